Background: an optimization exercise with open tools, aiming at small area, a short achievable clock period and few clock cycles. Do not read the settings as production practice. RTL that was checked went through simulation tests only; none was proved equivalent to the original. The runs stand in the order in which they began. Some may have run side by side, so a run need not build on the results above it, and the first need not be the original design. Not every run is shown, and edits may drop behaviour that the tests do not exercise. No functional check of the RTL was part of runs 3 and 4.

## flow/config.mk

```make
export PLATFORM = sky130hd
export DESIGN_NAME = HT_TOP
export DESIGN_NICKNAME = HT_TOP
export VERILOG_FILES = /design/flow/design.v
export SDC_FILE = /design/flow/constraint.sdc
export NUM_CORES = 4
export LEC_CHECK = 0
export CAP_MARGIN = 20
export CORE_MARGIN = 2
export CORE_UTILIZATION = 40
export SLEW_MARGIN = 20
```

## flow/constraint.sdc

```tcl
create_clock -name core_clock -period 15.0 [get_ports {clk}]
set_input_delay 3.0000 -clock core_clock [delete_from_list [all_inputs] [get_ports {clk}]]
set_output_delay 3.0000 -clock core_clock [all_outputs]
set_load 0.01 [all_outputs]
```

## flow/design.v

```verilog
module SORT_IP #(
  parameter IP_WIDTH = 8   
) (
  IN_character,   
  IN_weight,   
  OUT_character
);
  input [IP_WIDTH*4-1:0] IN_character;   
  input [IP_WIDTH*5-1:0] IN_weight;   
  output reg [IP_WIDTH*4-1:0] OUT_character;
  integer i, j, toBeInsert;
  generate
    case (IP_WIDTH)   
      2: begin : _7_9
        reg [3:0] ary0[0:1];
        reg [4:0] w0[0:1];
        always @(*) begin
          for (i = 0; i < 2; i = i + 1) begin
            ary0[i] = IN_character[4*(1-i)+:4];
            w0[i]   = IN_weight[5*(1-i)+:5];
          end
          if (w0[0] < w0[1]) OUT_character = {ary0[1], ary0[0]};
          else OUT_character = {ary0[0], ary0[1]};
        end
      end
    endcase
  endgenerate
endmodule
module HT_TOP (
  input clk,
  input rst_n,
  input in_valid,
  input [2:0] in_weight,   
  input out_mode,
  output reg out_valid,
  output reg out_code
);
  parameter IDLE = 0, EAT = 1, CALC = 2, OUTPUT = 3;
  integer i;
  reg [1:0] state;
  reg [2:0] char;   
  reg [3:0] cnt;   
  reg [3:0] node_reg[0:7];   
  wire [3:0] node_wire[0:7];
  reg [4:0] _weight[0:7];   
  reg [4:0] weight[0:8];   
  reg mode;
  reg [6:0] encode[0:7];
  reg [2:0] set[0:7], ptr[0:7];
  reg flag;
  reg zero[0:7];
  TWO_MIN_IP FIND (
    .IN_character({
      node_reg[0],
      node_reg[1],
      node_reg[2],
      node_reg[3],
      node_reg[4],
      node_reg[5],
      node_reg[6],
      node_reg[7]
    }),
    .IN_weight({
      weight[node_reg[0]],
      weight[node_reg[1]],
      weight[node_reg[2]],
      weight[node_reg[3]],
      weight[node_reg[4]],
      weight[node_reg[5]],
      weight[node_reg[6]],
      weight[node_reg[7]]
    }),
    .OUT_character({
      node_wire[0],
      node_wire[1],
      node_wire[2],
      node_wire[3],
      node_wire[4],
      node_wire[5],
      node_wire[6],
      node_wire[7]
    })
  );
  localparam A = 0;
  localparam B = 1;
  localparam C = 2;
  localparam E = 3;
  localparam I = 4;
  localparam L = 5;
  localparam O = 6;
  localparam V = 7;
  always @(posedge clk) begin
    if (state == IDLE) if (in_valid) mode <= out_mode;
  end
  always @(posedge clk) begin
    if (cnt[3] == 0)   
      _weight[cnt] <= {2'b0, in_weight};
    else begin   
      case (cnt)
        8, 9, 10, 11, 12, 13:
        _weight[node_wire[7]] <= _weight[node_wire[6]] + _weight[node_wire[7]];
      endcase
    end
  end
  always @(posedge clk) begin
    if (state == IDLE && !in_valid) begin
      cnt <= 0;
    end else cnt <= cnt + 1;
  end
  always @(*) begin
    for (i = 0; i < 8; i = i + 1) zero[i] = ptr[i] == 0;
  end
  always @(posedge clk) begin
    if (state == IDLE) for (i = 0; i < 8; i = i + 1) node_reg[i] <= i;   
    else if (state == CALC) begin   
      {node_reg[0], node_reg[1], node_reg[2], node_reg[3], 
      node_reg[4], node_reg[5], node_reg[6], node_reg[7]} <= 
    {
        4'd8,   
        node_wire[0],
        node_wire[1],
        node_wire[2],
        node_wire[3],
        node_wire[4],
        node_wire[5],
        node_wire[7]   
      };
    end
  end
  always @(*) begin
    for (i = 0; i < 8; i = i + 1) weight[i] = _weight[i];
    weight[8] = 31;   
  end
  always @(posedge clk) begin
    if (state == IDLE) char <= I;
    else if (char == E && zero[E] || char == B && zero[B]) char <= I;
    else if (state == OUTPUT) begin
      case (1)
        char == I: if (zero[I]) char <= mode == 0 ? L : C;
        char == A: if (zero[A]) char <= B;
        char == C: if (zero[C]) char <= L;
        char == L: if (zero[L]) char <= mode == 0 ? O : A;
        char == O: if (zero[O]) char <= V;
        char == V: if (zero[V]) char <= E;
        default:   char <= char;
      endcase
    end
  end
  always @(posedge clk, negedge rst_n) begin
    if (!rst_n) state <= IDLE;
    else begin
      case (1)
        state == OUTPUT: begin
          if (char == E && zero[E] || char == B && zero[B]) state <= IDLE;
        end
        state == CALC: begin
          if (cnt == 14) state <= OUTPUT;
        end
        state == EAT: if (cnt == 7) state <= CALC;
        in_valid: state <= EAT;
      endcase
    end
  end
  always @(posedge clk) begin
    if (state == IDLE) begin
      for (i = 0; i < 8; i = i + 1) begin
        encode[i] <= 8'b0;
        ptr[i] <= 3'd0;
      end
    end else if (state == CALC) begin
      for (i = 0; i < 8; i = i + 1) begin
        if (set[i] == set[node_wire[6]]) begin   
          if (cnt != 14) ptr[i] <= ptr[i] + 1;
        end else if (set[i] == set[node_wire[7]]) begin   
          encode[i][ptr[i]] <= 1'b1;
          if (cnt != 14) ptr[i] <= ptr[i] + 1;
        end else begin   
          if (cnt == 14) begin
            ptr[i] <= ptr[i] - 1;   
          end
        end
      end
    end else if (state == OUTPUT) begin
      if (!zero[char]) ptr[char] <= ptr[char] - 1;
    end
  end
  always @(posedge clk) begin
    if (state == IDLE) begin
      for (i = 0; i < 8; i = i + 1) begin
        set[i] <= i;
      end
    end else begin
      case (cnt)
        8, 9, 10, 11, 12, 13: begin
          for (i = 0; i < 8; i = i + 1) begin   
            if (set[i] == set[node_wire[6]]) begin   
              set[i] <= set[node_wire[7]];   
            end
          end
        end
      endcase
    end
  end
  always @(posedge clk, negedge rst_n) begin
    if (!rst_n) out_valid <= 0;
    else if (state == CALC) begin
      if (cnt == 14) out_valid <= 1;
    end else if (char == E && zero[E] || char == B && zero[B]) out_valid <= 0;
  end
  always @(*) begin
    if (state != OUTPUT) out_code = 0;
    else out_code = encode[char][ptr[char]];
  end
endmodule
module TWO_MIN_IP (
  input [31:0] IN_character,   
  input [39:0] IN_weight,   
  output reg [31:0] OUT_character
);
  integer i, toBeInsert;
  wire [3:0] prearr0[0:1];
  reg [3:0] arr0[0:7], arr1[0:7];
  reg [4:0] w0[0:7], w1[0:7];
  integer
    r_gold_candidate13,
    r_gold_loser13,
    r_gold_candidate57,
    r_gold_loser57,
    r_gold,
    r_subgold,
    r_best_silver,
    r_silver,
    l_gold_candidate02,
    l_gold_candidate46,
    l_gold,
    silver,
    gold,
    idx[0:7];
  SORT_IP #(   
    .IP_WIDTH(2)
  ) SORT (
    .IN_character(IN_character[31:24]),
    .IN_weight(IN_weight[39:30]),
    .OUT_character({prearr0[0], prearr0[1]})
  );
  always @(*) begin
    {arr0[0], arr0[1]} = {prearr0[0], prearr0[1]};
    for (i = 2; i < 8; i = i + 1) arr0[i] = IN_character[4*(7-i)+:4];
    for (i = 0; i < 8; i = i + 1) w0[i] = IN_weight[5*(7-i)+:5];
    if (w0[0] < w0[1]) begin   
      {w0[0], w0[1]} = {w0[1], w0[0]};
    end
    if (w0[2] < w0[3]) begin   
      {arr0[2], arr0[3]} = {arr0[3], arr0[2]};
      {w0[2], w0[3]} = {w0[3], w0[2]};
    end
    if (w0[4] < w0[5]) begin   
      {arr0[4], arr0[5]} = {arr0[5], arr0[4]};
      {w0[4], w0[5]} = {w0[5], w0[4]};
    end
    if (w0[6] < w0[7]) begin   
      {arr0[6], arr0[7]} = {arr0[7], arr0[6]};
      {w0[6], w0[7]} = {w0[7], w0[6]};
    end
    {idx[0], idx[1], idx[2], idx[3], idx[4], idx[5], idx[6], idx[7]} = {
      0, 1, 2, 3, 4, 5, 6, 7
    };
    r_gold_candidate13 = idx[3];
    r_gold_loser13 = idx[1];
    r_gold_candidate57 = idx[7];
    r_gold_loser57 = idx[5];
    if (w0[idx[1]] < w0[idx[3]]) begin   
      r_gold_candidate13 = idx[1];
      r_gold_loser13 = idx[3];
      {idx[1], idx[3]} = {idx[3], idx[1]};
    end
    if (w0[idx[5]] < w0[idx[7]]) begin   
      r_gold_candidate57 = idx[5];
      r_gold_loser57 = idx[7];
      {idx[5], idx[7]} = {idx[7], idx[5]};
    end
    gold = r_gold_candidate57;
    r_subgold = r_gold_candidate13;
    r_best_silver = r_gold_loser57;
    if (w0[idx[3]] < w0[idx[7]]) begin
      gold = r_gold_candidate13;
      r_subgold = r_gold_candidate57;
      r_best_silver = r_gold_loser13;
    end
    case (1)
      w0[r_subgold] > w0[r_best_silver]: r_silver = r_best_silver;
      w0[r_subgold] == w0[r_best_silver]:
      r_silver = r_subgold < r_best_silver ? r_best_silver : r_subgold;
      w0[r_subgold] < w0[r_best_silver]: r_silver = r_subgold;
      default: r_silver = 0;
    endcase
    if (w0[idx[0]] < w0[idx[2]]) begin
      l_gold_candidate02 = idx[0];
    end else l_gold_candidate02 = idx[2];
    if (w0[idx[4]] < w0[idx[6]]) begin
      l_gold_candidate46 = idx[4];
    end else l_gold_candidate46 = idx[6];
    if (w0[l_gold_candidate02] < w0[l_gold_candidate46]) begin
      l_gold = l_gold_candidate02;
    end else l_gold = l_gold_candidate46;
    case (1)
      w0[r_silver] > w0[l_gold]: silver = l_gold;
      w0[r_silver] == w0[l_gold]:
      silver = r_silver < l_gold ? l_gold : r_silver;
      w0[r_silver] < w0[l_gold]: silver = r_silver;
      default: silver = 0;
    endcase
    case ({
      silver, gold
    })
      {
        32'd0, 32'd1
      }, {
        32'd1, 32'd0
      } : begin
        {arr1[0], arr1[1], arr1[2], arr1[3], arr1[4], arr1[5]} = {
          arr0[2], arr0[3], arr0[4], arr0[5], arr0[6], arr0[7]
        };
      end
      {
        32'd0, 32'd2
      }, {
        32'd2, 32'd0
      } : begin
        {arr1[0], arr1[1], arr1[2], arr1[3], arr1[4], arr1[5]} = {
          arr0[1], arr0[3], arr0[4], arr0[5], arr0[6], arr0[7]
        };
      end
      {
        32'd0, 32'd3
      }, {
        32'd3, 32'd0
      } : begin
        {arr1[0], arr1[1], arr1[2], arr1[3], arr1[4], arr1[5]} = {
          arr0[1], arr0[2], arr0[4], arr0[5], arr0[6], arr0[7]
        };
      end
      {
        32'd0, 32'd4
      }, {
        32'd4, 32'd0
      } : begin
        {arr1[0], arr1[1], arr1[2], arr1[3], arr1[4], arr1[5]} = {
          arr0[1], arr0[2], arr0[3], arr0[5], arr0[6], arr0[7]
        };
      end
      {
        32'd0, 32'd5
      }, {
        32'd5, 32'd0
      } : begin
        {arr1[0], arr1[1], arr1[2], arr1[3], arr1[4], arr1[5]} = {
          arr0[1], arr0[2], arr0[3], arr0[4], arr0[6], arr0[7]
        };
      end
      {
        32'd0, 32'd6
      }, {
        32'd6, 32'd0
      } : begin
        {arr1[0], arr1[1], arr1[2], arr1[3], arr1[4], arr1[5]} = {
          arr0[1], arr0[2], arr0[3], arr0[4], arr0[5], arr0[7]
        };
      end
      {
        32'd0, 32'd7
      }, {
        32'd7, 32'd0
      } : begin
        {arr1[0], arr1[1], arr1[2], arr1[3], arr1[4], arr1[5]} = {
          arr0[1], arr0[2], arr0[3], arr0[4], arr0[5], arr0[6]
        };
      end
      {
        32'd1, 32'd2
      }, {
        32'd2, 32'd1
      } : begin
        {arr1[0], arr1[1], arr1[2], arr1[3], arr1[4], arr1[5]} = {
          arr0[0], arr0[3], arr0[4], arr0[5], arr0[6], arr0[7]
        };
      end
      {
        32'd1, 32'd3
      }, {
        32'd3, 32'd1
      } : begin
        {arr1[0], arr1[1], arr1[2], arr1[3], arr1[4], arr1[5]} = {
          arr0[0], arr0[2], arr0[4], arr0[5], arr0[6], arr0[7]
        };
      end
      {
        32'd1, 32'd4
      }, {
        32'd4, 32'd1
      } : begin
        {arr1[0], arr1[1], arr1[2], arr1[3], arr1[4], arr1[5]} = {
          arr0[0], arr0[2], arr0[3], arr0[5], arr0[6], arr0[7]
        };
      end
      {
        32'd1, 32'd5
      }, {
        32'd5, 32'd1
      } : begin
        {arr1[0], arr1[1], arr1[2], arr1[3], arr1[4], arr1[5]} = {
          arr0[0], arr0[2], arr0[3], arr0[4], arr0[6], arr0[7]
        };
      end
      {
        32'd1, 32'd6
      }, {
        32'd6, 32'd1
      } : begin
        {arr1[0], arr1[1], arr1[2], arr1[3], arr1[4], arr1[5]} = {
          arr0[0], arr0[2], arr0[3], arr0[4], arr0[5], arr0[7]
        };
      end
      {
        32'd1, 32'd7
      }, {
        32'd7, 32'd1
      } : begin
        {arr1[0], arr1[1], arr1[2], arr1[3], arr1[4], arr1[5]} = {
          arr0[0], arr0[2], arr0[3], arr0[4], arr0[5], arr0[6]
        };
      end
      {
        32'd2, 32'd3
      }, {
        32'd3, 32'd2
      } : begin
        {arr1[0], arr1[1], arr1[2], arr1[3], arr1[4], arr1[5]} = {
          arr0[0], arr0[1], arr0[4], arr0[5], arr0[6], arr0[7]
        };
      end
      {
        32'd2, 32'd4
      }, {
        32'd4, 32'd2
      } : begin
        {arr1[0], arr1[1], arr1[2], arr1[3], arr1[4], arr1[5]} = {
          arr0[0], arr0[1], arr0[3], arr0[5], arr0[6], arr0[7]
        };
      end
      {
        32'd2, 32'd5
      }, {
        32'd5, 32'd2
      } : begin
        {arr1[0], arr1[1], arr1[2], arr1[3], arr1[4], arr1[5]} = {
          arr0[0], arr0[1], arr0[3], arr0[4], arr0[6], arr0[7]
        };
      end
      {
        32'd2, 32'd6
      }, {
        32'd6, 32'd2
      } : begin
        {arr1[0], arr1[1], arr1[2], arr1[3], arr1[4], arr1[5]} = {
          arr0[0], arr0[1], arr0[3], arr0[4], arr0[5], arr0[7]
        };
      end
      {
        32'd2, 32'd7
      }, {
        32'd7, 32'd2
      } : begin
        {arr1[0], arr1[1], arr1[2], arr1[3], arr1[4], arr1[5]} = {
          arr0[0], arr0[1], arr0[3], arr0[4], arr0[5], arr0[6]
        };
      end
      {
        32'd3, 32'd4
      }, {
        32'd4, 32'd3
      } : begin
        {arr1[0], arr1[1], arr1[2], arr1[3], arr1[4], arr1[5]} = {
          arr0[0], arr0[1], arr0[2], arr0[5], arr0[6], arr0[7]
        };
      end
      {
        32'd3, 32'd5
      }, {
        32'd5, 32'd3
      } : begin
        {arr1[0], arr1[1], arr1[2], arr1[3], arr1[4], arr1[5]} = {
          arr0[0], arr0[1], arr0[2], arr0[4], arr0[6], arr0[7]
        };
      end
      {
        32'd3, 32'd6
      }, {
        32'd6, 32'd3
      } : begin
        {arr1[0], arr1[1], arr1[2], arr1[3], arr1[4], arr1[5]} = {
          arr0[0], arr0[1], arr0[2], arr0[4], arr0[5], arr0[7]
        };
      end
      {
        32'd3, 32'd7
      }, {
        32'd7, 32'd3
      } : begin
        {arr1[0], arr1[1], arr1[2], arr1[3], arr1[4], arr1[5]} = {
          arr0[0], arr0[1], arr0[2], arr0[4], arr0[5], arr0[6]
        };
      end
      {
        32'd4, 32'd5
      }, {
        32'd5, 32'd4
      } : begin
        {arr1[0], arr1[1], arr1[2], arr1[3], arr1[4], arr1[5]} = {
          arr0[0], arr0[1], arr0[2], arr0[3], arr0[6], arr0[7]
        };
      end
      {
        32'd4, 32'd6
      }, {
        32'd6, 32'd4
      } : begin
        {arr1[0], arr1[1], arr1[2], arr1[3], arr1[4], arr1[5]} = {
          arr0[0], arr0[1], arr0[2], arr0[3], arr0[5], arr0[7]
        };
      end
      {
        32'd4, 32'd7
      }, {
        32'd7, 32'd4
      } : begin
        {arr1[0], arr1[1], arr1[2], arr1[3], arr1[4], arr1[5]} = {
          arr0[0], arr0[1], arr0[2], arr0[3], arr0[5], arr0[6]
        };
      end
      {
        32'd5, 32'd6
      }, {
        32'd6, 32'd5
      } : begin
        {arr1[0], arr1[1], arr1[2], arr1[3], arr1[4], arr1[5]} = {
          arr0[0], arr0[1], arr0[2], arr0[3], arr0[4], arr0[7]
        };
      end
      {
        32'd5, 32'd7
      }, {
        32'd7, 32'd5
      } : begin
        {arr1[0], arr1[1], arr1[2], arr1[3], arr1[4], arr1[5]} = {
          arr0[0], arr0[1], arr0[2], arr0[3], arr0[4], arr0[6]
        };
      end
      {
        32'd6, 32'd7
      }, {
        32'd7, 32'd6
      } : begin
        {arr1[0], arr1[1], arr1[2], arr1[3], arr1[4], arr1[5]} = {
          arr0[0], arr0[1], arr0[2], arr0[3], arr0[4], arr0[5]
        };
      end
      default: begin
        {arr1[0], arr1[1], arr1[2], arr1[3], arr1[4], arr1[5]} = 24'b0;
      end
    endcase
    arr1[6] = arr0[silver];
    arr1[7] = arr0[gold];
    OUT_character = {
      arr1[0], arr1[1], arr1[2], arr1[3], arr1[4], arr1[5], arr1[6], arr1[7]
    };
  end
endmodule
```

## flow/run.sh

```bash
#!/bin/bash
# synth_recipe.tcl (not shown) runs the flow's synth.tcl, then flattens the netlist and writes it again
# the make line also repeats each setting of config.mk as NAME=value (left out here)
make -C /OpenROAD-flow-scripts/flow DESIGN_CONFIG=/design/flow/config.mk WORK_HOME=/design/flow/orfs CLKGATE_MAP_FILE= SYNTH_SCRIPT=/design/flow/synth_recipe.tcl finish
```

==> impl_metrics.toml, run 1 <==
[status]
status = "timing/DRC/antenna clean"

[global_route]
grt_first_pass_wirelength_um = 114000
grt_max_degree = 51
grtUsageTotal_pct = 30.0
first_global_vias = 18176
overflow = 0
grt_antenna_before_repair = 0

[synth]
synth-seq-cells = 184
synth_top_family_by_area = "compound AO/OA/AOI/OAI gates"
syn-num-nets = 2625
synthXorXnorAreaFrac_pct = 2.58
syn_avg_cell_area_um2 = 7.57
syn_inst = 2514
synth.area.mux_share_pct = 11.6
yosysWarningCount = 15
synth-compound-area-share_pct = 30.4
yosysUniqueCellTypes = 102
synth_area_um2 = 19000
synthSimpleGateAreaFrac_pct = 20.7
ys_seq_area_share_pct = 21.6
synth_top_flop_cell = "dfxtp_1"
async_reset_ff_share_pct = 1.63
synth_edf_count = 41
yosys.area_share.adder_pct = 6.87

[floorplanning]
start_util_pct = 40.7
core_area_um2 = 46800
core.rowCount = 79
die_width_um = 222
design.die.area_um2 = 49400
fp.dieH_um = 222
io_pins = 9

[cells_and_area]
finalNetCount = 2550
antenna_cells = 0
stdcell_count = 3059
layout_commonest_cell = "nor2_1"
area_delta_synth_final_pct = 8.49
num-fill-cells = 4733
mostFrequentLayoutCells = "nor2_1 (260), nand2_1 (256), a21oi_1 (195)"
largest_reg_flops = 56
drive_gt1_share_pct = 11.9

[timing]
relSlewSlack_pct = 24.9
fin_ws_ns = 0.598
fmax_mhz = 69.4
clock-skew-final_ns = 0.0172
setup_violations = 0
worstMarginPinSlew_ns = 1.12
slew_viol_final = 0
hold_viol_final = 0
period_minus_slack_ns = 14.40
period_share_pct = 96.0

[routing]
first_iter_violations = 2772
wirelength_um = 77200
wl_met3_um = 8620
top_layer_used = "met4"
drc = 0
wl_per_cell_um = 25.2
avgViaCountPerCell = 6.69
dr_wl_met2_um = 31900
antenna_left = 0
met1_length_um = 34300
via_count = 20453
first_pass_iters = 8

[critical_path]
path_class = "reg -> reg"
arrival_ns = 14.76
cp.required_ns = 15.36
cpMaxStageDelayCell = "a211oi_1"
cp_max_fo = 16
start_kind = "register"
cp-end-kind = "register"
slowest_delay_ns = 0.56

[place]
port_buffers = 8
dp_slack_ns = -0.0363
gp_congestion = 0.993
dp_cells = 3017
post-dp-hpwl_um = 56800

[clock_tree]
clockBufferDepth = 2
cts-buffers-inserted = 17
cts_root_buf = "clkbuf_16"
path_clk_slew_ns = 0.08
clk_latency_ns = 0.48
htreeDepth = 4
cts_tree = "done"
clock-sinks = 184

[min_path]
hold_class = "reg -> reg"

[run]
drv_cap = 0
synth_stat cells, types with 14 or more instances:
cell,count,area [um^2]
a211o_1,15,131
a211oi_1,53,398
a21o_1,24,180
a21oi_1,202,1010
a221oi_1,30,263
a22oi_1,22,165
a31oi_1,43,269
and2_1,20,125
and3_1,24,150
buf_1,28,105
buf_2,24,120
clkbuf_1,138,518
dfxtp_1,140,2800
edfxtp_1,41,1230
ha_1,103,1290
inv_1,106,398
mux2_2,37,417
mux2i_1,122,1220
mux4_2,24,541
nand2_1,256,961
nand2b_1,26,163
nand3_1,49,245
nor2_1,262,983
nor2b_1,30,188
nor3_1,64,320
o211ai_1,38,285
o21ai_0,148,741
o221ai_1,17,149
o22ai_1,36,225
or2_2,14,87.6
or3_1,18,113
xnor2_1,49,429
routing by layer:
| layer | GRT usage [%] | vias to the layer above |
|---|---|---|
| met3 | 6.31 | 148 |
| met4 | 9.81 | 0 |
| met5 | 0 | - |
| met1 | 44.0 | 9813 |
| met2 | 43.4 | 1251 |
| li1 | - | 9241 |
layout make-up:
type	count	area (um^2)	area share [%]
repair buffers	101	778	3.77
clock inverters	15	169	0.818
inverters	109	413	2.00
multi-input cells	2026	14000	67.7
flip-flops and latches	184	4130	20.0
well taps	607	759	3.68
clock buffers	17	425	2.06
worst paths after layout:
kind	from	depth (start not counted)	slack [ns]	to
min in group asynchronous	rst_n	1	2.72	out_valid
worst min-delay path	encode[6][0]	2	0.46	encode[6][0]
worst max-delay path	node_reg[6][0]	63	0.60	ptr[2][0]
worst max register to register	node_reg[6][0]	63	0.60	ptr[2][0]
worst min register to register	encode[6][0]	2	0.46	encode[6][0]
max in group asynchronous	rst_n	1	12.10	state[0]
cells by family (layout without fill, tap and decap cells):
| group | after synthesis | count (layout) |
|---|---|---|
| compound gates | 836 | 837 |
| xor+xnor | 56 | 56 |
| fa+ha+maj | 104 | 104 |
| buf+inv | 305 | 242 |
| flops | 184 | 184 |
| mux | 186 | 186 |
| simple gates | 843 | 843 |
critical path: cells and delay by family (launching register included):
kind | cells | cell delay, ns
AO/OA/AOI/OAI | 30 | 7.09
flip-flops | 1 | 0.44
buffers and inverters | 7 | 1.46
AND/OR/NAND/NOR | 19 | 3.17
adder cells (fa/ha/maj) | 5 | 1.52
multiplexers | 2 | 0.52
repair_timing:
action,4_1_cts,5_1_grt
buffers inserted,0,9
pin swaps,0,7
endpoints found under the setup margin,4,149
resized for setup,1,50
hold buffers,0,0
cloned,0,1
hold endpoints to repair,0,0
through the flow:
stage	TNS [ns]	hold slack, ns	area (um^2)	util, %
after global placement	0	0.445	19700	42.2
after CTS	0	0.466	20400	43.5
final	0	0.463	20700	44.2
after global routing	-1.04	0.479	20700	44.2
after floorplan	0	0.426	19000	-
after detailed placement	-0.0875	0.450	19700	42.2
Testbench counts, summed over its fixed seeds: cycles 32,151.
Power of run 1 is left out: the tool's default activity adds up to more than one toggle a clock period on the data nets, which glitch-free logic cannot reach.
==> run 2: changes to the inputs <==
==> flow/design.v (replaced) <==
module SORT_IP (
  input  [79:0] li,    
  input  [9:0]  xi,    
  input         xv,    
  output [79:0] lo,
  output [9:0]  xo,    
  output [4:0]  gm,    
  output [4:0]  sm     
);
  wire [9:0] e[0:9];
  genvar j;
  generate
    for (j = 0; j < 8; j = j + 1) begin : g_e
      assign e[j] = li[10*j+:10];
    end
  endgenerate
  assign e[8] = {5'd31, 5'd0};
  assign e[9] = {5'd31, 5'd0};
  wire [4:0] xw = xi[9:5], xm = xi[4:0];
  wire [4:0] e0w = e[0][9:5], e0m = e[0][4:0];
  wire [4:0] e1w = e[1][9:5], e1m = e[1][4:0];
  wire cC = !xv || (xw > e1w);
  wire cA = !cC && (xw <= e0w);
  assign gm = cA ? xm : e0m;
  assign sm = cA ? e0m : (cC ? e1m : xm);
  wire [4:0] ow = cC ? e1w : xw;
  wire [4:0] om = cC ? e1m : xm;
  assign xo = {e0w + ow, e0m | om};
  wire [7:0] c;
  generate
    for (j = 0; j < 8; j = j + 1) begin : g_c
      assign c[j] = xv && (xw <= e[j+2][9:5]);
    end
    for (j = 0; j < 8; j = j + 1) begin : g_lo
      if (j == 0)
        assign lo[10*j+:10] = !cC ? e[j+1] : (c[j] ? xi : e[j+2]);
      else
        assign lo[10*j+:10] = !cC ? e[j+1] : (c[j] ? (c[j-1] ? e[j+1] : xi) : e[j+2]);
    end
  endgenerate
endmodule
module HT_TOP (
  input clk,
  input rst_n,
  input in_valid,
  input [2:0] in_weight,
  input out_mode,
  output reg out_valid,
  output reg out_code
);
  localparam MPC = 2;           
  localparam NMC = 6 / MPC;     
  localparam IDLE = 2'd0, INPUT = 2'd1, MERGE = 2'd2, OUTPUT = 2'd3;
  reg [1:0] state;
  reg [2:0] cnt;
  reg mode;
  reg [9:0] L[0:7];    
  reg [9:0] x;         
  reg [7:0] cr[0:4];   
  integer i, k;
  wire md = (state == IDLE) ? out_mode : mode;
  reg [4:0] lm;   
  always @(*) begin
    case (cnt)
      3'd0: lm = md ? 5'b01000 : 5'b00000;   
      3'd1: lm = md ? 5'b10000 : 5'b00000;   
      3'd2: lm = md ? 5'b00010 : 5'b00000;   
      3'd3: lm = md ? 5'b00000 : 5'b10000;   
      3'd4: lm = 5'b00001;                   
      3'd5: lm = md ? 5'b00100 : 5'b00010;   
      3'd6: lm = md ? 5'b00000 : 5'b00100;   
      default: lm = md ? 5'b00000 : 5'b01000;   
    endcase
  end
  wire [9:0] xin = {2'b00, in_weight, lm};
  reg [8:0] B;   
  always @(*) begin
    for (i = 0; i < 8; i = i + 1) B[i] = (i < 8 - cnt) || (L[i][7:5] < in_weight);
    B[8] = 1'b0;
  end
  reg [9:0] Lin[0:7];
  always @(*) begin
    for (i = 0; i < 8; i = i + 1)
      if (i < 7 && B[i+1]) Lin[i] = L[i+1];
      else if (B[i]) Lin[i] = xin;
      else Lin[i] = L[i];
  end
  wire [79:0] lv[0:MPC];
  wire [9:0] xs[0:MPC];
  wire [4:0] gm[1:MPC], sm[1:MPC];
  genvar g;
  generate
    for (g = 0; g < 8; g = g + 1) begin : g_lv
      assign lv[0][10*g+:10] = L[g];
    end
    assign xs[0] = x;
    for (g = 0; g < MPC; g = g + 1) begin : g_st
      SORT_IP st (
        .li(lv[g]), .xi(xs[g]), .xv(g != 0 || cnt != 0),
        .lo(lv[g+1]), .xo(xs[g+1]), .gm(gm[g+1]), .sm(sm[g+1])
      );
    end
  endgenerate
  wire [9:0] xl = xs[MPC];
  wire [9:0] el = lv[MPC][9:0];
  wire xg = xl[9:5] <= el[9:5];             
  wire [4:0] b7 = xg ? xl[4:0] : ~xl[4:0];  
  wire last = (cnt == NMC - 1);
  reg [7:0] crm[0:4];
  always @(*) begin
    for (i = 0; i < 5; i = i + 1) begin
      crm[i] = cr[i];
      for (k = 1; k <= MPC; k = k + 1)
        if (gm[k][i]) crm[i] = {crm[i][6:0], 1'b1};
        else if (sm[k][i]) crm[i] = {crm[i][6:0], 1'b0};
      if (last && i != 0) crm[i] = {crm[i][6:0], b7[i]};
    end
  end
  always @(posedge clk) begin
    case (state)
      IDLE, INPUT: begin
        for (i = 0; i < 8; i = i + 1) L[i] <= Lin[i];
        for (i = 0; i < 5; i = i + 1) cr[i] <= 8'd1;
      end
      MERGE: begin
        for (i = 0; i < 8; i = i + 1) L[i] <= lv[MPC][10*i+:10];
        x <= xs[MPC];
        for (i = 0; i < 5; i = i + 1) cr[i] <= crm[i];
      end
      default: begin
        if (cr[0] == 8'd1) begin
          cr[0] <= {1'b0, cr[1][7:1]};
          cr[1] <= cr[2];
          cr[2] <= cr[3];
          cr[3] <= cr[4];
          cr[4] <= 8'd0;
        end else cr[0] <= {1'b0, cr[0][7:1]};
      end
    endcase
  end
  always @(posedge clk) begin
    if (state == IDLE) mode <= out_mode;
    if (state == IDLE && !in_valid) cnt <= 3'd0;
    else if (state == INPUT && cnt == 3'd7) cnt <= 3'd0;
    else cnt <= cnt + 3'd1;
  end
  always @(posedge clk, negedge rst_n) begin
    if (!rst_n) begin
      state <= IDLE;
      out_valid <= 1'b0;
      out_code <= 1'b0;
    end else begin
      case (state)
        IDLE: if (in_valid) state <= INPUT;
        INPUT: if (cnt == 3'd7) state <= MERGE;
        MERGE:
        if (last) begin
          state <= OUTPUT;
          out_valid <= 1'b1;
          out_code <= b7[0];
        end
        default:
        if (cr[0] != 8'd1) out_code <= cr[0][0];
        else if (cr[1] != 8'd0) out_code <= cr[1][0];
        else begin
          state <= IDLE;
          out_valid <= 1'b0;
          out_code <= 1'b0;
        end
      endcase
    end
  end
endmodule
==> run 2 against run 1 <==
Count of clock-buffer cells in the layout unchanged; clock skew down 0.0052 ns; maximum frequency up 64%; setup slack better by 5.6 ns; flip-flop and latch count down 48; critical path depth down 31; register-to-register slack better by 5.6 ns.
==> impl_metrics.toml, run 2 <==
[routing]
via_count = 13647
avgViaCountPerCell = 6.62
drc = 0
first_iter_violations = 1832
antenna_left = 0
wl_per_cell_um = 24.8
first_pass_iters = 6
wirelength_um = 51100

[run]
drv_cap = 0

[status]
status = "timing/DRC/antenna clean"

[global_route]
grt_first_pass_wirelength_um = 78400
first_global_vias = 13150
grt_max_degree = 65
grt_antenna_before_repair = 0
grtUsageTotal_pct = 28.5
overflow = 0

[synth]
yosys.area.top_type_share_pct = 26.7
syn_inst = 1643
ys_seq_area_share_pct = 29.0
syn-num-nets = 1768
synthTopCellsByArea = "edfxtp_1 (27%), ha_1 (11%), a21oi_1 (4.7%), nand2_1 (4.4%), o21ai_0 (4.0%)"
synth_edf_count = 121
synth_top_flop_cell = "edfxtp_1"
yosysUniqueCellTypes = 86
yosysMostFrequentCell = "nand2_1"
synth-seq-cells = 136
async_reset_ff_share_pct = 2.94
synthTopCellsByCount = "nand2_1 (158), nor2_1 (134), a21oi_1 (129)"
syn_avg_cell_area_um2 = 8.29
synth_area_leader_cell = "edfxtp_1"
yosysWarningCount = 10
synth_area_um2 = 13600

[critical_path]
path_class = "reg -> reg"
crit-reg2reg-launch = "cnt[0]"
cpMaxStageDelayCell = "a31oi_1"
slowest_delay_ns = 0.71
r2r-end = "cr[2][0]"
cp.required_ns = 15.16
rr_worst_depth = 32
cp-end-kind = "register"
critPathLaunch = "cnt[0]"
endpoint = "cr[2][0]"
rrSetupSlack_ns = 6.23
start_kind = "register"
path_common_cell = "ha_1"
arrival_ns = 8.94
cp_max_fo = 45

[cells_and_area]
top_register = "L"
drive_gt1_share_pct = 8.24
finalNetCount = 1729
largest_reg_flops = 78
mostFrequentLayoutCells = "nand2_1 (158), nor2_1 (133), a21oi_1 (126)"
layout_commonest_cell = "nand2_1"
antenna_cells = 0
area_delta_synth_final_pct = 8.60

[timing]
period_share_pct = 58.5
period_minus_slack_ns = 8.77
worstMarginPinSlew_ns = 1.11
relSlewSlack_pct = 25.6
slew_viol_final = 0
setup_violations = 0
hold_viol_final = 0
rsz0062_at_grt = "no"
fmax_mhz = 114
tns_ns = 0
clock-skew-final_ns = 0.0121

[floorplanning]
fp.dieH_um = 188
core_area_um2 = 33500
core.rowCount = 67
start_util_pct = 40.6
die_width_um = 188
design.die.area_um2 = 35500
io_pins = 9

[min_path]
hold_class = "reg -> reg"
min_from = "cnt[0]"

[clock_tree]
clock-sinks = 136
cts_setup_buffers = 0
cts_root_buf = "clkbuf_16"
clk_latency_ns = 0.44
cts-buffers-inserted = 17
htreeDepth = 4
cts_resized = 0
hold_buffers = 0
clockBufferDepth = 2
path_clk_slew_ns = 0.06
cts_tree = "done"

[place]
port_buffers = 8
post-dp-hpwl_um = 38000
gp_congestion = 0.980
[run 2: cell types whose count changed in the layout (fill, tap and decap cells not counted), sizes merged, moves of 29 or more]
cell and change:
edfxtp +80, xnor2 -40, mux2i -82, nor2 -128, o21a +30, buf -54, dfxtp -129, nor3 -37
nand2 -99, a21oi -73, o21ai -29
[run 2: per-layer routing]
metal	share of wire (%)	GRT usage (%)
met5	0	0
met4	5.0	14.4
met3	7.5	4.64
met2	46	46.0
met1	42	37.0
[run 2: final cells by class]
class                           instances  area, um^2
Fill cell                            3351       18700
Tap cell                              448         561
Timing Repair Buffer                   47         373
Inverter                               91         342
Multi-Input combinational cell       1311        8950
Clock inverter                         13         180
Sequential cell                       136        3950
Clock buffer                           17         425
[run 2: stage by stage]
stage	std cells	instance area [um^2]	worst slack (ns)	util, %	hold slack (ns)
5_1_grt	2063	14800	5.79	44.1	0.546
6_report	2063	14800	6.23	44.1	0.500
2_1_floorplan	1643	13600	6.37	-	0.444
4_1_cts	2063	14800	6.41	44.1	0.495
3_3_place_gp	2033	14200	6.71	42.3	0.464
3_5_place_dp	2033	14200	6.43	42.3	0.482
[run 2: worst min-delay path by stage]
stage                        end  slack, ns  depth (start not counted)
after global routing      cnt[0]       0.55                          1
after floorplan           cnt[0]       0.44                          1
final                     cnt[0]       0.50                          1
after global placement    cnt[0]       0.46                          1
after CTS                 cnt[0]       0.50                          1
after detailed placement  cnt[0]       0.48                          1
[run 2: logic make-up (layout without fill, tap and decap cells)]
| logic type | after synthesis | after routing | synth area share (%) |
|---|---|---|---|
| XOR/XNOR | 14 | 14 | 0.901 |
| AO/OA/AOI/OAI | 652 | 652 | 33.3 |
| multiplexers | 57 | 57 | 4.35 |
| buffers and inverters | 196 | 168 | 5.64 |
| flip-flops | 136 | 136 | 29.0 |
| adder cells (fa/ha/maj) | 118 | 118 | 11.0 |
| AND/OR/NAND/NOR | 470 | 470 | 15.8 |
[run 2: critical path, delay by kind of cell, from the launching register on]
family | cells | cell delay, ns
DFF | 1 | 0.41
and+or+nand+nor | 1 | 0.15
AOI/OAI and AO/OA | 12 | 2.62
buffers and inverters | 8 | 2.02
xor gates and xnor gates | 4 | 1.04
adders and majority gates | 7 | 2.18
Testbench counts for the RTL of run 2, summed over its fixed seeds: cycles 28,311.
Power of run 2 is left out for the same reason.
==> run 3: changes to the inputs <==
==> flow/design.v (replaced) <==
module SORT_IP (
  input  [4:0] a,
  input  [4:0] b,
  output       le    
);
  reg r;
  integer n;
  always @(*) begin
    r = 1'b1;
    for (n = 0; n < 5; n = n + 1) r = (~a[n] & b[n]) | ((~a[n] | b[n]) & r);
  end
  assign le = r;
endmodule
module HT_TOP (
  input clk,
  input rst_n,
  input in_valid,
  input [2:0] in_weight,
  input out_mode,
  output reg out_valid,
  output reg out_code
);
  localparam IDLE = 2'd0, INPUT = 2'd1, MERGE = 2'd2, OUTPUT = 2'd3;
  reg [1:0] state;
  reg [2:0] cnt;
  reg mode;
  reg last;            
  reg [4:0] W[0:6];    
  reg [4:0] xw;        
  reg [2:0] p[0:4];    
  reg inx[0:4];        
  reg [7:0] cr[0:4];   
  integer i, k;
  wire inmode = (state == IDLE) || (state == INPUT);
  wire [8:0] ce;
  genvar g;
  generate
    for (g = 0; g < 7; g = g + 1) begin : g_ce
      SORT_IP cmp (.a(xw), .b(W[g]), .le(ce[g]));
    end
  endgenerate
  assign ce[8:7] = 2'b11;
  wire [4:0] Wx[0:8];
  generate
    for (g = 0; g < 7; g = g + 1) begin : g_wx
      assign Wx[g] = W[g];
    end
  endgenerate
  assign Wx[7] = 5'd31;
  assign Wx[8] = 5'd31;
  reg [7:0] B;   
  reg [2:0] P;   
  always @(*) begin
    for (i = 0; i < 7; i = i + 1) B[i] = (i + cnt < 8) || !ce[i];
    B[7] = 1'b0;
    P = 3'd0;
    for (i = 1; i < 7; i = i + 1) if (B[i]) P = i;
  end
  wire md = (state == IDLE) ? out_mode : mode;
  reg [2:0] ls;
  always @(*) begin
    case (cnt)
      3'd0: ls = md ? 3'd3 : 3'd5;   
      3'd1: ls = md ? 3'd4 : 3'd5;   
      3'd2: ls = md ? 3'd1 : 3'd5;   
      3'd3: ls = md ? 3'd5 : 3'd4;   
      3'd4: ls = 3'd0;               
      3'd5: ls = md ? 3'd2 : 3'd1;   
      3'd6: ls = md ? 3'd5 : 3'd2;   
      default: ls = md ? 3'd5 : 3'd3;   
    endcase
  end
  wire cA = ce[0];
  wire cC = !ce[1];
  wire cB = !cA && !cC;
  wire [4:0] s01 = W[0] + W[1];
  wire [4:0] s0x = W[0] + xw;
  wire [4:0] sum = cC ? s01 : s0x;
  wire t01, t0x;
  SORT_IP c01 (.a(s01), .b(xw), .le(t01));
  SORT_IP c0x (.a(s0x), .b(W[1]), .le(t0x));
  wire xg = cC ? t01 : t0x;
  reg [2:0] Q;   
  always @(*) begin
    Q = 3'd6;
    for (i = 7; i >= 2; i = i - 1) if (ce[i]) Q = i - 2;
  end
  reg inG[0:4], inS[0:4];
  always @(*) begin
    for (i = 0; i < 5; i = i + 1) begin
      inG[i] = cA ? inx[i] : (!inx[i] && p[i] == 3'd0);
      inS[i] = cA ? (!inx[i] && p[i] == 3'd0) : cC ? (!inx[i] && p[i] == 3'd1) : inx[i];
    end
  end
  always @(posedge clk) begin
    if (inmode) begin
      xw <= {2'b00, in_weight};
      for (i = 0; i < 7; i = i + 1)
        if (i < 6 && B[i+1]) W[i] <= W[i+1];
        else if (B[i]) W[i] <= xw;
      for (i = 0; i < 5; i = i + 1) begin
        inx[i] <= (ls == i);
        if (inx[i]) p[i] <= P;
        else if (B[p[i]]) p[i] <= p[i] - 3'd1;
        cr[i] <= 8'd1;
      end
    end else if (state == MERGE) begin
      xw <= sum;
      for (i = 0; i < 7; i = i + 1)
        if (!cC || (ce[i+2] && ce[i+1])) W[i] <= Wx[i+1];
        else if (ce[i+2]) W[i] <= xw;
        else W[i] <= Wx[i+2];
      for (i = 0; i < 5; i = i + 1) begin
        inx[i] <= inG[i] || inS[i];
        if (inx[i] && !(inG[i] || inS[i])) p[i] <= Q;
        else if (cC && !ce[p[i]]) p[i] <= p[i] - 3'd2;
        else p[i] <= p[i] - 3'd1;
        if (last && i != 0) begin
          if (inG[i] || inS[i]) cr[i] <= {cr[i][5:0], inG[i], xg};
          else cr[i] <= {cr[i][6:0], !xg};
        end else if (inG[i] || inS[i]) cr[i] <= {cr[i][6:0], inG[i]};
      end
    end else begin
      if (cr[0] == 8'd1) begin
        cr[0] <= {1'b0, cr[1][7:1]};
        cr[1] <= cr[2];
        cr[2] <= cr[3];
        cr[3] <= cr[4];
        cr[4] <= 8'd0;
      end else cr[0] <= {1'b0, cr[0][7:1]};
    end
  end
  always @(posedge clk) begin
    if (state == IDLE) mode <= out_mode;
    last <= (state == MERGE) && (cnt == 3'd4);
    if (state == IDLE && !in_valid) cnt <= 3'd0;
    else if (state == INPUT && cnt == 3'd7) cnt <= 3'd0;
    else cnt <= cnt + 3'd1;
  end
  always @(posedge clk, negedge rst_n) begin
    if (!rst_n) begin
      state <= IDLE;
      out_valid <= 1'b0;
      out_code <= 1'b0;
    end else begin
      case (state)
        IDLE: if (in_valid) state <= INPUT;
        INPUT: if (cnt == 3'd7) state <= MERGE;
        MERGE:
        if (last) begin
          state <= OUTPUT;
          out_valid <= 1'b1;
          out_code <= (inG[0] || inS[0]) ~^ xg;
        end
        default:
        if (cr[0] != 8'd1) out_code <= cr[0][0];
        else if (cr[1] != 8'd0) out_code <= cr[1][0];
        else begin
          state <= IDLE;
          out_valid <= 1'b0;
          out_code <= 1'b0;
        end
      endcase
    end
  end
endmodule
==> run 3 against run 2 <==
Synthesized area fell by 39%; flip-flop and latch count down 27; first-iteration DRC count down 66%; critical path type is now in -> reg; synthesized cell count fell by 40%; register-to-register slack improved by 4.7 ns; critical path depth down 25; maximum frequency is 96% higher.
==> impl_metrics.toml, run 3 <==
[synth]
yosys.area.top_type_share_pct = 20.9
synth_top_flop_cell = "edfxtp_1"
synth_area_leader_cell = "edfxtp_1"
synthTopCellsByCount = "nand2_1 (94), a21oi_1 (92), nor2_1 (86)"
yosysMostFrequentCell = "nand2_1"
yosysUniqueCellTypes = 88
async_reset_ff_share_pct = 3.67
synth_area_um2 = 8340
synthTopCellsByArea = "edfxtp_1 (21%), dfxtp_1 (11%), ha_1 (6.3%), a21oi_1 (5.5%), mux2i_1 (4.6%)"
syn-num-nets = 1045
ys_seq_area_share_pct = 33.3
syn_inst = 994
syn_avg_cell_area_um2 = 8.39
synth_edf_count = 58
synth-seq-cells = 109
yosysWarningCount = 14

[routing]
via_count = 7445
wl_per_cell_um = 18.9
first_iter_violations = 631
wirelength_um = 23300
antenna_left = 0
drc = 0
first_pass_iters = 5
avgViaCountPerCell = 6.04

[clock_tree]
cts_setup_buffers = 0
cts-buffers-inserted = 9
path_clk_slew_ns = 0.08
clockBufferDepth = 2
htreeDepth = 3
cts_root_buf = "clkbuf_16"
cts_tree = "done"
clk_latency_ns = 0.37
clock-sinks = 109
cts_resized = 0
hold_buffers = 0

[critical_path]
critPathLaunch = "out_mode"
arrival_ns = 4.69
endpoint = "inx[4]"
rr_worst_depth = 8
rrSetupSlack_ns = 10.90
cp.required_ns = 15.22
cpMaxStageDelayCell = "or4_1"
r2r-end = "W[1][2]"
path_class = "in -> reg"
cp_cell_sequence = "clkdlybuf4s50_1 > mux2i_1 > inv_1 > nor3_1 > a21oi_1 > or4_1 > o21ai_0"
slowest_delay_ns = 0.48
cp-end-kind = "register"
crit-reg2reg-launch = "xw[4]"
cp_max_fo = 5
start_kind = "input pin"

[cells_and_area]
largest_reg_flops = 40
layout_commonest_cell = "nand2_1"
finalNetCount = 1008
num-fill-cells = 2026
top_register = "cr"
antenna_cells = 0
drive_gt1_share_pct = 4.89
area_delta_synth_final_pct = 5.70
mostFrequentLayoutCells = "nand2_1 (94), a21oi_1 (92), nor2_1 (85)"

[timing]
period_share_pct = 29.8
rsz0062_at_grt = "no"
clock-skew-final_ns = 0.00915
tns_ns = 0
setup_violations = 0
fmax_mhz = 223
slew_viol_final = 0
hold_viol_final = 0
period_minus_slack_ns = 4.48
relSlewSlack_pct = 27.2
worstMarginPinSlew_ns = 1.09

[status]
status = "timing/DRC/antenna clean"

[floorplanning]
fp.dieH_um = 148
io_pins = 9
die_width_um = 148
core_area_um2 = 20400
design.die.area_um2 = 22000
start_util_pct = 41.0
core.rowCount = 52

[global_route]
grt_first_pass_wirelength_um = 37200
first_global_vias = 6832
grt_max_degree = 69
overflow = 0
grt_antenna_before_repair = 0
grtUsageTotal_pct = 21.3

[min_path]
hold_class = "reg -> reg"

[run]
drv_cap = 0

[place]
gp_congestion = 0.881
port_buffers = 8
post-dp-hpwl_um = 16600
-- run 3: cell types whose count changed after synthesis, sizes merged, moves of 37 or more --
cell,change
nor2,-48
inv,-47
ha,-74
a21oi,-37
nand2,-65
clkbuf,-37
o21ai,-52
edfxtp,-63
-- run 3: layout make-up --
type / instances / area (um^2) / area share [%]
clock inverters: 7 / 76.3 / 0.865
clock buffers: 9 / 225 / 2.55
well taps: 270 / 338 / 3.83
repair buffers: 13 / 118 / 1.33
multi-input cells: 780 / 5110 / 57.9
inverters: 44 / 170 / 1.93
flip-flops and latches: 109 / 2780 / 31.6
-- run 3: cells by family after synthesis --
| group | share of synthesized area, % |
|---|---|
| AO/OA/AOI/OAI | 31.1 |
| AND/OR/NAND/NOR | 15.4 |
| flip-flops | 33.3 |
| buffers and inverters | 5.53 |
| adder cells (fa/ha/maj) | 8.26 |
| multiplexers | 4.69 |
| XOR/XNOR | 1.68 |
-- run 3: metal layers --
layer	GRT usage (%)	part of all wire [%]	vias up
met5	0	0	-
met4	6.00	1.8	0
met3	4.60	7.4	36
met2	31.4	42	260
met1	31.2	49	3477
li1	-	-	3672
-- run 3: per-stage QoR --
| step | setup WS, ns | instances | util [%] | hold slack [ns] | area (um^2) |
|---|---|---|---|---|---|
| after floorplan | 10.70 | 994 | - | 0.421 | 8340 |
| final | 10.52 | 1232 | 43.3 | 0.452 | 8820 |
| after detailed placement | 10.14 | 1216 | 41.8 | 0.434 | 8520 |
| after global placement | 10.17 | 1216 | 41.8 | 0.433 | 8520 |
| after global routing | 10.32 | 1232 | 43.3 | 0.496 | 8820 |
| after CTS | 10.53 | 1232 | 43.3 | 0.455 | 8820 |
-- run 3: how the worst min path moves through the flow --
stage / start / endpoint / slack (ns) / cells after the start
final: cr[3][7] / cr[3][7] / 0.45 / 1
after CTS: cr[3][7] / cr[3][7] / 0.46 / 1
after global routing: cr[3][7] / cr[3][7] / 0.50 / 1
after detailed placement: cr[3][7] / cr[3][7] / 0.43 / 1
after global placement: cr[3][7] / cr[3][7] / 0.43 / 1
after floorplan: cr[3][7] / cr[3][7] / 0.42 / 1
-- run 3: worst max-delay path: cells and delay by family --
kind | cells | cell delay (ns)
compound gates | 2 | 0.20
buf+inv | 2 | 0.51
mux | 1 | 0.31
simple gates | 2 | 0.67
Power of run 3 is not shown: the default activity estimate is doubtful for this run.
==> run 4: changes to the inputs <==
==> flow/flow/run.sh (new file) <==
#!/bin/bash
set -euo pipefail
bash standard.sh SETUP_SLACK_MARGIN=11 finish > standard_flow.log 2>&1
==> flow/standard.sh (new file) <==
#!/bin/bash
# synth_recipe.tcl (not shown) runs the flow's synth.tcl, then flattens the netlist and writes it again
# the make line also repeats each setting of config.mk as NAME=value (left out here)
make -C /OpenROAD-flow-scripts/flow DESIGN_CONFIG=/design/flow/config.mk WORK_HOME=/design/flow/orfs CLKGATE_MAP_FILE= SYNTH_SCRIPT=/design/flow/synth_recipe.tcl "${@:-finish}"
removed: flow/run.sh
==> run 4 against run 3 <==
Still clean; global-route usage up 0.63 points; core utilization up 0.62 points; die area unchanged; first-iteration DRC count up 29%; largest cell class unchanged; highest routed layer unchanged.
==> impl_metrics.toml, run 4 <==
[status]
status = "timing/DRC/antenna clean"

[timing]
tns_ns = 0
fmax_mhz = 252
slew_viol_final = 0
period_share_pct = 26.5
relSlewSlack_pct = 31.9
rsz0062_at_grt = "yes"
period_minus_slack_ns = 3.98
worstMarginPinSlew_ns = 1.02
hold_viol_final = 0
setup_violations = 0
clock-skew-final_ns = 0.00758

[floorplanning]
die_width_um = 148
io_pins = 9
core.rowCount = 52
fp.dieH_um = 148
start_util_pct = 41.0
core_area_um2 = 20400
design.die.area_um2 = 22000

[routing]
wl_per_cell_um = 19.1
top_layer_used = "met4"
drc = 0
dr_wl_met2_um = 10300
wl_met3_um = 1620
avgViaCountPerCell = 6.13
wirelength_um = 23700
first_iter_violations = 816
antenna_left = 0
first_pass_iters = 5
via_count = 7605
met1_length_um = 11400

[critical_path]
cp-end-kind = "register"
start_kind = "input pin"
arrival_ns = 4.19
cp_max_fo = 5
path_class = "in -> reg"
cp.required_ns = 15.22

[synth]
synth-seq-cells = 109
syn-num-nets = 1045
synth_area_um2 = 8340
ys_seq_area_share_pct = 33.3
synthTopCellsByCount = "nand2_1 (94), a21oi_1 (92), nor2_1 (86)"
synth_edf_count = 58
syn_avg_cell_area_um2 = 8.39
yosysUniqueCellTypes = 88
syn_inst = 994
synth_top_flop_cell = "edfxtp_1"
synthTopCellsByArea = "edfxtp_1 (21%), dfxtp_1 (11%), ha_1 (6.3%), a21oi_1 (5.5%), mux2i_1 (4.6%)"
yosysMostFrequentCell = "nand2_1"
yosysWarningCount = 14
synth_area_leader_cell = "edfxtp_1"
yosys.area.top_type_share_pct = 20.9
async_reset_ff_share_pct = 3.67

[global_route]
grt_antenna_before_repair = 0
grt_first_pass_wirelength_um = 38400
overflow = 0
first_global_vias = 7132
grt_max_degree = 69
grtUsageTotal_pct = 21.9

[place]
gp_congestion = 0.885
post-dp-hpwl_um = 16800
port_buffers = 8

[clock_tree]
htreeDepth = 3
clockBufferDepth = 2
cts-buffers-inserted = 9
cts_tree = "done"
cts_root_buf = "clkbuf_16"
path_clk_slew_ns = 0.08
clock-sinks = 109
clk_latency_ns = 0.36
hold_buffers = 0

[cells_and_area]
antenna_cells = 0
layout_commonest_cell = "nand2_1"
top_register = "cr"
finalNetCount = 1017
largest_reg_flops = 40
mostFrequentLayoutCells = "nand2_1 (94), a21oi_1 (90), nor2_1 (84)"
drive_gt1_share_pct = 7.72
area_delta_synth_final_pct = 7.21

[run]
drv_cap = 0

[min_path]
hold_class = "reg -> reg"
==> run 4: layer usage <==
layer,global-route usage [%],up-vias
li1,-,3682
met1,32.6,3609
met2,32.7,277
met3,3.53,37
met4,6.10,0
met5,0,-
==> run 4: cells by family after synthesis <==
group,after synthesis,share of synthesized area [%]
compound gates,387,31.1
simple gates,282,15.4
flops,109,33.3
buf+inv,105,5.53
fa+ha+maj,56,8.26
mux,39,4.69
xor+xnor,16,1.68
==> run 4: layout make-up <==
class	count	area, um^2
Tap cell	270	338
Clock buffer	9	225
Fill cell	2036	11400
Clock inverter	7	65.1
Sequential cell	109	2780
Multi-Input combinational cell	780	5190
Timing Repair Buffer	22	176
Inverter	44	170
==> run 4: path summary, 6_finish.rpt <==
| check | start | end | slack [ns] | cells past startpoint |
|---|---|---|---|---|
| min | cr[3][7] | cr[3][7] | 0.45 | 1 |
| max | out_mode | inx[4] | 11.02 | 6 |
| max in group asynchronous | rst_n | out_code | 11.80 | 1 |
| max reg2reg | xw[1] | p[3][0] | 11.22 | 9 |
| min reg2reg | cr[3][7] | cr[3][7] | 0.45 | 1 |
| min in group asynchronous | rst_n | out_valid | 2.92 | 1 |
==> run 4: worst max-delay path: stages <==
cell and delay [ns]:
buf_6 0.09, mux2i_4 0.20, o32a_1 0.23, o31ai_4 0.08
or4_1 0.51, o21ai_1 0.08
==> run 4: stage by stage <==
stage	setup slack [ns]	utilization [%]	hold WS [ns]	area, um^2	instances
floorplan	10.87	-	0.421	8370	994
global placement	10.28	42.0	0.433	8550	1217
detailed placement	10.27	42.0	0.440	8550	1217
CTS	11.01	43.5	0.460	8850	1233
global route	10.94	43.9	0.473	8950	1241
finish	11.02	43.9	0.451	8950	1241
==> run 4: repair_timing <==
action / 4_1_cts / 5_1_grt
setup endpoints to repair: 9 / 73
resized for setup: 15 / 12
buffers inserted: 0 / 8
pin swaps: 4 / 5
Power of run 4 is not shown: the default activity estimate is doubtful for this run.
==> run 5: changes to the inputs <==
--- a/flow/design.v
+++ b/flow/design.v
@@ -25,11 +25,12 @@
   reg [2:0] cnt;
   reg mode;
   reg last;            
+  reg xgr;             
   reg [4:0] W[0:6];    
   reg [4:0] xw;        
   reg [2:0] p[0:4];    
   reg inx[0:4];        
-  reg [7:0] cr[0:4];   
+  reg [6:0] cr[0:4];   
   integer i, k;
   wire inmode = (state == IDLE) || (state == INPUT);
   wire [8:0] ce;
@@ -56,20 +57,20 @@
     P = 3'd0;
     for (i = 1; i < 7; i = i + 1) if (B[i]) P = i;
   end
-  wire md = (state == IDLE) ? out_mode : mode;
-  reg [2:0] ls;
-  always @(*) begin
-    case (cnt)
-      3'd0: ls = md ? 3'd3 : 3'd5;   
-      3'd1: ls = md ? 3'd4 : 3'd5;   
-      3'd2: ls = md ? 3'd1 : 3'd5;   
-      3'd3: ls = md ? 3'd5 : 3'd4;   
-      3'd4: ls = 3'd0;               
-      3'd5: ls = md ? 3'd2 : 3'd1;   
-      3'd6: ls = md ? 3'd5 : 3'd2;   
-      default: ls = md ? 3'd5 : 3'd3;   
+  function automatic [2:0] slot(input [2:0] n, input md);
+    case (n)
+      3'd0: slot = md ? 3'd3 : 3'd5;   
+      3'd1: slot = md ? 3'd4 : 3'd5;   
+      3'd2: slot = md ? 3'd1 : 3'd5;   
+      3'd3: slot = md ? 3'd5 : 3'd4;   
+      3'd4: slot = 3'd0;               
+      3'd5: slot = md ? 3'd2 : 3'd1;   
+      3'd6: slot = md ? 3'd5 : 3'd2;   
+      default: slot = md ? 3'd5 : 3'd3;   
     endcase
-  end
+  endfunction
+  wire [2:0] sx = slot(cnt - 3'd1, mode);   
+  wire [2:0] sv = slot(3'd7, mode);         
   wire cA = ce[0];
   wire cC = !ce[1];
   wire cB = !cA && !cC;
@@ -99,10 +100,10 @@
         if (i < 6 && B[i+1]) W[i] <= W[i+1];
         else if (B[i]) W[i] <= xw;
       for (i = 0; i < 5; i = i + 1) begin
-        inx[i] <= (ls == i);
-        if (inx[i]) p[i] <= P;
-        else if (B[p[i]]) p[i] <= p[i] - 3'd1;
-        cr[i] <= 8'd1;
+        inx[i] <= (sv == i);
+        if (sx == i) p[i] <= P;
+        else if (!ce[p[i]]) p[i] <= p[i] - 3'd1;
+        cr[i] <= 7'd1;
       end
     end else if (state == MERGE) begin
       xw <= sum;
@@ -115,24 +116,23 @@
         if (inx[i] && !(inG[i] || inS[i])) p[i] <= Q;
         else if (cC && !ce[p[i]]) p[i] <= p[i] - 3'd2;
         else p[i] <= p[i] - 3'd1;
-        if (last && i != 0) begin
-          if (inG[i] || inS[i]) cr[i] <= {cr[i][5:0], inG[i], xg};
-          else cr[i] <= {cr[i][6:0], !xg};
-        end else if (inG[i] || inS[i]) cr[i] <= {cr[i][6:0], inG[i]};
+        if (inG[i] || inS[i]) cr[i] <= {cr[i][5:0], inG[i]};
       end
     end else begin
-      if (cr[0] == 8'd1) begin
-        cr[0] <= {1'b0, cr[1][7:1]};
+      if (cr[0] == 7'd1) begin
+        cr[0] <= cr[1];
+        for (i = 0; i < 4; i = i + 1) inx[i] <= inx[i+1];
         cr[1] <= cr[2];
         cr[2] <= cr[3];
         cr[3] <= cr[4];
-        cr[4] <= 8'd0;
-      end else cr[0] <= {1'b0, cr[0][7:1]};
+        cr[4] <= 7'd0;
+      end else cr[0] <= {1'b0, cr[0][6:1]};
     end
   end
   always @(posedge clk) begin
     if (state == IDLE) mode <= out_mode;
     last <= (state == MERGE) && (cnt == 3'd4);
+    if (last) xgr <= xg;
     if (state == IDLE && !in_valid) cnt <= 3'd0;
     else if (state == INPUT && cnt == 3'd7) cnt <= 3'd0;
     else cnt <= cnt + 3'd1;
@@ -153,8 +153,8 @@
           out_code <= (inG[0] || inS[0]) ~^ xg;
         end
         default:
-        if (cr[0] != 8'd1) out_code <= cr[0][0];
-        else if (cr[1] != 8'd0) out_code <= cr[1][0];
+        if (cr[0] != 7'd1) out_code <= cr[0][0];
+        else if (cr[1] != 7'd0) out_code <= inx[1] ~^ xgr;   
         else begin
           state <= IDLE;
           out_valid <= 1'b0;
==> flow/run.sh (new file) <==
#!/bin/bash
# synth_recipe.tcl (not shown) runs the flow's synth.tcl, then flattens the netlist and writes it again
# the make line also repeats each setting of config.mk as NAME=value (left out here)
make -C /OpenROAD-flow-scripts/flow DESIGN_CONFIG=/design/flow/config.mk WORK_HOME=/design/flow/orfs CLKGATE_MAP_FILE= SYNTH_SCRIPT=/design/flow/synth_recipe.tcl finish
removed: flow/flow/run.sh
removed: flow/standard.sh
==> run 5 against run 4 <==
Still clean; maximum frequency is 6.8% lower; non-clock buffer count shrank 5; global-route usage rose by 0.054 points; sequential share of layout area grew 1.1 points; synthesized cell count decreased by 7.6%; core utilization fell by 0.27 points; count of clock-buffer cells in the layout rose by 3; flip-flop and latch count fell by 4; clock skew about the same; cell area shrank 5.6%; critical path type is now reg -> out.
==> impl_metrics.toml, run 5 <==
[status]
status = "timing/DRC/antenna clean"

[critical_path]
cp_max_fo = 3
cp_top_family = "buffers and inverters"
cp_cell_sequence = "clkdlybuf4s50_1"
slowest_delay_ns = 0.54
cpMaxStageDelayCell = "clkdlybuf4s50_1"
path_class = "reg -> out"
arrival_ns = 1.26
crit_buf_inv = 1
cp-end-kind = "primary output"
start_kind = "register"
cp.required_ns = 12.00

[place]
post-dp-hpwl_um = 15600
gp_congestion = 0.921
port_buffers = 8

[global_route]
grtUsageTotal_pct = 21.9
grt_antenna_before_repair = 0
grt_max_degree = 51
overflow = 0
grt_first_pass_wirelength_um = 35600
first_global_vias = 6572

[routing]
drc = 0
wl_per_cell_um = 18.9
via_count = 7008
wirelength_um = 22000
first_iter_violations = 794
antenna_left = 0
first_pass_iters = 6
avgViaCountPerCell = 6.02

[timing]
tns_ns = 0
setup_violations = 0
period_share_pct = 28.4
clock-skew-final_ns = 0.00765
relSlewSlack_pct = 26.4
period_minus_slack_ns = 4.26
slew_viol_final = 0
hold_viol_final = 0
rsz0062_at_grt = "no"
fmax_mhz = 235
worstMarginPinSlew_ns = 1.10

[clock_tree]
htreeDepth = 3
clockBufferDepth = 2
cts-buffers-inserted = 9
cts_setup_buffers = 0
hold_buffers = 0
cts_tree = "done"
clk_latency_ns = 0.36
clock-sinks = 105
cts_resized = 0
cts_root_buf = "clkbuf_16"
path_clk_slew_ns = 0.08

[synth]
syn_inst = 918
synth_area_leader_cell = "edfxtp_1"
synth_top_flop_cell = "edfxtp_1"
async_reset_ff_share_pct = 3.81
yosysWarningCount = 14
yosys.area.top_type_share_pct = 23.0
synth_area_um2 = 7820
synth_edf_count = 60
ys_seq_area_share_pct = 34.8
synth-seq-cells = 105
synthTopCellsByCount = "nor2_1 (90), a21oi_1 (79), nand2_1 (75)"
synthTopCellsByArea = "edfxtp_1 (23%), dfxtp_1 (10%), ha_1 (6.9%), a21oi_1 (5.1%), nor2_1 (4.3%)"
syn-num-nets = 970
syn_avg_cell_area_um2 = 8.52
yosysMostFrequentCell = "nor2_1"
yosysUniqueCellTypes = 87

[cells_and_area]
finalNetCount = 947
antenna_cells = 0
drive_gt1_share_pct = 6.11
layout_commonest_cell = "nor2_1"
mostFrequentLayoutCells = "nor2_1 (89), a21oi_1 (79), nand2_1 (75)"
area_delta_synth_final_pct = 7.92

[floorplanning]
core.rowCount = 51
design.die.area_um2 = 20700
io_pins = 9
die_width_um = 144
fp.dieH_um = 144
core_area_um2 = 19300
start_util_pct = 40.5

[min_path]
hold_class = "reg -> reg"

[run]
drv_cap = 0
-- run 5: changes by cell type after synthesis, moves of 9 or more --
cell	before	now
inv_1	38	58
nand2_1	94	75
a21o_1	21	6
o21ai_0	63	48
a21oi_1	92	79
mux2i_1	38	25
o221ai_1	2	14
a211oi_1	16	27
a22o_1	15	6
nand3_1	27	18
o21a_1	12	3
-- run 5: tightest hold or removal path, cell delays in order (launching register included) --
cell,delay [ns]
dfxtp_1,0.32
inv_1,0.05
a21oi_1,0.05
-- run 5: worst paths after layout --
kind	startpoint	end	cells past startpoint	slack, ns
worst max-delay path	out_valid	out_valid	1	10.74
max in group asynchronous	rst_n	state[1]	1	11.99
worst min-delay path	cr[3][6]	cr[3][6]	2	0.45
min in group asynchronous	rst_n	out_valid	1	2.83
worst max register to register	xw[3]	p[0][0]	10	11.08
worst min register to register	cr[3][6]	cr[3][6]	2	0.45
-- run 5: per-stage QoR --
stage | std cells | utilization (%) | worst slack [ns] | hold slack (ns) | area (um^2)
after global routing | 1165 | 43.7 | 10.48 | 0.470 | 8440
final | 1165 | 43.7 | 10.74 | 0.455 | 8440
after detailed placement | 1149 | 41.9 | 10.46 | 0.445 | 8100
after floorplan | 918 | - | 11.05 | 0.424 | 7820
after global placement | 1149 | 41.9 | 10.46 | 0.456 | 8100
after CTS | 1165 | 43.6 | 10.71 | 0.461 | 8430
-- run 5: cell type report --
| cell class | count | area [um^2] |
|---|---|---|
| clock buffer | 12 | 300 |
| clock inverter | 4 | 32.5 |
| fill | 1921 | 10900 |
| inverter | 63 | 239 |
| multi-input combinational | 699 | 4670 |
| sequential | 105 | 2720 |
| tap | 265 | 332 |
| timing repair buffer | 17 | 148 |
-- run 5: cells by family after synthesis --
kind of cell	Yosys count	share of synthesized area, %
AO/OA/AOI/OAI	325	28.6
XOR/XNOR	14	1.57
adder cells (fa/ha/maj)	52	8.30
buffers and inverters	114	5.87
flip-flops	105	34.8
multiplexers	30	3.97
AND/OR/NAND/NOR	278	16.9
-- run 5: layer usage --
metal / global-route usage (%) / share of wire (%)
met1: 32.0 / 47
met5: 0 / 0
met2: 32.8 / 44
met3: 3.77 / 7.1
met4: 7.07 / 1.7
Testbench counts for the RTL of run 5, summed over its fixed seeds: cycles 31,191.
Power of run 5 is left out: the tool's default activity adds up to more than one toggle a clock period on the data nets, which glitch-free logic cannot reach.
==> run 6: changes to the inputs <==
==> flow/flow/run.sh (new file) <==
#!/bin/bash
set -euo pipefail
bash standard.sh SETUP_SLACK_MARGIN=11.3 finish > standard_flow.log 2>&1
==> flow/standard.sh (new file) <==
#!/bin/bash
# synth_recipe.tcl (not shown) runs the flow's synth.tcl, then flattens the netlist and writes it again
# the make line also repeats each setting of config.mk as NAME=value (left out here)
make -C /OpenROAD-flow-scripts/flow DESIGN_CONFIG=/design/flow/config.mk WORK_HOME=/design/flow/orfs CLKGATE_MAP_FILE= SYNTH_SCRIPT=/design/flow/synth_recipe.tcl "${@:-finish}"
removed: flow/run.sh
==> run 6 against run 5 <==
Register-to-register slack improved by 0.24 ns; setup slack better by 0.39 ns; maximum frequency increased by 10%; wire length increased by 2.5%; worst hold slack improved by 0.0097 ns; clock skew shrank 0.00069 ns; via count increased by 2.8%; critical path type unchanged; highest routed layer unchanged.
==> impl_metrics.toml, run 6 <==
[status]
status = "timing/DRC/antenna clean"

[routing]
wl_per_cell_um = 19.2
drc = 0
via_count = 7205
first_pass_iters = 6
wirelength_um = 22500
antenna_left = 0
first_iter_violations = 918
avgViaCountPerCell = 6.14

[min_path]
whs_endpoint = "cr[3][6]"
hold_path_depth = 2
min_from = "cr[3][6]"
hold_class = "reg -> reg"

[critical_path]
cp_top_family = "flip-flops"
arrival_ns = 0.88
cp-end-kind = "primary output"
path_class = "reg -> out"
r2r-end = "p[1][2]"
rr_worst_depth = 8
crit-reg2reg-launch = "xw[0]"
slowest_delay_ns = 0.38
cp_cell_sequence = "buf_2"
cp_max_fo = 2
rrSetupSlack_ns = 11.32
cp.depth = 1
crit_buf_inv = 1
cpMaxStageDelayCell = "dfrtp_1"
cp.required_ns = 12.00
start_kind = "register"

[global_route]
grtUsageMet3_pct = 4.73
use_met1_pct = 32.4
busiest_layer = "met2"
grtUsageTotal_pct = 22.4
first_global_vias = 6662
overflow = 0
grt_antenna_before_repair = 0
use_met2_pct = 33.1
grt_max_degree = 50
grt_first_pass_wirelength_um = 36200

[floorplanning]
die_width_um = 144
start_util_pct = 40.5
core_area_um2 = 19300
io_pins = 9
design.die.area_um2 = 20700
fp.dieH_um = 144
core.rowCount = 51

[clock_tree]
cts-buffers-inserted = 9
cts_tree = "done"
htreeDepth = 3
clockBufferDepth = 2
clk_latency_ns = 0.36
path_clk_slew_ns = 0.07
cts_root_buf = "clkbuf_16"
clock-sinks = 105

[cells_and_area]
stdcell_count = 1173
area_delta_synth_final_pct = 8.75
drive_gt1_share_pct = 8.26
final_area_um2 = 8510
layout_commonest_cell = "nor2_1"
mostFrequentLayoutCells = "nor2_1 (89), a21oi_1 (78), nand2_1 (75)"
finalNetCount = 955
antenna_cells = 0

[synth]
syn-num-nets = 970
ys_seq_area_share_pct = 34.8
synth-seq-cells = 105
synth_top_flop_cell = "edfxtp_1"
synth_area_leader_cell = "edfxtp_1"
syn_avg_cell_area_um2 = 8.52
yosysMostFrequentCell = "nor2_1"
synth_area_um2 = 7820
async_reset_ff_share_pct = 3.81
synth_edf_count = 60
yosys.area.top_type_share_pct = 23.0
yosysWarningCount = 14
synthTopCellsByCount = "nor2_1 (90), a21oi_1 (79), nand2_1 (75)"
yosysUniqueCellTypes = 87
synthTopCellsByArea = "edfxtp_1 (23%), dfxtp_1 (10%), ha_1 (6.9%), a21oi_1 (5.1%), nor2_1 (4.3%)"
syn_inst = 918

[run]
drv_cap = 0

[timing]
period_minus_slack_ns = 3.88
fmax_mhz = 258
clock-skew-final_ns = 0.00696
whs_ns = 0.465
worstMarginPinSlew_ns = 0.891
hold_viol_final = 0
rsz0062_at_grt = "yes"
tns_ns = 0
relSlewSlack_pct = 40.2
slew_viol_final = 0
setup_violations = 0
period_share_pct = 25.8

[place]
dp_cells = 1148
gp_congestion = 0.923
post-dp-hpwl_um = 15800
port_buffers = 8
postPlaceCellArea_um2 = 8100
[run 6: cell counts after synthesis]
Identical to the previous run, type by type.
[run 6: logic make-up after synthesis]
group,share of synthesized area (%)
adder cells (fa/ha/maj),8.30
multiplexers,3.97
XOR/XNOR,1.57
flip-flops,34.8
buffers and inverters,5.87
AO/OA/AOI/OAI,28.6
AND/OR/NAND/NOR,16.9
[run 6: worst max path at each step]
stage               endpoint     start  slack [ns]
floorplan           state[0]  in_valid       11.32
CTS                 out_code  out_code       11.11
global route        out_code  out_code       11.09
global placement    state[0]  in_valid       10.78
finish              out_code  out_code       11.12
detailed placement  state[0]  in_valid       10.78
[run 6: routing by layer]
layer	routed length [um]	share of wire (%)	up-vias
met3	1560	6.9	42
met1	10600	47	3470
met5	0	0	-
li1	-	-	3420
met4	463	2.1	0
met2	9900	44	273
[run 6: worst min-delay path, cell delays in order, from the launching register on]
cell	delay (ns)
dfxtp_1	0.32
inv_1	0.05
a21oi_1	0.05
[run 6: cell type report]
| class | count | area [um^2] |
|---|---|---|
| fill | 1910 | 10800 |
| multi-input combinational | 699 | 4720 |
| sequential | 105 | 2730 |
| tap | 265 | 332 |
| clock buffer | 11 | 243 |
| inverter | 63 | 239 |
| timing repair buffer | 25 | 200 |
| clock inverter | 5 | 43.8 |
[run 6: repair_timing]
action                     in CTS  in global routing
pin swaps                       1                  4
setup endpoints to repair      29                 41
gates resized for setup        12                 16
cloned                          0                  0
hold buffers                    0                  0
setup buffers                   4                  5
[run 6: per-stage QoR]
stage	setup WS [ns]	util, %
after global routing	11.09	44.0
after floorplan	11.32	-
after CTS	11.11	43.6
after detailed placement	10.78	41.9
after global placement	10.78	41.9
final	11.12	44.0
Power of run 6 is left out for the same reason.

what the ideal ports hide:
No port has a modelled driver above. Below, the same layouts with a new extraction and two added sets of constraints.
Step 1 assumes that a clkbuf_16 drives the clock port and a buf_2 every other input.
Step 2 times the ports against the registers' clock, not the clock port: input delays grow and output delays shrink by t, the midpoint of the rising clock arrivals with the driver on.
Slacks: ideal ports / drivers / drivers and shift; pairs: ideal ports / drivers.
| run | shift t [ns] | setup slack, ns | hold WS [ns] |
|---|---|---|---|
| run 1 | 0.527 | 0.598 / 0.598 / 0.598 | 0.463 / 0.463 / 0.463 |
| run 2 | 0.491 | 6.229 / 6.229 / 6.229 | 0.500 / 0.500 / 0.500 |
| run 3 | 0.413 | 10.525 / 10.552 / 10.138 | 0.452 / 0.452 / 0.452 |
| run 4 | 0.407 | 11.024 / 11.041 / 10.634 | 0.451 / 0.451 / 0.451 |
| run 5 | 0.408 | 10.736 / 10.689 / 10.467 | 0.455 / 0.455 / 0.455 |
| run 6 | 0.406 | 11.124 / 11.078 / 11.067 | 0.465 / 0.465 / 0.465 |
After both steps setup and hold are still met in every run listed. For run 4, which loses most, drivers alone change the setup slack by +0.017 ns; drivers and shift together by -0.390 ns.
